This design comes from an exercise in tuning for small area, a short achievable clock period and few clock cycles on the open sky130 flow, not from production work. At most, simulation tests tie the RTL to the original design; equivalence was not proved. Order is by start time. A run may have started before the one above it ended, and the first run may already hold edits. Some runs may be left out. An edit can pass the tests and still lose a function that they never use. For run 9, only the layout was checked, not whether the RTL still works.

$ cat flow/run.sh
#!/bin/bash
# synth_recipe.tcl (not shown) runs the flow's synth.tcl, then flattens the netlist and writes it again
# the make line also repeats each setting of config.mk as NAME=value (left out here)
make -C /OpenROAD-flow-scripts/flow DESIGN_CONFIG=/design/flow/config.mk WORK_HOME=/design/flow/orfs CLKGATE_MAP_FILE= SYNTH_SCRIPT=/design/flow/synth_recipe.tcl finish
$ cat flow/config.mk
export PLATFORM = sky130hd
export DESIGN_NAME = LBP
export DESIGN_NICKNAME = LBP
export VERILOG_FILES = /design/flow/design.v
export SDC_FILE = /design/flow/constraint.sdc
export NUM_CORES = 4
export LEC_CHECK = 0
export CAP_MARGIN = 20
export CORE_MARGIN = 2
export CORE_UTILIZATION = 40
export PLACE_DENSITY = 0.6
export SLEW_MARGIN = 20
$ cat flow/constraint.sdc
create_clock -name core_clock -period 3.5 [get_ports {clk}]
set_input_delay 0.7000 -clock core_clock [delete_from_list [all_inputs] [get_ports {clk}]]
set_output_delay 0.7000 -clock core_clock [all_outputs]
set_load 0.01 [all_outputs]
$ cat flow/design.v
`timescale 1ns/10ps
module LBP ( clk, reset, gray_addr, gray_req, gray_ready, gray_data, lbp_addr, lbp_valid, lbp_data, finish);
input clk;
input reset;
input gray_ready;
input [7:0] gray_data;
output [13:0] gray_addr;
output gray_req;
output [13:0] lbp_addr;
output lbp_valid;
output [7:0] lbp_data;
output finish;
localparam IDLE = 3'd0;
localparam READUR = 3'd1;
localparam READR = 3'd2;
localparam READDR = 3'd3;
localparam WRITE = 3'd4;
localparam FININSH = 3'd5;
reg finish;
reg gray_req;
reg lbp_valid;
reg [2:0] state, nxt_state;
reg [7:0] lbp_data;
reg [7:0] data [8:0];
reg [13:0] lbp_addr;
reg [13:0] gray_addr;
reg [13:0] pos;
wire [6:0] pos_row = pos[13:7];
wire [6:0] pos_col = pos[6:0];
wire [13:0] pos_r = pos + {7'd0,7'd1};
wire [13:0] pos_dr = pos + {7'd1,7'd1};
wire [13:0] pos_ur = pos - {7'd0, 7'd127};
wire [13:0] pos_urr = pos - {7'd0, 7'd126};
wire is_first_col = (pos_col == 7'd0);
wire is_last_col = (pos_col == 7'd127);
wire dont_output = (is_first_col || is_last_col);
always @(posedge clk or posedge reset) begin
    if (reset) state <= IDLE;
    else state <= nxt_state;
end 
always @(*) begin
    nxt_state <= state;
    case(state)
        IDLE: if (gray_ready) nxt_state <= READUR;
        READUR: nxt_state <= READR;
        READR:  nxt_state <= READDR;
        READDR: nxt_state <= WRITE;
        WRITE: begin
            if (pos_row == 7'd127) nxt_state <= FININSH;
            else nxt_state <= READUR; 
        end
    endcase
end
always @(posedge clk) begin
    gray_req <= 1;
    lbp_valid <= 0;
    lbp_addr <= 14'd0;
    lbp_data <= 8'd0;
    case (state)
        IDLE: begin
            gray_addr <= {7'd0, 7'd0};
            pos <= {7'd0, 7'd127};
            finish <= 0;
        end
        READUR: begin
            data[2] <= gray_data; 
            gray_addr <= pos_r;
        end
        READR: begin
            data[5] <= gray_data;
            gray_addr <= pos_dr;
        end
        READDR: begin
            data[8] <= gray_data;            
        end
        WRITE: begin
            lbp_valid <= !dont_output;
            lbp_addr <= pos;
            lbp_data[0] <= (data[0] >= data[4]);
            lbp_data[1] <= (data[1] >= data[4]);
            lbp_data[2] <= (data[2] >= data[4]);
            lbp_data[3] <= (data[3] >= data[4]);
            lbp_data[4] <= (data[5] >= data[4]);
            lbp_data[5] <= (data[6] >= data[4]);
            lbp_data[6] <= (data[7] >= data[4]);
            lbp_data[7] <= (data[8] >= data[4]);
            data[0] <= data[1];
            data[3] <= data[4];
            data[6] <= data[7];
            data[1] <= data[2];
            data[4] <= data[5];
            data[7] <= data[8];
            pos <= pos_r;
            gray_addr <= pos_urr;
        end
        FININSH: finish <= 1;
    endcase
end
endmodule
==> qor.txt, run 1 <==
Clock latency on the worst-skew pair -> 0.42 ns
Top Ports -> 50
Most common cell after layout, fill and taps aside -> edfxtp_1
Sequential share of the synthesized area -> 58.2%
Crit path launch type -> register
Fin. Hold Viols -> 0
Count of input and output buffers -> 48
Core area -> 15100 um2
Largest net degree at the start of global routing -> 53
Final worst-path cycle share -> 67.6%
Post-Route WL -> 12300 um
Slew HR -> 47.1%
Post-synthesis cell area -> 6130 um2
Met1 Wirelength -> 5180 um
Fin. max-slew vios -> 0
Status -> finished clean
CTS tree -> yes
Fmax -> 423 MHz
Post-route DRC -> 0
Mux share of post-synthesis cell area -> 0%
WL/cell -> 16.6 um
Slowest stage delay, CP -> 0.56 ns
Synth Area in Compound Gates -> 12.2%
Xor/xnor cell area share of the yosys netlist -> 2.57%
Die height -> 128 um
Commonest non-fill, non-tap cells in the layout -> 101 x edfxtp_1, 67 x ha_1, 48 x clkdlybuf4s50_1
Via-to-Cell Ratio -> 5.23
Num CTS Buffers -> 17
Critical path class -> reg -> reg
Synth-to-layout area growth -> 21.0%
Setup repair bufs after CTS -> 0
Total Routing Usage GR -> 16.0%
Die area -> 16300 um2
Post-Synth Adder-Cell Area -> 13.7%
Antenna cell count -> 0
EDFF count, synth -> 101
Hold buffers post-CTS -> 0
Synth Area in Simple Gates -> 9.57%
Final setup fails -> 0
Yosys reg bits -> 127
Met2 WL -> 6290 um
Max layer used -> met4
Worst Setup End Kind -> register
Clock Tree Root -> clkbuf_16
Chip width -> 128 um
Clock buffer depth -> 2
Vias in the first global route -> 3894
Post_cts resized -> 0
Final Net Count -> 618
CP Cell Sequence -> ha_1 > nand2_1 > nor2_1 > a21o_1 > a31oi_1 > o32ai_1
Min-delay worst type -> reg -> reg
Least-Margin Pin Slew -> 0.791 ns
Clock slew at reported path FFs -> 0.05 ns
Final min period -> 2.37 ns
H-tree lvl count -> 4
CP required -> 3.71 ns
Initial Util -> 40.6%
Layout cells sized above 1 -> 8.14%
Clk sinks -> 127
Max-cap viol count -> 0
Initial antenna violation count -> 0
RePlAce Congestion -> 0.863
CP bufs+invs -> 0
Initial DRC Count -> 184
Top_reg_cell synth -> edfxtp_1
Post-Route Setup TNS -> 0 ns
Critical Path AT -> 2.57 ns
Warnings, synthesis -> 2
Netlist cell types -> 54
Pre-antenna DRT Iters -> 5
Post-synth net total -> 567
Std-Cell Rows -> 45
GR Overflow Total -> 0
Detailed placer's ending HPWL -> 8760 um
Routed vias -> 3874
Delay-heaviest family, CP -> compound AO/OA/AOI/OAI gates
Async SR Flop Fraction -> 2.36%
Slowest CP cell -> edfxtp_1
First-pass GRT wire length -> 19800 um
Critical path peak fanout -> 10
Cell count after synthesis -> 489
Wire length on met3 -> 605 um
RSZ-0062 raised after global routing -> false
Post-DRT Antenna Nets -> 0
Post-layout util -> 49.2%
Combinational family with the most area after synthesis -> adder cells
Mapped Avg Cell Area -> 12.5 um2
Final Skew -> 0.0123 ns
==> area by class of cell <==
| cell class | count | area, um2 |
|---|---|---|
| Clock inverter | 14 | 215 |
| Multi-Input combinational cell | 308 | 2340 |
| Tap cell | 188 | 235 |
| Timing Repair Buffer | 51 | 503 |
| Inverter | 35 | 131 |
| Fill cell | 1321 | 7670 |
| Clock buffer | 18 | 429 |
| Sequential cell | 127 | 3570 |
==> cells by family after synthesis <==
family / after synthesis
flops: 127
compound gates: 116
simple gates: 106
fa+ha+maj: 67
buf+inv: 54
xor+xnor: 18
other cells: 1
==> cell usage after synthesis (2+ instances only) <==
master,instances,area (um2)
edfxtp_1,101,3030
ha_1,67,838
a21oi_1,37,185
inv_1,35,131
nor2_1,26,97.6
a21o_1,25,188
dfxtp_1,23,460
nand2_1,17,63.8
o21ai_0,17,85.1
xnor2_1,14,123
nand4_1,13,81.3
and2_1,11,68.8
buf_2,10,50.1
nand2b_1,10,62.6
o21a_1,8,60.1
nor3_1,7,35.0
o22ai_1,7,43.8
a31oi_1,5,31.3
clkbuf_1,5,18.8
nand3_1,4,20.0
xor2_1,4,35.0
and4_1,3,26.3
dfrtp_1,3,75.1
nor2b_1,3,18.8
a221oi_1,2,17.5
and3_1,2,12.5
nor4_1,2,12.5
o221a_2,2,22.5
==> flip-flops by register name, summed over array words and instances, names as in the netlist <==
name / cells
data: 72
gray_addr: 14
finish: 1
lbp_data: 8
state: 3
lbp_valid: 1
lbp_addr: 14
pos: 14
==> final timing paths <==
kind | startpoint | endpoint | slack (ns) | cells after the start
max | pos[2]$_SDFFCE_PP1P_ | gray_addr[9]$_DFFE_PP_ | 1.13 | 6
min | data[4][5]$_DFFE_PN_ | data[3][5]$_DFFE_PN_ | 0.44 | 0
max reg2reg | pos[2]$_SDFFCE_PP1P_ | gray_addr[9]$_DFFE_PP_ | 1.13 | 6
min reg2reg | data[4][5]$_DFFE_PN_ | data[3][5]$_DFFE_PN_ | 0.44 | 0
max in group asynchronous | reset | state[1]$_DFFE_PP0P_ | 2.91 | 2
min in group asynchronous | reset | state[2]$_DFFE_PP0P_ | 0.45 | 2
==> per-stage QoR <==
step / cells / hold slack (ns) / instance area [um2] / setup WS, ns
floorplan: 489 / 0.426 / 6130 / 1.30
global placement: 709 / 0.429 / 6770 / 1.02
detailed placement: 709 / 0.434 / 6770 / 0.929
CTS: 741 / 0.441 / 7420 / 0.927
global route: 741 / 0.452 / 7420 / 0.982
finish: 741 / 0.439 / 7420 / 1.13
==> metal layers <==
layer / vias to the layer above / global-route usage, %
met2: 98 / 27.5
met4: 0 / 6.27
li1: 1921 / -
met3: 18 / 4.34
met1: 1837 / 19.1
met5: - / 0
Testbench counts, summed over its fixed seeds: cycles 1,032,352.
Power of run 1 is not shown: the default activity estimate is doubtful for this run.
==> inputs of run 2 (changes only) <==
==> flow/design.v (replaced) <==
`timescale 1ns/10ps
module LBP ( clk, reset, gray_addr, gray_req, gray_ready, gray_data, lbp_addr, lbp_valid, lbp_data, finish);
input clk;
input reset;
input gray_ready;
input [7:0] gray_data;
output [13:0] gray_addr;
output gray_req;
output [13:0] lbp_addr;
output lbp_valid;
output [7:0] lbp_data;
output finish;
localparam H = 6;             
localparam L = H + 2;         
localparam IW = (L > 8) ? 4 : 3;
localparam [6:0] LASTF = 7'd126 - H;    
reg [6:0] rd_row, rd_col;
reg [IW-1:0] rd_i;
reg rd_done;
reg v1;
reg finish;
wire rd_en = gray_ready & ~rd_done;
wire col_end = (rd_i == L-1);
wire strip_end = col_end & (rd_col == 7'd127);
wire [6:0] nxt_first = rd_row - 7'd1;
assign gray_addr = {rd_row, rd_col};
assign gray_req = 1'b1;
always @(posedge clk or posedge reset) begin
    if (reset) begin
        rd_row <= 7'd0;
        rd_col <= 7'd0;
        rd_i <= {IW{1'b0}};
        rd_done <= 1'b0;
        v1 <= 1'b0;
        finish <= 1'b0;
    end else begin
        v1 <= rd_en;
        finish <= rd_done & ~v1;
        if (rd_en) begin
            if (col_end) begin
                rd_i <= {IW{1'b0}};
                rd_col <= rd_col + 7'd1;
                if (strip_end) begin
                    if (rd_row == 7'd127) rd_done <= 1'b1;
                    rd_row <= (nxt_first > LASTF) ? LASTF : nxt_first;
                end else begin
                    rd_row <= rd_row - (L-1);
                end
            end else begin
                rd_i <= rd_i + 1'b1;
                rd_row <= rd_row + 7'd1;
            end
        end
    end
end
reg [7:0] sr [0:L+1];
integer k;
always @(posedge clk) begin
    sr[0] <= gray_data;
    for (k = 1; k <= L+1; k = k + 1) sr[k] <= sr[k-1];
end
wire [7:0] p = sr[0];
wire [7:0] pu = sr[1];
wire [7:0] pdl = sr[L-1];
wire [7:0] pl = sr[L];
wire [7:0] pul = sr[L+1];
wire geU = p >= pu,  leU = pu >= p;
wire geUL = p >= pul, leUL = pul >= p;
wire geL = p >= pl,  leL = pl >= p;
wire geDL = p >= pdl, leDL = pdl >= p;
reg [3:0] dle [0:L+1];    
reg [L:0] dgu;            
reg [1:0] dgl;            
reg [2:0] dgdl;           
reg b7;
always @(posedge clk) begin
    dle[0] <= {leDL, leL, leU, leUL};
    for (k = 1; k <= L+1; k = k + 1) dle[k] <= dle[k-1];
    dgu <= {dgu[L-1:0], geU};
    dgl <= {dgl[0], geL};
    dgdl <= {dgdl[1:0], geDL};
    b7 <= geUL;
end
wire [3:0] lo = dle[L+1];
assign lbp_data = {b7, dgu[L], lo[3], dgl[1], lo[2], dgdl[2], lo[1], lo[0]};
reg [6:0] lb_row, lb_col;
reg lbp_valid;
wire i0 = (rd_i == 0);
wire [6:0] lcn = rd_col - (i0 ? 7'd2 : 7'd1);
always @(posedge clk or posedge reset) begin
    if (reset) lbp_valid <= 1'b0;
    else lbp_valid <= v1 & (i0 | (rd_i >= 3)) & (lcn != 7'd0) & (lcn != 7'd127);
end
always @(posedge clk) begin
    lb_col <= lcn;
    lb_row <= i0 ? lb_row + 7'd1 : rd_row - 7'd2;
end
assign lbp_addr = {lb_row, lb_col};
endmodule
==> qor.txt, run 2 <==
Antenna cell count -> 0 (unchanged)
Top reg by flops -> sr (was data)
Max FFs per register -> 80 (was 72)
WL/cell -> 12.3 um (was 16.6 um)
Clock latency on the worst-skew pair -> 0.42 ns (about the same)
Routed vias -> 3337 (was 3874)
Min-delay worst type -> reg -> reg (unchanged)
Commonest non-fill, non-tap cells in the layout -> 149 x dfxtp_1, 48 x clkdlybuf4s50_1, 46 x ha_1 (was 101 x edfxtp_1, 67 x ha_1, 48 x clkdlybuf4s50_1)
Warnings, synthesis -> 3 (was 2)
Sequential share of the synthesized area -> 61.6% (was 58.2%)
Most common cell after layout, fill and taps aside -> dfxtp_1 (was edfxtp_1)
Initial antenna violation count -> 0 (unchanged)
Slew HR -> 43.5% (was 47.1%)
Detailed placer's ending HPWL -> 6190 um (was 8760 um)
Post-synth net total -> 528 (was 567)
Total Routing Usage GR -> 12.8% (was 16.0%)
Post-Route WL -> 8710 um (was 12300 um)
Post-synthesis cell area -> 5700 um2 (was 6130 um2)
Critical path peak fanout -> 17 (was 10)
Clock Tree Root -> clkbuf_16 (unchanged)
Hold buffers post-CTS -> 0 (unchanged)
Count of input and output buffers -> 48 (unchanged)
Top_reg_cell synth -> dfxtp_1 (was edfxtp_1)
Crit path launch type -> register (unchanged)
Clock slew at reported path FFs -> 0.07 ns (was 0.05 ns)
Die area -> 15200 um2 (was 16300 um2)
Die height -> 123 um (was 128 um)
Synth-to-layout area growth -> 20.6% (was 21.0%)
Async SR Flop Fraction -> 12.4% (was 2.36%)
Clock buffer depth -> 2 (unchanged)
Initial Util -> 41.0% (was 40.6%)
Least-Margin Pin Slew -> 0.846 ns (was 0.791 ns)
Top Ports -> 50 (unchanged)
Fmax -> 346 MHz (was 423 MHz)
Netlist cell types -> 59 (was 54)
Synth cell count leaders -> 149 x dfxtp_1, 46 x ha_1, 27 x nand2_1 (was 101 x edfxtp_1, 67 x ha_1, 37 x a21oi_1)
Worst Setup End Kind -> register (unchanged)
Critical path class -> reg -> reg (unchanged)
Final min period -> 2.89 ns (was 2.37 ns)
Post_cts resized -> 0 (unchanged)
Std-Cell Rows -> 43 (was 45)
Final worst-path cycle share -> 82.7% (was 67.6%)
Top-area cell type share of the netlist area -> 52.4% (was 49.5%)
Final Net Count -> 574 (was 618)
Largest regs -> sr: 80 flops, dle: 40 flops, dgu: 9 flops
Synth area leaders -> dfxtp_1 52%, ha_1 10%, dfrtp_1 9.2%, xor2_1 2.3%, xnor2_1 1.8% (was edfxtp_1 49%, ha_1 14%, dfxtp_1 7.5%, a21o_1 3.1%, a21oi_1 3.0%)
Yosys reg bits -> 170 (was 127)
Post-route DRC -> 0 (unchanged)
EDFF count, synth -> 0 (was 101)
Pre-antenna DRT Iters -> 4 (was 5)
Initial DRC Count -> 139 (was 184)
Critical Path AT -> 3.19 ns (was 2.57 ns)
Most common cell in the netlist -> dfxtp_1 (was edfxtp_1)
GR Overflow Total -> 0 (unchanged)
RSZ-0062 raised after global routing -> false (unchanged)
Fin. Hold Viols -> 0 (unchanged)
RePlAce Congestion -> 0.805 (was 0.863)
Chip width -> 123 um (was 128 um)
Largest net degree at the start of global routing -> 22 (was 53)
Post-Route Setup TNS -> 0 ns (unchanged)
Final setup fails -> 0 (unchanged)
Clk sinks -> 170 (was 127)
Num CTS Buffers -> 17 (unchanged)
Post-DRT Antenna Nets -> 0 (unchanged)
Fin. max-slew vios -> 0 (unchanged)
Vias in the first global route -> 3345 (was 3894)
Post-synth top area cell -> dfxtp_1 (was edfxtp_1)
Status -> finished clean (unchanged)
CP required -> 3.79 ns (was 3.71 ns)
Via-to-Cell Ratio -> 4.71 (was 5.23)
Cell count after synthesis -> 470 (was 489)
Max-cap viol count -> 0 (unchanged)
Mapped Avg Cell Area -> 12.1 um2 (was 12.5 um2)
CTS tree -> yes (unchanged)
H-tree lvl count -> 4 (unchanged)
First-pass GRT wire length -> 14900 um (was 19800 um)
Setup repair bufs after CTS -> 0 (unchanged)
Layout cells sized above 1 -> 8.70% (was 8.14%)
Final Skew -> 0.00437 ns (was 0.0123 ns)
Core area -> 13900 um2 (was 15100 um2)
==> run 2: worst max-delay path: stages, from the launching register on <==
cell,delay [ns]
dfrtp_1,0.40
inv_1,0.09
ha_1,0.17
nand2_1,0.32
ha_1,0.37
fa_1,0.49
inv_1,0.06
or4_1,0.50
nor4_1,0.28
a211oi_2,0.08
==> run 2: final cells by class <==
type | instances | area (um2)
inverter | 25 | 93.8
clock inverter | 14 | 173
timing repair buffer | 48 | 480
sequential | 170 | 3510
tap | 180 | 225
fill | 1249 | 7010
clock buffer | 18 | 429
multi-input combinational | 254 | 1960
==> run 2: path summary, 6_finish.rpt <==
check	from	endpoint	slack (ns)	cells past startpoint
worst max-delay path	rd_i[0]$_DFFE_PP0P_	lbp_valid$_DFF_PP0_	0.61	9
worst min-delay path	dle[0][0]$_DFF_P_	dle[1][0]$_DFF_P_	0.33	0
worst max register to register	rd_i[0]$_DFFE_PP0P_	lbp_valid$_DFF_PP0_	0.61	9
worst min register to register	dle[0][0]$_DFF_P_	dle[1][0]$_DFF_P_	0.33	0
max in group asynchronous	reset	rd_row[2]$_DFFE_PP0P_	2.22	2
min in group asynchronous	reset	rd_col[3]$_DFFE_PP0P_	0.75	2
==> run 2: kinds of logic (layout without fill, tap and decap cells) <==
logic type                 after synthesis  after routing  synth area share, %
AOI/OAI and AO/OA                       73             73                 8.77
xor gates and xnor gates                27             27                 4.15
adders and majority gates               47             47                 10.5
buffers and inverters                   46            105                 4.02
DFF                                    170            170                 61.6
muxes                                    3              3                0.637
other                                    1              1               0.0658
and+or+nand+nor                        103            103                 10.3
==> run 2: metrics by stage <==
step / setup slack, ns / instance area (um2) / std cells / utilization, % / hold WS (ns)
floorplan: 0.909 / 5700 / 470 / - / 0.310
global placement: 0.762 / 6270 / 677 / 45.1 / 0.310
detailed placement: 0.589 / 6270 / 677 / 45.1 / 0.312
CTS: 0.588 / 6870 / 709 / 49.5 / 0.327
global route: 0.386 / 6870 / 709 / 49.5 / 0.332
finish: 0.606 / 6870 / 709 / 49.5 / 0.326
==> run 2: routing by layer <==
layer / vias to the layer above / share of wire (%) / track usage (%)
met1: 1561 / 45 / 14.8
met2: 77 / 48 / 20.7
met4: 0 / 2.5 / 7.53
li1: 1681 / - / -
met3: 18 / 4.7 / 4.20
met5: - / 0 / 0
Testbench counts for the RTL of run 2, summed over its fixed seeds: cycles 344,096.
Power of run 2 is not shown: the default activity estimate is doubtful for this run.
==> inputs of run 3 (changes only) <==
--- a/flow/design.v
+++ b/flow/design.v
@@ -14,4 +14,3 @@
 localparam L = H + 2;         
-localparam IW = (L > 8) ? 4 : 3;
-localparam [6:0] LASTF = 7'd126 - H;    
+localparam IW = 3;            
 reg [6:0] rd_row, rd_col;
@@ -19,4 +18,4 @@
 reg rd_done;
-reg v1;
 reg finish;
+reg lbp_valid;
 wire rd_en = gray_ready & ~rd_done;
@@ -24,3 +23,2 @@
 wire strip_end = col_end & (rd_col == 7'd127);
-wire [6:0] nxt_first = rd_row - 7'd1;
 assign gray_addr = {rd_row, rd_col};
@@ -33,7 +31,7 @@
         rd_done <= 1'b0;
-        v1 <= 1'b0;
         finish <= 1'b0;
+        lbp_valid <= 1'b0;
     end else begin
-        v1 <= rd_en;
-        finish <= rd_done & ~v1;
+        finish <= rd_done;
+        lbp_valid <= rd_en & (rd_i >= 2) & (rd_col >= 2);
         if (rd_en) begin
@@ -44,3 +42,3 @@
                     if (rd_row == 7'd127) rd_done <= 1'b1;
-                    rd_row <= (nxt_first > LASTF) ? LASTF : nxt_first;
+                    rd_row <= rd_row - 7'd1;
                 end else begin
@@ -55,9 +53,15 @@
 end
-reg [7:0] sr [0:L+1];
+reg [6:0] lb_row, lb_col;
+always @(posedge clk) begin
+    lb_row <= rd_row - 7'd1;
+    lb_col <= rd_col - 7'd1;
+end
+assign lbp_addr = {lb_row, lb_col};
+reg [7:0] sr [1:L+1];
 integer k;
 always @(posedge clk) begin
-    sr[0] <= gray_data;
-    for (k = 1; k <= L+1; k = k + 1) sr[k] <= sr[k-1];
+    sr[1] <= gray_data;
+    for (k = 2; k <= L+1; k = k + 1) sr[k] <= sr[k-1];
 end
-wire [7:0] p = sr[0];
+wire [7:0] p = gray_data;
 wire [7:0] pu = sr[1];
@@ -85,15 +89,2 @@
 assign lbp_data = {b7, dgu[L], lo[3], dgl[1], lo[2], dgdl[2], lo[1], lo[0]};
-reg [6:0] lb_row, lb_col;
-reg lbp_valid;
-wire i0 = (rd_i == 0);
-wire [6:0] lcn = rd_col - (i0 ? 7'd2 : 7'd1);
-always @(posedge clk or posedge reset) begin
-    if (reset) lbp_valid <= 1'b0;
-    else lbp_valid <= v1 & (i0 | (rd_i >= 3)) & (lcn != 7'd0) & (lcn != 7'd127);
-end
-always @(posedge clk) begin
-    lb_col <= lcn;
-    lb_row <= i0 ? lb_row + 7'd1 : rd_row - 7'd2;
-end
-assign lbp_addr = {lb_row, lb_col};
 endmodule
==> qor.txt, run 3 <==
Status -> finished clean (unchanged)
Die height -> 114 um (was 123 um)
Critical path peak fanout -> 9 (was 17)
Critical path class -> reg -> out (was reg -> reg)
Max-cap viol count -> 0 (unchanged)
Final WS setup -> 1.19 ns (was 0.606 ns)
Critical path endpoint -> gray_addr[2] (was lbp_valid$_DFF_PP0_)
GR Overflow Total -> 0 (unchanged)
Clock latency on the worst-skew pair -> 0.41 ns (was 0.42 ns)
WL/cell -> 11.7 um (was 12.3 um)
Post-DRT Antenna Nets -> 0 (unchanged)
Final worst-path cycle share -> 66.0% (was 82.7%)
Top-area cell type share of the netlist area -> 58.1% (was 52.4%)
Final Skew -> 0.00640 ns (was 0.00437 ns)
Synth area leaders -> dfxtp_1 58%, dfrtp_1 10%, ha_1 10%, xnor2_1 2.5%, inv_1 1.7% (was dfxtp_1 52%, ha_1 10%, dfrtp_1 9.2%, xor2_1 2.3%, xnor2_1 1.8%)
RSZ-0062 raised after global routing -> false (unchanged)
Clock slew at reported path FFs -> 0.06 ns (was 0.07 ns)
CP Cell Sequence -> clkdlybuf4s50_1 (was inv_1 > ha_1 > nand2_1 > ha_1 > fa_1 > inv_1 > or4_1 > nor4_1 > a211oi_2)
Stages on worst setup path -> 1 (was 9)
Pre-antenna DRT Iters -> 7 (was 4)
Least-Margin Pin Slew -> 0.804 ns (was 0.846 ns)
Mapped Avg Cell Area -> 12.8 um2 (was 12.1 um2)
Clock buffer depth -> 2 (unchanged)
Fin. max-slew vios -> 0 (unchanged)
Warnings, synthesis -> 3 (unchanged)
Initial Util -> 40.8% (was 41.0%)
Total Routing Usage GR -> 11.8% (was 12.8%)
Post_cts resized -> 0 (unchanged)
Sequential share of the synthesized area -> 68.4% (was 61.6%)
Post-synth top area cell -> dfxtp_1 (unchanged)
Commonest non-fill, non-tap cells in the layout -> 141 x dfxtp_1, 48 x clkdlybuf4s50_1, 39 x ha_1 (was 149 x dfxtp_1, 48 x clkdlybuf4s50_1, 46 x ha_1)
Fin. Hold Viols -> 0 (unchanged)
H-tree lvl count -> 4 (unchanged)
Netlist cell types -> 39 (was 59)
Crit path launch type -> register (unchanged)
Vias in the first global route -> 2562 (was 3345)
Post-synth net total -> 428 (was 528)
Slowest CP cell -> clkdlybuf4s50_1 (was or4_1)
CP bufs+invs -> 1 (was 2)
Layout cells sized above 1 -> 8.33% (was 8.70%)
Clk sinks -> 161 (was 170)
Num CTS Buffers -> 17 (unchanged)
Final setup fails -> 0 (unchanged)
Worst Hold Depth -> 0 (unchanged)
Cell count after synthesis -> 378 (was 470)
Max FFs per register -> 72 (was 80)
Synth-to-layout area growth -> 22.8% (was 20.6%)
Delay-heaviest family, CP -> buffers and inverters (was simple AND/OR/NAND/NOR gates)
Chip width -> 114 um (was 123 um)
Top reg by flops -> sr (unchanged)
Worst Setup End Kind -> output port (was register)
Slowest stage delay, CP -> 0.62 ns (was 0.50 ns)
R2r startpoint -> rd_i[0]$_DFFE_PP0P_ (unchanged)
Count of input and output buffers -> 48 (unchanged)
Synth cell count leaders -> 141 x dfxtp_1, 39 x ha_1, 22 x inv_1 (was 149 x dfxtp_1, 46 x ha_1, 27 x nand2_1)
EDFF count, synth -> 0 (unchanged)
Slew HR -> 46.3% (was 43.5%)
Min-delay worst type -> reg -> reg (unchanged)
Detailed placer's ending HPWL -> 4890 um (was 6190 um)
CTS tree -> yes (unchanged)
Top_reg_cell synth -> dfxtp_1 (unchanged)
Most common cell after layout, fill and taps aside -> dfxtp_1 (unchanged)
Std-Cell Rows -> 40 (was 43)
Critical Path AT -> 1.61 ns (was 3.19 ns)
Final Net Count -> 483 (was 574)
R2R setup slack -> 1.71 ns (was 0.61 ns)
RePlAce Congestion -> 0.814 (was 0.805)
Post-route DRC -> 0 (unchanged)
Die area -> 13000 um2 (was 15200 um2)
Post-Route WL -> 6940 um (was 8710 um)
Most common cell in the netlist -> dfxtp_1 (unchanged)
First-pass GRT wire length -> 11500 um (was 14900 um)
Largest net degree at the start of global routing -> 21 (was 22)
Initial DRC Count -> 87 (was 139)
Yosys reg bits -> 161 (was 170)
Setup crit start -> rd_col[2]$_DFFE_PP0P_ (was rd_i[0]$_DFFE_PP0P_)
Via-to-Cell Ratio -> 4.59 (was 4.71)
R2R Path End -> rd_row[2]$_DFFE_PP0P_ (was lbp_valid$_DFF_PP0_)
Post-synthesis cell area -> 4860 um2 (was 5700 um2)
Fmax -> 433 MHz (was 346 MHz)
Routed vias -> 2714 (was 3337)
Hold buffers post-CTS -> 0 (unchanged)
Async SR Flop Fraction -> 12.4% (about the same)
Final min period -> 2.31 ns (was 2.89 ns)
Reg2reg path depth -> 7 (was 9)
Post-Route Setup TNS -> 0 ns (unchanged)
Top Ports -> 50 (unchanged)
Largest regs -> sr: 72 flops, dle: 40 flops, dgu: 9 flops (was sr: 80 flops, dle: 40 flops, dgu: 9 flops)
Post-Place Setup Slack -> 0.860 ns (was 0.589 ns)
Setup repair bufs after CTS -> 0 (unchanged)
Antenna cell count -> 0 (unchanged)
Core area -> 11900 um2 (was 13900 um2)
Clock Tree Root -> clkbuf_16 (unchanged)
Initial antenna violation count -> 0 (unchanged)
CP required -> 2.80 ns (was 3.79 ns)
run 3: per-stage QoR:
stage	util [%]	cells	instance area [um2]	hold slack, ns
finish	50.1	591	5960	0.325
global route	50.1	591	5960	0.328
CTS	50.1	591	5960	0.326
detailed placement	45.7	561	5440	0.312
global placement	45.7	561	5440	0.310
floorplan	-	378	4860	0.310
run 3: worst min-delay path by stage:
stage | startpoint | endpoint | slack, ns
floorplan | dgdl[0]$_DFF_P_ | dgdl[1]$_DFF_P_ | 0.31
global placement | dle[6][1]$_DFF_P_ | dle[7][1]$_DFF_P_ | 0.31
detailed placement | dgl[0]$_DFF_P_ | dgl[1]$_DFF_P_ | 0.31
CTS | dgu[7]$_DFF_P_ | dgu[8]$_DFF_P_ | 0.33
global route | sr[2][7]$_DFF_P_ | sr[3][7]$_DFF_P_ | 0.33
finish | dle[2][2]$_DFF_P_ | dle[3][2]$_DFF_P_ | 0.32
run 3: cell families (layout without fill, tap and decap cells):
group                      after synthesis  in the layout  share of synthesized area [%]
DFF                                    161            161                           68.4
and+or+nand+nor                         77             77                           8.37
AOI/OAI and AO/OA                       41             41                           5.44
adders and majority gates               39             39                           10.0
buffers and inverters                   36            102                           3.50
xor gates and xnor gates                23             23                           4.15
other                                    1              1                         0.0772
run 3: layer usage:
| metal | part of all wire, % | global-route usage [%] |
|---|---|---|
| met4 | 2.8 | 8.05 |
| met1 | 47 | 13.9 |
| met2 | 45 | 17.9 |
| met3 | 4.9 | 4.61 |
| met5 | 0 | 0 |
run 3: layout make-up:
class,instances,area (um2)
inverter,24,90.1
fill,1060,5950
tap,147,184
timing repair buffer,48,480
multi-input combinational,181,1360
clock buffer,22,465
sequential,161,3320
clock inverter,8,57.6
Testbench counts for the RTL of run 3, summed over its fixed seeds: cycles 344,080.
Power of run 3 is not shown: the default activity estimate is doubtful for this run.
==> inputs of run 4 (changes only) <==
--- a/flow/config.mk
+++ b/flow/config.mk
@@ -7,2 +7,3 @@
 export LEC_CHECK = 0
+export ABC_CLOCK_PERIOD_IN_PS = 1600
 export CAP_MARGIN = 20
@@ -11,2 +12,3 @@
 export PLACE_DENSITY = 0.6
+export SETUP_SLACK_MARGIN = 1.9
 export SLEW_MARGIN = 20
==> qor.txt, run 4 <==
Post-Route WL -> 7470 um (was 6940 um)
Slowest stage delay, CP -> 0.42 ns (was 0.62 ns)
Die height -> 114 um (unchanged)
Reg2reg path depth -> 7 (unchanged)
Routed vias -> 2789 (was 2714)
Clk sinks -> 161 (unchanged)
WL/cell -> 12.0 um (was 11.7 um)
Final setup fails -> 0 (unchanged)
Synth-to-layout area growth -> 32.4% (was 22.8%)
Met1 Wirelength -> 3490 um (was 3290 um)
Hold buffers post-CTS -> 0 (unchanged)
H-tree lvl count -> 4 (unchanged)
Fmax -> 603 MHz (was 433 MHz)
Hold wc startpoint -> sr[6][0]$_DFF_P_ (was dle[2][2]$_DFF_P_)
Fin. max-slew vios -> 0 (unchanged)
Fin Hold WS -> 0.323 ns (was 0.325 ns)
Clock slew at reported path FFs -> 0.06 ns (about the same)
Worst Hold Depth -> 0 (unchanged)
Yosys reg bits -> 161 (unchanged)
Top-area cell type share of the netlist area -> 58.1% (unchanged)
Top reg by flops -> sr (unchanged)
Wire length on met3 -> 406 um (was 343 um)
Initial DRC Count -> 113 (was 87)
Min-delay worst type -> reg -> reg (unchanged)
Sequential share of the synthesized area -> 68.4% (unchanged)
Chip width -> 114 um (unchanged)
Post-route DRC -> 0 (unchanged)
Clock latency on the worst-skew pair -> 0.41 ns (about the same)
Slowest CP cell -> dfrtp_2 (was clkdlybuf4s50_1)
Most common cell in the netlist -> dfxtp_1 (unchanged)
Final Net Count -> 512 (was 483)
Synth area leaders -> dfxtp_1 58%, dfrtp_1 10%, ha_1 10%, xnor2_1 2.5%, inv_1 1.7% (unchanged)
Largest net degree at the start of global routing -> 21 (unchanged)
Post-DRT Antenna Nets -> 0 (unchanged)
Vias in the first global route -> 2703 (was 2562)
Met2 WL -> 3420 um (was 3110 um)
Detailed placer's ending HPWL -> 4920 um (was 4890 um)
Synth cell count leaders -> 141 x dfxtp_1, 39 x ha_1, 22 x inv_1 (unchanged)
Top_reg_cell synth -> dfxtp_1 (unchanged)
Post-Place Cells -> 561 (unchanged)
Commonest non-fill, non-tap cells in the layout -> 141 x dfxtp_1, 31 x buf_4, 28 x buf_2 (was 141 x dfxtp_1, 48 x clkdlybuf4s50_1, 39 x ha_1)
CP bufs+invs -> 1 (unchanged)
Warnings, synthesis -> 3 (unchanged)
Count of input and output buffers -> 48 (unchanged)
CP Cell Sequence -> buf_6 (was clkdlybuf4s50_1)
Final worst-path cycle share -> 47.4% (was 66.0%)
EDFF count, synth -> 0 (unchanged)
Final min period -> 1.66 ns (was 2.31 ns)
Most common cell after layout, fill and taps aside -> dfxtp_1 (unchanged)
Initial antenna violation count -> 0 (unchanged)
Pre-antenna DRT Iters -> 4 (was 7)
Via-to-Cell Ratio -> 4.49 (was 4.59)
Initial Util -> 40.8% (unchanged)
Setup crit start -> rd_col[6]$_DFFE_PP0P_ (was rd_col[2]$_DFFE_PP0P_)
Largest regs -> sr: 72 flops, dle: 40 flops, dgu: 9 flops (unchanged)
Post-synthesis cell area -> 4860 um2 (unchanged)
R2r startpoint -> rd_row[1]$_DFFE_PP0P_ (was rd_i[0]$_DFFE_PP0P_)
Clock Tree Root -> clkbuf_16 (unchanged)
Delay-heaviest family, CP -> flip-flops (was buffers and inverters)
Critical path class -> reg -> out (unchanged)
Final Skew -> 0.00612 ns (was 0.00640 ns)
Die area -> 13000 um2 (unchanged)
Post-Route Setup TNS -> 0 ns (unchanged)
Least-Margin Pin Slew -> 0.801 ns (was 0.804 ns)
Fin. Hold Viols -> 0 (unchanged)
Crit path launch type -> register (unchanged)
Worst Setup End Kind -> output port (unchanged)
Cell count after synthesis -> 378 (unchanged)
Stages on worst setup path -> 1 (unchanged)
Core area -> 11900 um2 (unchanged)
Total Routing Usage GR -> 12.7% (was 11.8%)
Netlist cell types -> 39 (unchanged)
Mapped Avg Cell Area -> 12.8 um2 (unchanged)
Async SR Flop Fraction -> 12.4% (unchanged)
Post-synth net total -> 428 (unchanged)
Slew HR -> 46.5% (was 46.3%)
Num CTS Buffers -> 17 (unchanged)
Std-Cell Rows -> 40 (unchanged)
GR Overflow Total -> 0 (unchanged)
Layout cells sized above 1 -> 33.5% (was 8.33%)
Max FFs per register -> 72 (unchanged)
# fillers -> 1022 (was 1060)
Post-synth top area cell -> dfxtp_1 (unchanged)
Status -> finished clean (unchanged)
CP required -> 2.80 ns (about the same)
Top Ports -> 50 (unchanged)
RePlAce Congestion -> 0.796 (was 0.814)
Post-route insts no fill -> 621 (was 591)
Max layer used -> met4 (unchanged)
Clock buffer depth -> 2 (unchanged)
RSZ-0062 raised after global routing -> true (was false)
Critical Path AT -> 0.96 ns (was 1.61 ns)
Max-cap viol count -> 0 (unchanged)
Antenna cell count -> 0 (unchanged)
Critical path peak fanout -> 2 (was 9)
First-pass GRT wire length -> 12300 um (was 11500 um)
CTS tree -> yes (unchanged)
[run 4: cell types whose count changed in the layout (fill, tap and decap cells not counted), sizes merged, moves of 2 or more]
cell | previous run | this run
buf | 0 | 70
clkbuf | 22 | 25
clkdlybuf4s15 | 0 | 3
clkdlybuf4s50 | 48 | 1
dlygate4sd2 | 0 | 2
inv | 25 | 23
[run 4: per-stage QoR]
step | utilization [%] | worst slack, ns | area [um2]
2_1_floorplan | - | 1.71 | 4990
3_3_place_gp | 46.8 | 0.982 | 5570
3_5_place_dp | 46.8 | 0.956 | 5570
4_1_cts | 53.3 | 1.82 | 6350
5_1_grt | 54.0 | 1.81 | 6430
6_report | 54.0 | 1.84 | 6430
[run 4: metal layers]
metal,up-vias,GRT usage [%]
li1,1416,-
met1,1301,14.8
met2,59,20.0
met3,13,5.24
met4,0,6.83
met5,-,0
[run 4: cell type report]
class	instances	area, um2	area share, %
Timing Repair Buffer	77	562	8.74
Tap cell	147	184	2.86
Inverter	24	129	2.00
Multi-Input combinational cell	181	1650	25.7
Sequential cell	161	3340	51.9
Clock buffer	24	493	7.67
Clock inverter	7	76.3	1.19
[run 4: cells by family after synthesis]
group                    share of synthesized area (%)
flip-flops                                        68.4
AO/OA/AOI/OAI                                     5.44
buffers and inverters                             3.50
adder cells (fa/ha/maj)                           10.0
other                                           0.0772
AND/OR/NAND/NOR                                   8.37
XOR/XNOR                                          4.15
[run 4: path summary, 6_finish.rpt]
check,endpoint,slack [ns]
worst max-delay path,gray_addr[6],1.84
worst min-delay path,sr[7][0]$_DFF_P_,0.32
worst min register to register,sr[7][0]$_DFF_P_,0.32
min in group asynchronous,rd_col[0]$_DFFE_PP0P_,0.74
worst max register to register,rd_row[6]$_DFFE_PP0P_,1.91
max in group asynchronous,rd_row[1]$_DFFE_PP0P_,2.20
[run 4: what timing repair did]
action	in CTS	in global routing
cloned	0	0
pin swaps	11	9
buffers inserted	24	5
gates resized for setup	220	15
endpoints found under the setup margin	58	30
Power of run 4 is not shown: the default activity estimate is doubtful for this run.
==> inputs of run 5 (changes only) <==
--- a/flow/config.mk
+++ b/flow/config.mk
@@ -11,2 +11,5 @@
 export CORE_UTILIZATION = 40
+export CTS_BUF_LIST = sky130_fd_sc_hd__clkbuf_16
+export CTS_CLUSTER_DIAMETER = 200
+export CTS_CLUSTER_SIZE = 80
 export PLACE_DENSITY = 0.6
==> qor.txt, run 5 <==
Num CTS Buffers -> 17 (unchanged)
Synth Area in Simple Gates -> 8.37% (unchanged)
Post-Route Setup TNS -> 0 ns (unchanged)
Slowest stage delay, CP -> 0.42 ns (about the same)
Post-DRT Antenna Nets -> 0 (unchanged)
Critical path peak fanout -> 2 (unchanged)
Antenna cell count -> 0 (unchanged)
Post-Synth Adder-Cell Area -> 10.0% (unchanged)
WL/cell -> 12.0 um (about the same)
Largest net degree at the start of global routing -> 21 (unchanged)
Final Skew -> 0.00612 ns (about the same)
Netlist cell types -> 39 (unchanged)
R2r startpoint -> rd_row[1]$_DFFE_PP0P_ (unchanged)
Largest regs -> sr: 72 flops, dle: 40 flops, dgu: 9 flops (unchanged)
Final Net Count -> 512 (unchanged)
Vias in the first global route -> 2701 (was 2703)
Combinational family with the most area after synthesis -> adder cells (unchanged)
# fillers -> 1025 (was 1022)
Top-area cell type share of the netlist area -> 58.1% (unchanged)
Die height -> 114 um (unchanged)
Fmax -> 603 MHz (about the same)
Final worst-path cycle share -> 47.4% (about the same)
Xor/xnor cell area share of the yosys netlist -> 4.15% (unchanged)
Post-synth top area cell -> dfxtp_1 (unchanged)
Mux share of post-synthesis cell area -> 0% (unchanged)
Clock latency on the worst-skew pair -> 0.41 ns (about the same)
Synth Area in Compound Gates -> 5.44% (unchanged)
Sequential cell area -> 3340 um2 (unchanged)
R2R setup slack -> 1.91 ns (about the same)
First-pass GRT wire length -> 12300 um (about the same)
Post-route DRC -> 0 (unchanged)
Commonest non-fill, non-tap cells in the layout -> 141 x dfxtp_1, 31 x buf_4, 28 x buf_2 (unchanged)
Top Ports -> 50 (unchanged)
Die area -> 13000 um2 (unchanged)
Initial antenna violation count -> 0 (unchanged)
Clk sinks -> 161 (unchanged)
Most common cell after layout, fill and taps aside -> dfxtp_1 (unchanged)
Async SR Flop Fraction -> 12.4% (unchanged)
R2R Path End -> rd_row[6]$_DFFE_PP0P_ (unchanged)
CP bufs+invs -> 1 (unchanged)
Top_reg_cell synth -> dfxtp_1 (unchanged)
Total Routing Usage GR -> 12.7% (about the same)
Worst Setup End Kind -> output port (unchanged)
Warnings, synthesis -> 3 (unchanged)
Synth-to-layout area growth -> 32.0% (was 32.4%)
Reg2reg path depth -> 7 (unchanged)
Critical path class -> reg -> out (unchanged)
Post-Route WL -> 7440 um (was 7470 um)
Slowest CP cell -> dfrtp_2 (unchanged)
Final setup fails -> 0 (unchanged)
Wire length on met3 -> 398 um (was 406 um)
Post-synth net total -> 428 (unchanged)
Met1 Wirelength -> 3480 um (was 3490 um)
Clock slew at reported path FFs -> 0.06 ns (about the same)
H-tree lvl count -> 4 (unchanged)
Chip width -> 114 um (unchanged)
Most common cell in the netlist -> dfxtp_1 (unchanged)
Pre-antenna DRT Iters -> 4 (unchanged)
Cell count after synthesis -> 378 (unchanged)
Synth cell count leaders -> 141 x dfxtp_1, 39 x ha_1, 22 x inv_1 (unchanged)
Area of the multi-input gates -> 1650 um2 (unchanged)
Core area -> 11900 um2 (unchanged)
Top reg by flops -> sr (unchanged)
Hold buffers post-CTS -> 0 (unchanged)
Max FFs per register -> 72 (unchanged)
Min-delay worst type -> reg -> reg (unchanged)
CP required -> 2.80 ns (about the same)
Final min period -> 1.66 ns (about the same)
Hold path endpoint -> sr[7][0]$_DFF_P_ (unchanged)
Count of input and output buffers -> 48 (unchanged)
Detailed placer's ending HPWL -> 4920 um (unchanged)
Crit path launch type -> register (unchanged)
Initial Util -> 40.8% (unchanged)
Hold wc startpoint -> sr[6][0]$_DFF_P_ (unchanged)
Via-to-Cell Ratio -> 4.49 (about the same)
Delay-heaviest family, CP -> flip-flops (unchanged)
CTS tree -> yes (unchanged)
Fin. max-slew vios -> 0 (unchanged)
Initial DRC Count -> 118 (was 113)
Max layer used -> met4 (unchanged)
Worst Hold Depth -> 0 (unchanged)
Post-synthesis cell area -> 4860 um2 (unchanged)
Synth area leaders -> dfxtp_1 58%, dfrtp_1 10%, ha_1 10%, xnor2_1 2.5%, inv_1 1.7% (unchanged)
RePlAce Congestion -> 0.796 (unchanged)
Mapped Avg Cell Area -> 12.8 um2 (unchanged)
Status -> finished clean (unchanged)
Routed vias -> 2790 (was 2789)
Max-cap viol count -> 0 (unchanged)
Clock Tree Root -> clkbuf_16 (unchanged)
Layout cells sized above 1 -> 33.1% (was 33.5%)
Yosys reg bits -> 161 (unchanged)
CP Cell Sequence -> buf_6 (unchanged)
Slew HR -> 46.5% (unchanged)
Fin. Hold Viols -> 0 (unchanged)
Least-Margin Pin Slew -> 0.801 ns (unchanged)
Critical Path AT -> 0.96 ns (about the same)
Sequential share of the synthesized area -> 68.4% (unchanged)
EDFF count, synth -> 0 (unchanged)
Met2 WL -> 3410 um (was 3420 um)
Clock buffer depth -> 2 (unchanged)
Std-Cell Rows -> 40 (unchanged)
GR Overflow Total -> 0 (unchanged)
RSZ-0062 raised after global routing -> true (unchanged)
run 5: timing repair:
item                       CTS  global route
resized for setup          220            15
setup buffers               24             5
cloned                       0             0
setup endpoints to repair   58            30
pin swaps                   11             9
run 5: how the worst max path moves through the flow:
| stage | startpoint | cells past startpoint | slack (ns) | endpoint |
|---|---|---|---|---|
| 5_1_grt | rd_col[2]$_DFFE_PP0P_ | 1 | 1.81 | gray_addr[2] |
| 3_5_place_dp | gray_data[1] | 8 | 0.96 | dle[0][3]$_DFF_P_ |
| 6_report | rd_col[6]$_DFFE_PP0P_ | 1 | 1.84 | gray_addr[6] |
| 3_3_place_gp | gray_data[1] | 8 | 0.98 | dle[0][3]$_DFF_P_ |
| 2_1_floorplan | gray_data[1] | 7 | 1.71 | dle[0][2]$_DFF_P_ |
| 4_1_cts | rd_col[2]$_DFFE_PP0P_ | 1 | 1.82 | gray_addr[2] |
run 5: kinds of logic (layout without fill, tap and decap cells):
family	count (synthesis)	in the layout
AOI/OAI and AO/OA	41	41
xor gates and xnor gates	23	23
adders and majority gates	39	39
buffers and inverters	36	132
DFF	161	161
other	1	1
and+or+nand+nor	77	77
run 5: layer usage:
metal,vias to the layer above,track usage (%)
met5,-,0
met1,1304,14.7
met3,13,5.24
li1,1416,-
met4,0,6.83
met2,57,19.9
run 5: stage by stage:
stage                     std cells  hold WS, ns  area, um2  utilization (%)  worst slack, ns
final                           621        0.323       6410             53.8             1.84
after detailed placement        561        0.312       5570             46.8            0.956
after floorplan                 378        0.310       4990                -             1.71
after global routing            621        0.328       6410             53.8             1.81
after global placement          561        0.310       5570             46.8            0.982
after CTS                       616        0.323       6330             53.1             1.82
run 5: area by class of cell:
cell class | instances | share of cell area, %
Sequential cell | 161 | 52.0
Tap cell | 147 | 2.87
Multi-Input combinational cell | 181 | 25.8
Clock inverter | 13 | 1.54
Inverter | 24 | 2.01
Clock buffer | 18 | 7.03
Timing Repair Buffer | 77 | 8.76
Power of run 5 is not shown: the default activity estimate is doubtful for this run.
==> inputs of run 6 (changes only) <==
--- a/flow/config.mk
+++ b/flow/config.mk
@@ -11,5 +11,4 @@
 export CORE_UTILIZATION = 40
-export CTS_BUF_LIST = sky130_fd_sc_hd__clkbuf_16
-export CTS_CLUSTER_DIAMETER = 200
-export CTS_CLUSTER_SIZE = 80
+export CTS_CLUSTER_DIAMETER = 100
+export CTS_CLUSTER_SIZE = 40
 export PLACE_DENSITY = 0.6
==> qor.txt, run 6 <==
Via-to-Cell Ratio -> 4.49 (about the same)
Post-synthesis cell area -> 4860 um2 (unchanged)
Max-cap viol count -> 0 (unchanged)
Fin. max-slew vios -> 0 (unchanged)
Post-layout util -> 54.0% (was 53.8%)
Sequential share of the synthesized area -> 68.4% (unchanged)
Post-synth net total -> 428 (unchanged)
Post-Place Setup Slack -> 0.956 ns (unchanged)
Num CTS Buffers -> 17 (unchanged)
Top-area cell type share of the netlist area -> 58.1% (unchanged)
CTS tree -> yes (unchanged)
Setup crit start -> rd_col[6]$_DFFE_PP0P_ (unchanged)
Warnings, synthesis -> 3 (unchanged)
Total Routing Usage GR -> 12.7% (about the same)
Post-DRT Antenna Nets -> 0 (unchanged)
Post-synth top area cell -> dfxtp_1 (unchanged)
RePlAce Congestion -> 0.796 (unchanged)
GR Overflow Total -> 0 (unchanged)
Yosys reg bits -> 161 (unchanged)
Synth-to-layout area growth -> 32.4% (was 32.0%)
Largest net degree at the start of global routing -> 21 (unchanged)
Min-delay worst type -> reg -> reg (unchanged)
Antenna cell count -> 0 (unchanged)
Netlist cell types -> 39 (unchanged)
Critical path endpoint -> gray_addr[6] (unchanged)
Slew HR -> 46.5% (unchanged)
Top reg by flops -> sr (unchanged)
Die area -> 13000 um2 (unchanged)
Post-Place Cells -> 561 (unchanged)
Final worst-path cycle share -> 47.4% (about the same)
Fin. Hold Viols -> 0 (unchanged)
Final Net Count -> 512 (unchanged)
# fillers -> 1022 (was 1025)
R2r startpoint -> rd_row[1]$_DFFE_PP0P_ (unchanged)
Crit path launch type -> register (unchanged)
Initial antenna violation count -> 0 (unchanged)
Fmax -> 603 MHz (about the same)
Count of input and output buffers -> 48 (unchanged)
Top Ports -> 50 (unchanged)
Worst Setup End Kind -> output port (unchanged)
Final Skew -> 0.00612 ns (about the same)
Critical path class -> reg -> out (unchanged)
Most common cell in the netlist -> dfxtp_1 (unchanged)
Mapped Avg Cell Area -> 12.8 um2 (unchanged)
Initial Util -> 40.8% (unchanged)
Post-route DRC -> 0 (unchanged)
Detailed placer's ending HPWL -> 4920 um (unchanged)
Clk sinks -> 161 (unchanged)
Slowest stage delay, CP -> 0.42 ns (about the same)
Async SR Flop Fraction -> 12.4% (unchanged)
Core area -> 11900 um2 (unchanged)
Critical path peak fanout -> 2 (unchanged)
Layout cells sized above 1 -> 33.5% (was 33.1%)
Std-Cell Rows -> 40 (unchanged)
Final min period -> 1.66 ns (about the same)
Synth area leaders -> dfxtp_1 58%, dfrtp_1 10%, ha_1 10%, xnor2_1 2.5%, inv_1 1.7% (unchanged)
Cell count after synthesis -> 378 (unchanged)
Largest regs -> sr: 72 flops, dle: 40 flops, dgu: 9 flops (unchanged)
Clock latency on the worst-skew pair -> 0.41 ns (about the same)
Synth cell count leaders -> 141 x dfxtp_1, 39 x ha_1, 22 x inv_1 (unchanged)
Critical Path AT -> 0.96 ns (about the same)
WL/cell -> 12.0 um (about the same)
Clock buffer depth -> 2 (unchanged)
Post-Route Setup TNS -> 0 ns (unchanged)
Initial DRC Count -> 113 (was 118)
R2R Path End -> rd_row[6]$_DFFE_PP0P_ (unchanged)
CP bufs+invs -> 1 (unchanged)
Status -> finished clean (unchanged)
Pre-antenna DRT Iters -> 4 (unchanged)
Chip width -> 114 um (unchanged)
Clock Tree Root -> clkbuf_16 (unchanged)
Vias in the first global route -> 2703 (was 2701)
Final setup fails -> 0 (unchanged)
First-pass GRT wire length -> 12300 um (about the same)
Max FFs per register -> 72 (unchanged)
Clock slew at reported path FFs -> 0.06 ns (about the same)
H-tree lvl count -> 4 (unchanged)
CP Cell Sequence -> buf_6 (unchanged)
RSZ-0062 raised after global routing -> true (unchanged)
EDFF count, synth -> 0 (unchanged)
Routed vias -> 2789 (was 2790)
Final WS setup -> 1.84 ns (about the same)
Delay-heaviest family, CP -> flip-flops (unchanged)
CP required -> 2.80 ns (about the same)
Stages on worst setup path -> 1 (unchanged)
Post-route insts no fill -> 621 (unchanged)
Die height -> 114 um (unchanged)
Post-Route WL -> 7470 um (was 7440 um)
R2R setup slack -> 1.91 ns (about the same)
Top_reg_cell synth -> dfxtp_1 (unchanged)
Commonest non-fill, non-tap cells in the layout -> 141 x dfxtp_1, 31 x buf_4, 28 x buf_2 (unchanged)
Reg2reg path depth -> 7 (unchanged)
Least-Margin Pin Slew -> 0.801 ns (unchanged)
Slowest CP cell -> dfrtp_2 (unchanged)
Most common cell after layout, fill and taps aside -> dfxtp_1 (unchanged)
Hold buffers post-CTS -> 0 (unchanged)
==> run 6: cell counts after synthesis <==
No cell type changed its count.
==> run 6: cell families (layout without fill, tap and decap cells) <==
family	Yosys count	count (layout)	synth area share, %
flip-flops	161	161	68.4
AND/OR/NAND/NOR	77	77	8.37
AO/OA/AOI/OAI	41	41	5.44
adder cells (fa/ha/maj)	39	39	10.0
buffers and inverters	36	132	3.50
XOR/XNOR	23	23	4.15
other	1	1	0.0772
==> run 6: worst min-delay path by stage <==
stage / start / to / slack (ns) / depth (start not counted)
3_3_place_gp: dle[7][3]$_DFF_P_ / dle[8][3]$_DFF_P_ / 0.31 / 0
5_1_grt: dle[4][3]$_DFF_P_ / dle[5][3]$_DFF_P_ / 0.33 / 0
2_1_floorplan: dgdl[0]$_DFF_P_ / dgdl[1]$_DFF_P_ / 0.31 / 0
4_1_cts: dle[4][0]$_DFF_P_ / dle[5][0]$_DFF_P_ / 0.32 / 0
3_5_place_dp: dle[0][0]$_DFF_P_ / dle[1][0]$_DFF_P_ / 0.31 / 0
6_report: sr[6][0]$_DFF_P_ / sr[7][0]$_DFF_P_ / 0.32 / 0
==> run 6: cell type report <==
class	count	area (um2)	area share [%]
Tap cell	147	184	2.86
Sequential cell	161	3340	51.9
Clock inverter	7	76.3	1.19
Multi-Input combinational cell	181	1650	25.7
Timing Repair Buffer	77	562	8.74
Inverter	24	129	2.00
Clock buffer	24	493	7.67
==> run 6: per-layer routing <==
metal	track usage (%)	part of all wire, %	routed length (um)
met1	14.8	47	3490
met2	20.0	46	3420
met3	5.24	5.4	406
met4	6.83	2.0	153
met5	0	0	0
==> run 6: worst reg2reg max path, stage by stage, from the launching register on <==
cell and delay, ns:
dfrtp_2 0.41, buf_4 0.16, ha_2 0.20, a21oi_2 0.16
nand3_1 0.10, a2bb2oi_1 0.15, a21oi_1 0.16, xor2_1 0.17
==> run 6: metrics by stage <==
stage                     hold WS, ns  cell area [um2]
final                           0.323             6430
after global placement          0.310             5570
after floorplan                 0.310             4990
after CTS                       0.323             6350
after global routing            0.328             6430
after detailed placement        0.312             5570
==> run 6: repair_timing <==
action / 4_1_cts / 5_1_grt
resized for setup: 220 / 15
pin swaps: 11 / 9
setup buffers: 24 / 5
hold endpoints to repair: 0 / 0
cloned: 0 / 0
endpoints found under the setup margin: 58 / 30
Power of run 6 is not shown: the default activity estimate is doubtful for this run.
==> inputs of run 7 (changes only) <==
--- a/flow/design.v
+++ b/flow/design.v
@@ -65,26 +65,23 @@
 end
-wire [7:0] p = gray_data;
-wire [7:0] pu = sr[1];
-wire [7:0] pdl = sr[L-1];
-wire [7:0] pl = sr[L];
-wire [7:0] pul = sr[L+1];
-wire geU = p >= pu,  leU = pu >= p;
-wire geUL = p >= pul, leUL = pul >= p;
-wire geL = p >= pl,  leL = pl >= p;
-wire geDL = p >= pdl, leDL = pdl >= p;
-reg [3:0] dle [0:L+1];    
-reg [L:0] dgu;            
-reg [1:0] dgl;            
-reg [2:0] dgdl;           
-reg b7;
+wire [7:0] ctr = sr[L+1];
+wire [7:0] n7 = gray_data;    
+wire [7:0] n4 = sr[1];        
+wire [7:0] n2 = sr[2];        
+wire [7:0] n6 = sr[L];        
+wire b7 = n7 >= ctr, o0 = ctr >= n7;    
+wire b4 = n4 >= ctr, o3 = ctr >= n4;    
+wire b2 = n2 >= ctr, o5 = ctr >= n2;    
+wire b6 = n6 >= ctr, o1 = ctr >= n6;    
+reg [L:0] d0;       
+reg [L-1:0] d3;     
+reg [L-2:0] d5;     
+reg d1;             
+reg [7:0] lbp_data;
 always @(posedge clk) begin
-    dle[0] <= {leDL, leL, leU, leUL};
-    for (k = 1; k <= L+1; k = k + 1) dle[k] <= dle[k-1];
-    dgu <= {dgu[L-1:0], geU};
-    dgl <= {dgl[0], geL};
-    dgdl <= {dgdl[1:0], geDL};
-    b7 <= geUL;
+    d0 <= {d0[L-1:0], o0};
+    d3 <= {d3[L-2:0], o3};
+    d5 <= {d5[L-3:0], o5};
+    d1 <= o1;
+    lbp_data <= {b7, b6, d5[L-2], b4, d3[L-1], b2, d1, d0[L]};
 end
-wire [3:0] lo = dle[L+1];
-assign lbp_data = {b7, dgu[L], lo[3], dgl[1], lo[2], dgdl[2], lo[1], lo[0]};
 endmodule
--- a/flow/config.mk
+++ b/flow/config.mk
@@ -11,6 +11,4 @@
 export CORE_UTILIZATION = 40
-export CTS_CLUSTER_DIAMETER = 100
-export CTS_CLUSTER_SIZE = 40
 export PLACE_DENSITY = 0.6
-export SETUP_SLACK_MARGIN = 1.9
+export SETUP_SLACK_MARGIN = 1.85
 export SLEW_MARGIN = 20
==> qor.txt, run 7 <==
Total Routing Usage GR -> 13.5% (was 12.7%)
Critical path peak fanout -> 5 (was 2)
H-tree lvl count -> 4 (unchanged)
Num CTS Buffers -> 17 (unchanged)
Initial Util -> 41.2% (was 40.8%)
Sequential share of the synthesized area -> 64.2% (was 68.4%)
Crit path launch type -> register (unchanged)
CTS tree -> yes (unchanged)
Largest net degree at the start of global routing -> 21 (unchanged)
Netlist cell types -> 42 (was 39)
Pre-antenna DRT Iters -> 6 (was 4)
Post-DRT Antenna Nets -> 0 (unchanged)
Final Skew -> 0.00561 ns (was 0.00612 ns)
Detailed placer's ending HPWL -> 4760 um (was 4920 um)
Die height -> 110 um (was 114 um)
M2 GR Usage -> 20.7% (was 20.0%)
Std-Cell Rows -> 38 (was 40)
Yosys reg bits -> 139 (was 161)
Post-synth top area cell -> dfxtp_1 (unchanged)
Worst Setup End Kind -> register (was output port)
Initial DRC Count -> 59 (was 113)
Clock latency on the worst-skew pair -> 0.51 ns (was 0.41 ns)
Post-route DRC -> 0 (unchanged)
Final min period -> 1.77 ns (was 1.66 ns)
Critical path endpoint -> rd_row[5]$_DFFE_PP0P_ (was gray_addr[6])
Vias in the first global route -> 2639 (was 2703)
Status -> finished clean (unchanged)
Via-to-Cell Ratio -> 4.51 (was 4.49)
GR Overflow Total -> 0 (unchanged)
Most common cell in the netlist -> dfxtp_1 (unchanged)
Critical path class -> reg -> reg (was reg -> out)
Cell count after synthesis -> 373 (was 378)
CP required -> 3.93 ns (was 2.80 ns)
Grt met3 use -> 4.86% (was 5.24%)
Post-synth net total -> 423 (was 428)
Top-area cell type share of the netlist area -> 53.1% (was 58.1%)
# fillers -> 914 (was 1022)
Top Ports -> 50 (unchanged)
Min-delay worst type -> reg -> reg (unchanged)
R2R setup slack -> 1.73 ns (was 1.91 ns)
Fin Hold WS -> 0.324 ns (was 0.323 ns)
Final WS setup -> 1.73 ns (was 1.84 ns)
Top_reg_cell synth -> dfxtp_1 (unchanged)
Warnings, synthesis -> 2 (was 3)
R2r startpoint -> rd_col[0]$_DFFE_PP0P_ (was rd_row[1]$_DFFE_PP0P_)
Post-Route Setup TNS -> 0 ns (unchanged)
Routed vias -> 2741 (was 2789)
Layer with the highest usage -> met2 (unchanged)
Setup crit start -> rd_col[0]$_DFFE_PP0P_ (was rd_col[6]$_DFFE_PP0P_)
Reg2reg path depth -> 7 (unchanged)
Post-Place Setup Slack -> 1.01 ns (was 0.956 ns)
Antenna cell count -> 0 (unchanged)
Chip width -> 110 um (was 114 um)
Count of input and output buffers -> 48 (unchanged)
Least-Margin Pin Slew -> 0.756 ns (was 0.801 ns)
Max FFs per register -> 72 (unchanged)
Post-route cell area -> 6110 um2 (was 6430 um2)
Max-cap viol count -> 0 (unchanged)
Area of the multi-input gates -> 1650 um2 (unchanged)
Final worst-path cycle share -> 50.6% (was 47.4%)
Most common cell after layout, fill and taps aside -> dfxtp_1 (unchanged)
Commonest non-fill, non-tap cells in the layout -> 109 x dfxtp_1, 32 x inv_1, 28 x ha_1 (was 141 x dfxtp_1, 31 x buf_4, 28 x buf_2)
Mapped Avg Cell Area -> 12.0 um2 (was 12.8 um2)
Core area -> 10900 um2 (was 11900 um2)
Final Net Count -> 505 (was 512)
Post-Route WL -> 7310 um (was 7470 um)
Grt met1 use -> 15.9% (was 14.8%)
RSZ-0062 raised after global routing -> true (unchanged)
Final setup fails -> 0 (unchanged)
Clock buffer depth -> 2 (unchanged)
WL/cell -> 12.0 um (about the same)
Synth-to-layout area growth -> 36.1% (was 32.4%)
R2R Path End -> rd_row[5]$_DFFE_PP0P_ (was rd_row[6]$_DFFE_PP0P_)
Clk sinks -> 139 (was 161)
Synth area leaders -> dfxtp_1 53%, dfrtp_1 11%, ha_1 11%, inv_1 3.3%, xnor2_1 2.5% (was dfxtp_1 58%, dfrtp_1 10%, ha_1 10%, xnor2_1 2.5%, inv_1 1.7%)
Critical Path AT -> 2.20 ns (was 0.96 ns)
Die area -> 12100 um2 (was 13000 um2)
Synth cell count leaders -> 119 x dfxtp_1, 40 x inv_1, 39 x ha_1 (was 141 x dfxtp_1, 39 x ha_1, 22 x inv_1)
Clock Tree Root -> clkbuf_8 (was clkbuf_16)
Top reg by flops -> sr (unchanged)
Clock slew at reported path FFs -> 0.06 ns (about the same)
Async SR Flop Fraction -> 14.4% (was 12.4%)
EDFF count, synth -> 0 (unchanged)
First-pass GRT wire length -> 12100 um (was 12300 um)
RePlAce Congestion -> 0.784 (was 0.796)
Fin. Hold Viols -> 0 (unchanged)
Fmax -> 565 MHz (was 603 MHz)
Post-synthesis cell area -> 4490 um2 (was 4860 um2)
Layout cells sized above 1 -> 34.4% (was 33.5%)
Fin. max-slew vios -> 0 (unchanged)
Hold buffers post-CTS -> 0 (unchanged)
Slew HR -> 49.5% (was 46.5%)
Placement Cell Area -> 5140 um2 (was 5570 um2)
Sequential cell area -> 2920 um2 (was 3340 um2)
Initial antenna violation count -> 0 (unchanged)
Largest regs -> sr: 72 flops, d0: 9 flops (was sr: 72 flops, dle: 40 flops, dgu: 9 flops)
==> run 7: cell count changes in the layout (fill, tap and decap cells not counted), sizes merged, moves of 4 or more <==
cell | before | now
a21oi | 13 | 9
buf | 70 | 63
clkbuf | 25 | 21
dfxtp | 141 | 119
dlymetal6s2s | 0 | 4
inv | 23 | 45
nand2 | 21 | 15
==> run 7: metrics by stage <==
stage	std cells	utilization, %
2_1_floorplan	373	-
3_3_place_gp	551	47.2
3_5_place_dp	551	47.2
4_1_cts	599	54.3
5_1_grt	608	56.1
6_report	608	56.1
==> run 7: final cells by class <==
class / count / area share (%)
repair buffers: 73 / 9.91
clock buffers: 20 / 7.13
flip-flops and latches: 139 / 47.7
clock inverters: 12 / 2.64
inverters: 40 / 2.70
multi-input cells: 184 / 27.0
well taps: 140 / 2.87
==> run 7: critical path, stage by stage (launching register included) <==
cell and delay (ns):
dfrtp_2 0.43, buf_4 0.17, ha_4 0.18, nand4_4 0.10
nor3_2 0.07, o32a_1 0.38, o31ai_2 0.22, xor2_1 0.16
==> run 7: cells by family after synthesis <==
| group | count (synthesis) | share of synthesized area [%] |
|---|---|---|
| DFF | 139 | 64.2 |
| and+or+nand+nor | 77 | 9.09 |
| adders and majority gates | 39 | 10.9 |
| AOI/OAI and AO/OA | 42 | 6.21 |
| muxes | 1 | 0.223 |
| buffers and inverters | 50 | 4.63 |
| xor gates and xnor gates | 24 | 4.68 |
| other | 1 | 0.0835 |
==> run 7: worst min path at each step <==
stage                                 from             endpoint  slack (ns)  cells past startpoint
after detailed placement        d1$_DFF_P_  lbp_data[1]$_DFF_P_        0.31                      0
after global routing          gray_data[7]     sr[1][7]$_DFF_P_        0.31                      1
after CTS                 sr[7][6]$_DFF_P_     sr[8][6]$_DFF_P_        0.33                      0
final                     sr[6][7]$_DFF_P_     sr[7][7]$_DFF_P_        0.32                      0
after global placement    sr[4][3]$_DFF_P_     sr[5][3]$_DFF_P_        0.31                      0
after floorplan              d0[0]$_DFF_P_        d0[1]$_DFF_P_        0.31                      0
==> run 7: layer usage <==
layer  share of wire (%)  wire [um]
met5                   0          0
met4                0.86         63
met3                 5.1        376
met2                  48       3490
met1                  46       3380
==> run 7: timing repair <==
item,4_1_cts,5_1_grt
endpoints found under the setup margin,48,48
buffers inserted,16,9
gates resized for setup,215,40
pin swaps,12,16
Testbench counts for the RTL of run 7, summed over its fixed seeds: cycles 344,080.
Power of run 7 is not shown: the default activity estimate is doubtful for this run.
==> inputs of run 8 (changes only) <==
--- a/flow/config.mk
+++ b/flow/config.mk
@@ -7,3 +7,3 @@
 export LEC_CHECK = 0
-export ABC_CLOCK_PERIOD_IN_PS = 1600
+export ABC_CLOCK_PERIOD_IN_PS = 1800
 export CAP_MARGIN = 20
@@ -12,3 +12,3 @@
 export PLACE_DENSITY = 0.6
-export SETUP_SLACK_MARGIN = 1.85
+export SETUP_SLACK_MARGIN = 1.7
 export SLEW_MARGIN = 20
==> qor.txt, run 8 <==
Post-Route WL -> 7360 um (was 7310 um)
Initial antenna violation count -> 0 (unchanged)
Cell count after synthesis -> 373 (unchanged)
RSZ-0062 raised after global routing -> true (unchanged)
Final Skew -> 0.00437 ns (was 0.00561 ns)
Max FFs per register -> 72 (unchanged)
Post-synthesis cell area -> 4490 um2 (unchanged)
Count of input and output buffers -> 48 (unchanged)
Synth cell count leaders -> 119 x dfxtp_1, 40 x inv_1, 39 x ha_1 (unchanged)
CP required -> 3.94 ns (was 3.93 ns)
Num CTS Buffers -> 17 (unchanged)
Final setup fails -> 0 (unchanged)
Total Routing Usage GR -> 13.6% (was 13.5%)
Post-DRT Antenna Nets -> 0 (unchanged)
Most common cell in the netlist -> dfxtp_1 (unchanged)
Post-synth top area cell -> dfxtp_1 (unchanged)
Std-Cell Rows -> 38 (unchanged)
Most common cell after layout, fill and taps aside -> dfxtp_1 (unchanged)
Sequential share of the synthesized area -> 64.2% (unchanged)
Status -> finished clean (unchanged)
Clock buffer depth -> 2 (unchanged)
Post-layout util -> 53.2% (was 56.1%)
Xor/xnor cell area share of the yosys netlist -> 4.68% (unchanged)
Antenna cell count -> 0 (unchanged)
Chip width -> 110 um (unchanged)
Top-area cell type share of the netlist area -> 53.1% (unchanged)
Die height -> 110 um (unchanged)
Mapped Avg Cell Area -> 12.0 um2 (unchanged)
Initial Util -> 41.2% (unchanged)
Fin. max-slew vios -> 0 (unchanged)
Largest regs -> sr: 72 flops, d0: 9 flops (unchanged)
Post-Synth Adder-Cell Area -> 10.9% (unchanged)
Final Net Count -> 500 (was 505)
Clock latency on the worst-skew pair -> 0.52 ns (was 0.51 ns)
Yosys reg bits -> 139 (unchanged)
First-pass GRT wire length -> 12100 um (about the same)
Post-synth net total -> 423 (unchanged)
Warnings, synthesis -> 2 (unchanged)
Combinational family with the most area after synthesis -> adder cells (unchanged)
RePlAce Congestion -> 0.763 (was 0.784)
Vias in the first global route -> 2604 (was 2639)
WL/cell -> 12.2 um (was 12.0 um)
Slew HR -> 47.1% (was 49.5%)
Final min period -> 1.78 ns (was 1.77 ns)
Synth area leaders -> dfxtp_1 53%, dfrtp_1 11%, ha_1 11%, inv_1 3.3%, xnor2_1 2.5% (unchanged)
Die area -> 12100 um2 (unchanged)
Routed vias -> 2705 (was 2741)
Largest net degree at the start of global routing -> 21 (unchanged)
Top Ports -> 50 (unchanged)
Async SR Flop Fraction -> 14.4% (unchanged)
Top reg by flops -> sr (unchanged)
Initial DRC Count -> 57 (was 59)
Least-Margin Pin Slew -> 0.793 ns (was 0.756 ns)
Core area -> 10900 um2 (unchanged)
Clock slew at reported path FFs -> 0.06 ns (about the same)
Fin Hold WS -> 0.321 ns (was 0.324 ns)
Top_reg_cell synth -> dfxtp_1 (unchanged)
Clock Tree Root -> clkbuf_8 (unchanged)
Post-route DRC -> 0 (unchanged)
Final worst-path cycle share -> 50.9% (was 50.6%)
Netlist cell types -> 42 (unchanged)
Fmax -> 561 MHz (was 565 MHz)
Layout cells sized above 1 -> 27.2% (was 34.4%)
Fin. Hold Viols -> 0 (unchanged)
Max-cap viol count -> 0 (unchanged)
Pre-antenna DRT Iters -> 4 (was 6)
Synth-to-layout area growth -> 29.0% (was 36.1%)
Commonest non-fill, non-tap cells in the layout -> 117 x dfxtp_1, 35 x inv_1, 32 x ha_1 (was 109 x dfxtp_1, 32 x inv_1, 28 x ha_1)
CTS tree -> yes (unchanged)
EDFF count, synth -> 0 (unchanged)
Crit path launch type -> input port (was register)
Detailed placer's ending HPWL -> 4900 um (was 4760 um)
Via-to-Cell Ratio -> 4.49 (was 4.51)
Worst Setup End Kind -> register (unchanged)
Post-Route Setup TNS -> 0 ns (unchanged)
Min-delay worst type -> in -> reg (was reg -> reg)
Critical path class -> in -> reg (was reg -> reg)
Synth Area in Compound Gates -> 6.22% (unchanged)
Clk sinks -> 139 (unchanged)
Critical path peak fanout -> 7 (was 5)
Critical Path AT -> 2.22 ns (was 2.20 ns)
H-tree lvl count -> 4 (unchanged)
Synth Area in Simple Gates -> 9.09% (unchanged)
Mux share of post-synthesis cell area -> 0.223% (unchanged)
GR Overflow Total -> 0 (unchanged)
## run 8: cell counts after synthesis
No cell type changed its count.
## run 8: cell families after synthesis
logic type               after synthesis
AND/OR/NAND/NOR                       77
flip-flops                           139
XOR/XNOR                              24
buffers and inverters                 50
AO/OA/AOI/OAI                         42
other                                  1
multiplexers                           1
adder cells (fa/ha/maj)               39
## run 8: what timing repair did
| item | CTS | global route |
|---|---|---|
| hold buffers | 0 | 0 |
| resized for setup | 126 | 45 |
| endpoints found under the setup margin | 44 | 36 |
| pin swaps | 0 | 8 |
| buffers inserted | 14 | 6 |
## run 8: through the flow
stage	setup slack [ns]	cells	instance area (um2)
6_report	1.72	603	5790
5_1_grt	1.65	603	5790
4_1_cts	1.58	597	5760
3_5_place_dp	1.07	551	5120
3_3_place_gp	1.08	551	5120
2_1_floorplan	1.70	373	4520
## run 8: worst max-delay path, cell delays in order
cell and delay [ns]:
clkdlybuf4s50_1 0.54, nand3b_2 0.19, o32a_1 0.41, o31ai_2 0.21
xor2_1 0.16
## run 8: routing by layer
| metal | up-vias | track usage (%) | part of all wire [%] |
|---|---|---|---|
| met5 | - | 0 | 0 |
| met4 | 0 | 6.87 | 1.5 |
| met3 | 11 | 5.57 | 5.5 |
| met2 | 62 | 21.0 | 47 |
| met1 | 1247 | 16.4 | 46 |
| li1 | 1385 | - | - |
## run 8: cell type report
class / instances / area, um2
clock buffers: 17 / 414
clock inverters: 15 / 135
fillers: 983 / 5100
inverters: 40 / 158
multi-input cells: 184 / 1510
flip-flops and latches: 139 / 2900
well taps: 140 / 175
repair buffers: 68 / 499
## run 8: worst paths after layout
path	cells after the start	slack (ns)	start	endpoint
setup / recovery	5	1.72	gray_ready	rd_row[5]$_DFFE_PP0P_
hold / removal	1	0.32	gray_data[6]	sr[1][6]$_DFF_P_
setup reg to reg	6	1.75	rd_i[1]$_DFFE_PP0P_	rd_row[5]$_DFFE_PP0P_
hold reg to reg	0	0.33	d3[2]$_DFF_P_	d3[3]$_DFF_P_
max in group asynchronous	2	2.31	reset	rd_row[0]$_DFFE_PP0P_
min in group asynchronous	2	0.64	reset	rd_done$_DFFE_PP0P_
Power of run 8 is not shown: the default activity estimate is doubtful for this run.
==> inputs of run 9 (changes only) <==
--- a/flow/design.v
+++ b/flow/design.v
@@ -17,8 +17,11 @@
 reg [IW-1:0] rd_i;
-reg rd_done;
+reg go;           
+reg rd_done;      
 reg finish;
 reg lbp_valid;
-wire rd_en = gray_ready & ~rd_done;
-wire col_end = (rd_i == L-1);
-wire strip_end = col_end & (rd_col == 7'd127);
+wire col_end = &rd_i;             
+wire last_col = &rd_col;
+wire [6:0] row_inc = rd_row + 7'd1;
+wire [6:0] row_dec = rd_row - 7'd1;
+wire [6:0] row_back = rd_row - (L-1);
 assign gray_addr = {rd_row, rd_col};
@@ -27,5 +30,3 @@
     if (reset) begin
-        rd_row <= 7'd0;
-        rd_col <= 7'd0;
-        rd_i <= {IW{1'b0}};
+        go <= 1'b0;
         rd_done <= 1'b0;
@@ -34,18 +35,20 @@
     end else begin
+        go <= gray_ready;
+        if (go & col_end & last_col & (&rd_row)) rd_done <= 1'b1;
         finish <= rd_done;
-        lbp_valid <= rd_en & (rd_i >= 2) & (rd_col >= 2);
-        if (rd_en) begin
-            if (col_end) begin
-                rd_i <= {IW{1'b0}};
-                rd_col <= rd_col + 7'd1;
-                if (strip_end) begin
-                    if (rd_row == 7'd127) rd_done <= 1'b1;
-                    rd_row <= rd_row - 7'd1;
-                end else begin
-                    rd_row <= rd_row - (L-1);
-                end
-            end else begin
-                rd_i <= rd_i + 1'b1;
-                rd_row <= rd_row + 7'd1;
-            end
+        lbp_valid <= go & ~rd_done & (rd_i >= 2) & (rd_col >= 2);
+    end
+end
+always @(posedge clk) begin
+    if (!go) begin
+        rd_row <= 7'd0;
+        rd_col <= 7'd0;
+        rd_i <= {IW{1'b0}};
+    end else begin
+        rd_i <= rd_i + 1'b1;
+        if (col_end) begin
+            rd_col <= rd_col + 7'd1;
+            rd_row <= last_col ? row_dec : row_back;
+        end else begin
+            rd_row <= row_inc;
         end
@@ -55,3 +58,3 @@
 always @(posedge clk) begin
-    lb_row <= rd_row - 7'd1;
+    lb_row <= row_dec;
     lb_col <= rd_col - 7'd1;
--- a/flow/config.mk
+++ b/flow/config.mk
@@ -7,3 +7,2 @@
 export LEC_CHECK = 0
-export ABC_CLOCK_PERIOD_IN_PS = 1800
 export CAP_MARGIN = 20
==> qor.txt, run 9 <==
Status -> finished clean (unchanged)
First-pass GRT wire length -> 11900 um (was 12100 um)
GR Overflow Total -> 0 (unchanged)
Max-cap viol count -> 0 (unchanged)
Yosys reg bits -> 140 (was 139)
Slew HR -> 61.2% (was 47.1%)
Total Routing Usage GR -> 13.4% (was 13.6%)
Area of the multi-input gates -> 1470 um2 (was 1510 um2)
Mapped Avg Cell Area -> 12.1 um2 (was 12.0 um2)
Top Ports -> 50 (unchanged)
Hold wc startpoint -> d5[4]$_DFF_P_ (was gray_data[6])
Post-route insts no fill -> 593 (was 603)
Fmax -> 571 MHz (was 561 MHz)
Synth-to-layout area growth -> 25.9% (was 29.0%)
Count of input and output buffers -> 48 (unchanged)
Clock slew at reported path FFs -> 0.06 ns (about the same)
Synth cell count leaders -> 136 x dfxtp_1, 40 x ha_1, 37 x inv_1 (was 119 x dfxtp_1, 40 x inv_1, 39 x ha_1)
Commonest non-fill, non-tap cells in the layout -> 122 x dfxtp_1, 39 x ha_1, 37 x inv_1 (was 117 x dfxtp_1, 35 x inv_1, 32 x ha_1)
WL/cell -> 12.2 um (about the same)
CP required -> 3.91 ns (was 3.94 ns)
Sequential share of the synthesized area -> 62.8% (was 64.2%)
Critical path class -> in -> reg (unchanged)
Warnings, synthesis -> 2 (unchanged)
Top reg by flops -> sr (unchanged)
Core area -> 10900 um2 (unchanged)
Post-synthesis cell area -> 4500 um2 (was 4490 um2)
EDFF count, synth -> 0 (unchanged)
RePlAce Congestion -> 0.755 (was 0.763)
Critical path peak fanout -> 2 (was 7)
Post-Place Cells -> 548 (was 551)
Detailed placer's ending HPWL -> 4960 um (was 4900 um)
CTS tree -> yes (unchanged)
Clock Tree Root -> clkbuf_8 (unchanged)
Synth area leaders -> dfxtp_1 61%, ha_1 11%, inv_1 3.1%, dfrtp_1 2.2%, xnor2_1 1.8% (was dfxtp_1 53%, dfrtp_1 11%, ha_1 11%, inv_1 3.3%, xnor2_1 2.5%)
Most common cell after layout, fill and taps aside -> dfxtp_1 (unchanged)
Post-DRT Antenna Nets -> 0 (unchanged)
RSZ-0062 raised after global routing -> false (was true)
Sequential cell area -> 2870 um2 (was 2900 um2)
Die area -> 12100 um2 (about the same)
Die height -> 110 um (about the same)
Hold buffers post-CTS -> 0 (unchanged)
Top_reg_cell synth -> dfxtp_1 (unchanged)
Final Skew -> 0.00882 ns (was 0.00437 ns)
Placement Cell Area -> 5070 um2 (was 5120 um2)
Cell count after synthesis -> 371 (was 373)
Max FFs per register -> 72 (unchanged)
Largest regs -> sr: 72 flops, d0: 9 flops (unchanged)
Largest net degree at the start of global routing -> 24 (was 21)
Clock latency on the worst-skew pair -> 0.52 ns (about the same)
Fin. Hold Viols -> 0 (unchanged)
Crit path launch type -> input port (unchanged)
Setup crit start -> gray_data[3] (was gray_ready)
Clk sinks -> 140 (was 139)
Layout cells sized above 1 -> 22.3% (was 27.2%)
Post-Route WL -> 7240 um (was 7360 um)
Final setup fails -> 0 (unchanged)
Fin. max-slew vios -> 0 (unchanged)
Final worst-path cycle share -> 50.0% (was 50.9%)
Worst Setup End Kind -> register (unchanged)
Vias in the first global route -> 2630 (was 2604)
Final Net Count -> 492 (was 500)
Via-to-Cell Ratio -> 4.60 (was 4.49)
Pre-antenna DRT Iters -> 4 (unchanged)
Most common cell in the netlist -> dfxtp_1 (unchanged)
Post-Route Setup TNS -> 0 ns (unchanged)
Least-Margin Pin Slew -> 0.581 ns (was 0.793 ns)
Initial Util -> 41.3% (was 41.2%)
Async SR Flop Fraction -> 2.86% (was 14.4%)
# fillers -> 993 (was 983)
Final min period -> 1.75 ns (was 1.78 ns)
Chip width -> 110 um (about the same)
Initial DRC Count -> 53 (was 57)
Num CTS Buffers -> 17 (unchanged)
Antenna cell count -> 0 (unchanged)
R2r startpoint -> rd_col[0]$_SDFFE_PN0P_ (was rd_i[1]$_DFFE_PP0P_)
Clock buffer depth -> 2 (unchanged)
Routed vias -> 2725 (was 2705)
Post-synth net total -> 422 (was 423)
Netlist cell types -> 46 (was 42)
Initial antenna violation count -> 0 (unchanged)
H-tree lvl count -> 4 (unchanged)
Std-Cell Rows -> 38 (unchanged)
Min-delay worst type -> reg -> reg (was in -> reg)
Fin Hold WS -> 0.324 ns (was 0.321 ns)
Post-synth top area cell -> dfxtp_1 (unchanged)
Top-area cell type share of the netlist area -> 60.5% (was 53.1%)
Critical Path AT -> 2.16 ns (was 2.22 ns)
Post-route DRC -> 0 (unchanged)
Post-route cell area -> 5660 um2 (was 5790 um2)
[run 9: final cells by class]
cell class	count	share of cell area (%)
Sequential cell	140	50.7
Multi-Input combinational cell	183	26.0
Clock buffer	21	8.29
Timing Repair Buffer	62	7.36
Tap cell	140	3.09
Inverter	37	2.45
Clock inverter	10	2.03
[run 9: metrics by stage]
| stage | util, % | setup WS (ns) |
|---|---|---|
| 4_1_cts | 53.1 | 1.65 |
| 5_1_grt | 52.0 | 1.70 |
| 3_3_place_gp | 46.5 | 1.21 |
| 2_1_floorplan | - | 1.77 |
| 6_report | 52.0 | 1.75 |
| 3_5_place_dp | 46.5 | 1.14 |
[run 9: worst max-delay path, cell delays in order]
cell and delay, ns:
clkdlybuf4s50_1 0.47, inv_1 0.04, ha_1 0.28, and2_1 0.14, o21ai_0 0.08, a21boi_1 0.16
o21ai_0 0.11, a22o_1 0.18
[run 9: what timing repair did]
action                                  in CTS  in global routing
endpoints found under the setup margin      43                 32
setup buffers                               14                  0
resized for setup                          129                 31
[run 9: per-layer routing]
metal  global-route usage (%)  part of all wire (%)  vias to the layer above
li1                         -                     -                     1371
met1                     15.9                    46                     1282
met2                     20.6                    46                       59
met3                     6.00                   5.6                       13
met4                     6.51                   1.6                        0
met5                        0                     0                        -
[run 9: cells by family (layout without fill, tap and decap cells)]
group           after synthesis  after routing  synth area share (%)
compound gates               42             42                  5.98
xor+xnor                     18             18                  3.51
fa+ha+maj                    40             40                  11.1
buf+inv                      48            130                  4.98
mux                           5              5                  1.20
flops                       140            140                  62.8
other cells                   1              1                0.0834
simple gates                 77             77                  10.4
[run 9: final timing paths]
kind / slack (ns) / end / depth (start not counted)
min reg2reg: 0.32 / d5[5]$_DFF_P_ / 0
min: 0.32 / d5[5]$_DFF_P_ / 0
max: 1.75 / lbp_data[7]$_DFF_P_ / 8
max in group asynchronous: 2.99 / rd_done$_DFFE_PP0P_ / 2
max reg2reg: 1.81 / rd_row[5]$_SDFF_PN0_ / 7
min in group asynchronous: 0.37 / go$_DFF_PP0_ / 2
Power of run 9 is not shown: the default activity estimate is doubtful for this run.

## static timing again, ports no longer ideal
Ports are ideal in the flow. The routed layouts listed here were re-timed in OpenROAD.
Step 1: set_driving_cell puts a clkbuf_16 on clk and a buf_2 on each other input, an assumption about the parent block.
Step 2 moves the port delays by t, midway between the first and last clock arrival at a register: inputs arrive t later, outputs are due t later. That takes back most of the time a late clock gives input paths.
a / b / c = ideal ports / drivers / drivers and shift; a / b = the first two.
| run | shift t [ns] | slack for setup (ns) | clock arrival spread, ns | worst register clock-pin slew, ns | worst slew at a driven data input, ns |
|---|---|---|---|---|---|
| run 1 | 0.448 | 1.133 / 1.133 / 1.133 | 0.013 / 0.014 | 0.06 / 0.06 | 0.03 |
| run 2 | 0.455 | 0.606 / 0.606 / 0.606 | 0.006 / 0.006 | 0.07 / 0.07 | 0.03 |
| run 3 | 0.445 | 1.188 / 1.153 / 0.826 | 0.007 / 0.007 | 0.06 / 0.06 | 0.03 |
| run 4 | 0.446 | 1.842 / 1.806 / 1.486 | 0.008 / 0.007 | 0.06 / 0.06 | 0.04 |
| run 5 | 0.446 | 1.842 / 1.806 / 1.485 | 0.008 / 0.007 | 0.06 / 0.06 | 0.04 |
| run 6 | 0.446 | 1.842 / 1.806 / 1.486 | 0.008 / 0.007 | 0.06 / 0.06 | 0.04 |
| run 7 | 0.539 | 1.729 / 1.705 / 1.385 | 0.006 / 0.006 | 0.06 / 0.06 | 0.03 |
| run 8 | 0.545 | 1.719 / 1.695 / 1.180 | 0.005 / 0.004 | 0.06 / 0.06 | 0.03 |
| run 9 | 0.542 | 1.750 / 1.722 / 1.216 | 0.010 / 0.009 | 0.06 / 0.06 | 0.03 |
After both steps every run listed still meets setup and hold. The setup slack of run 8, which loses most, moves by -0.024 ns with the drivers and by -0.539 ns with both steps.
